Context: an optimization exercise on an open-source flow, tuned for small area. The choices shown serve that exercise and are no tape-out recipe.
Only simulation tests tie the RTL to the original design; equivalence was not proved.
The runs stand in the order in which they began. Some may have run side by side, so a run need not build on the results above it, and the first need not be the original design.
The series may have gaps, and a smaller design here may also do less where the tests do not look.
The clock cells of runs 2 to 10 come from the design's own scripts or RTL, not from TritonCTS.
The flow treats the clock pin as an ideal source. Dropping or thinning the clock tree relies on that and would not hold on a real chip.
Power is estimated from default activity; no workload was simulated.

[flow/run.sh]
#!/bin/bash
# synth_recipe.tcl (not shown) runs the flow's synth.tcl, then flattens the netlist and writes it again
# the make line also repeats each setting of config.mk as NAME=value (left out here)
make -C /OpenROAD-flow-scripts/flow DESIGN_CONFIG=/design/flow/config.mk WORK_HOME=/design/flow/orfs CLKGATE_MAP_FILE= SYNTH_SCRIPT=/design/flow/synth_recipe.tcl finish
[flow/config.mk]
export PLATFORM = sky130hd
export DESIGN_NAME = blink_led_BlinkLED
export DESIGN_NICKNAME = blink_led_BlinkLED
export VERILOG_FILES = /design/flow/design.v
export SDC_FILE = /design/flow/constraint.sdc
export NUM_CORES = 4
export LEC_CHECK = 0
export CAP_MARGIN = 20
export CORE_MARGIN = 2
export CORE_UTILIZATION = 40
export SLEW_MARGIN = 20
[flow/constraint.sdc]
create_clock -name core_clock -period 5.0 [get_ports {clk}]
set_input_delay 1.0000 -clock core_clock [delete_from_list [all_inputs] [get_ports {clk}]]
set_output_delay 1.0000 -clock core_clock [all_outputs]
set_load 0.01 [all_outputs]
[flow/design.v]
module blink_led_BlinkLED
(
  input  clk,
  input  reset,
  input  led_in,
  input  led_we,
  output  led_out,
  output  run_busy,
  input  run_req
);
  wire  clk_sig;
  wire  reset_sig;
  wire  led_in_sig;
  wire  led_we_sig;
  wire  led_out_sig;
  reg  run_busy_sig;
  wire  run_req_sig;
  reg  class_led_0000;
  wire  class_led_0000_mux;
  wire  tmp_0001;
  reg signed [32-1 : 0] run_i_0001;
  reg  binary_expr_00002;
  reg signed [32-1 : 0] unary_expr_00003;
  reg signed [32-1 : 0] run_i_0004;
  reg  binary_expr_00005;
  reg signed [32-1 : 0] unary_expr_00006;
  wire  run_req_flag;
  wire  run_req_local = 1'b0;
  wire  tmp_0002;
  localparam run_method_IDLE = 32'd0;
  localparam run_method_S_0000 = 32'd1;
  localparam run_method_S_0001 = 32'd2;
  localparam run_method_S_0002 = 32'd3;
  localparam run_method_S_0003 = 32'd4;
  localparam run_method_S_0004 = 32'd5;
  localparam run_method_S_0006 = 32'd6;
  localparam run_method_S_0007 = 32'd7;
  localparam run_method_S_0008 = 32'd8;
  localparam run_method_S_0009 = 32'd9;
  localparam run_method_S_0010 = 32'd10;
  localparam run_method_S_0011 = 32'd11;
  localparam run_method_S_0012 = 32'd12;
  localparam run_method_S_0013 = 32'd13;
  localparam run_method_S_0015 = 32'd14;
  localparam run_method_S_0016 = 32'd15;
  localparam run_method_S_0017 = 32'd16;
  localparam run_method_S_0018 = 32'd17;
  localparam run_method_S_0019 = 32'd18;
  localparam run_method_S_0020 = 32'd19;
  localparam run_method_S_0021 = 32'd20;
  localparam run_method_S_0022 = 32'd21;
  localparam run_method_S_0023 = 32'd22;
  reg [31:0] run_method;
  reg signed [32-1 : 0] run_method_delay;
  reg  run_req_flag_d;
  wire  run_req_flag_edge;
  wire  tmp_0003;
  wire  tmp_0004;
  wire  tmp_0005;
  wire  tmp_0006;
  wire  tmp_0007;
  wire  tmp_0008;
  wire  tmp_0009;
  wire  tmp_0010;
  wire  tmp_0011;
  wire  tmp_0012;
  wire  tmp_0013;
  wire  tmp_0014;
  wire  tmp_0015;
  wire  tmp_0016;
  wire  tmp_0017;
  wire signed [32-1 : 0] tmp_0018;
  wire  tmp_0019;
  wire signed [32-1 : 0] tmp_0020;
  assign clk_sig = clk;
  assign reset_sig = reset;
  assign led_in_sig = led_in;
  assign led_we_sig = led_we;
  assign led_out = led_out_sig;
  assign led_out_sig = class_led_0000;
  assign run_busy = run_busy_sig;
  always @(posedge clk) begin
    if(reset == 1'b1) begin
      run_busy_sig <= 1'b1;
    end else begin
      if (run_method == run_method_S_0000) begin
        run_busy_sig <= 1'b0;
      end else if (run_method == run_method_S_0001) begin
        run_busy_sig <= tmp_0006;
      end
    end
  end
  assign run_req_sig = run_req;
  assign tmp_0001 = led_we_sig == 1'b1 ? led_in_sig : class_led_0000;
  assign tmp_0002 = run_req_local | run_req_sig;
  assign tmp_0003 = ~run_req_flag_d;
  assign tmp_0004 = run_req_flag & tmp_0003;
  assign tmp_0005 = run_req_flag | run_req_flag_d;
  assign tmp_0006 = run_req_flag | run_req_flag_d;
  assign tmp_0007 = 1'b1 == 1'b1 ? 1'b1 : 1'b0;
  assign tmp_0008 = 1'b1 == 1'b0 ? 1'b1 : 1'b0;
  assign tmp_0009 = binary_expr_00002 == 1'b1 ? 1'b1 : 1'b0;
  assign tmp_0010 = binary_expr_00002 == 1'b0 ? 1'b1 : 1'b0;
  assign tmp_0011 = binary_expr_00005 == 1'b1 ? 1'b1 : 1'b0;
  assign tmp_0012 = binary_expr_00005 == 1'b0 ? 1'b1 : 1'b0;
  assign tmp_0013 = run_method != run_method_S_0000 ? 1'b1 : 1'b0;
  assign tmp_0014 = run_method != run_method_S_0001 ? 1'b1 : 1'b0;
  assign tmp_0015 = tmp_0014 & run_req_flag_edge;
  assign tmp_0016 = tmp_0013 & tmp_0015;
  assign tmp_0017 = run_i_0001 < 32'h004c4b40 ? 1'b1 : 1'b0;
  assign tmp_0018 = run_i_0001 + 32'h00000001;
  assign tmp_0019 = run_i_0004 < 32'h004c4b40 ? 1'b1 : 1'b0;
  assign tmp_0020 = run_i_0004 + 32'h00000001;
  always @(posedge clk) begin
    if(reset == 1'b1) begin
      run_method <= run_method_IDLE;
      run_method_delay <= 32'h0;
      run_req_flag_d <= 1'b0;
    end else begin
      case (run_method)
        run_method_IDLE : begin
          run_method <= run_method_S_0000;
        end
        run_method_S_0000 : begin
          run_method <= run_method_S_0001;
        end
        run_method_S_0001 : begin
          if (tmp_0005 == 1'b1) begin
            run_method <= run_method_S_0002;
          end
        end
        run_method_S_0002 : begin
          if (tmp_0007 == 1'b1) begin
            run_method <= run_method_S_0004;
          end else if (tmp_0008 == 1'b1) begin
            run_method <= run_method_S_0003;
          end
        end
        run_method_S_0003 : begin
          run_method <= run_method_S_0023;
        end
        run_method_S_0004 : begin
          run_method <= run_method_S_0006;
        end
        run_method_S_0006 : begin
          run_method <= run_method_S_0007;
        end
        run_method_S_0007 : begin
          if (tmp_0009 == 1'b1) begin
            run_method <= run_method_S_0012;
          end else if (tmp_0010 == 1'b1) begin
            run_method <= run_method_S_0008;
          end
        end
        run_method_S_0008 : begin
          run_method <= run_method_S_0013;
        end
        run_method_S_0009 : begin
          run_method <= run_method_S_0010;
        end
        run_method_S_0010 : begin
          run_method <= run_method_S_0011;
        end
        run_method_S_0011 : begin
          run_method <= run_method_S_0006;
        end
        run_method_S_0012 : begin
          run_method <= run_method_S_0009;
        end
        run_method_S_0013 : begin
          run_method <= run_method_S_0015;
        end
        run_method_S_0015 : begin
          run_method <= run_method_S_0016;
        end
        run_method_S_0016 : begin
          if (tmp_0011 == 1'b1) begin
            run_method <= run_method_S_0021;
          end else if (tmp_0012 == 1'b1) begin
            run_method <= run_method_S_0017;
          end
        end
        run_method_S_0017 : begin
          run_method <= run_method_S_0022;
        end
        run_method_S_0018 : begin
          run_method <= run_method_S_0019;
        end
        run_method_S_0019 : begin
          run_method <= run_method_S_0020;
        end
        run_method_S_0020 : begin
          run_method <= run_method_S_0015;
        end
        run_method_S_0021 : begin
          run_method <= run_method_S_0018;
        end
        run_method_S_0022 : begin
          run_method <= run_method_S_0002;
        end
        run_method_S_0023 : begin
          run_method <= run_method_S_0000;
        end
      endcase
      run_req_flag_d <= run_req_flag;
      if(tmp_0013 & tmp_0015 == 1'b1) begin
        run_method <= run_method_S_0001;
      end
    end
  end
  always @(posedge clk) begin
    if(reset == 1'b1) begin
      class_led_0000 <= 1'b0;
    end else begin
      if (run_method == run_method_S_0004) begin
        class_led_0000 <= 1'b1;
      end else if (run_method == run_method_S_0013) begin
        class_led_0000 <= 1'b0;
      end else begin
        class_led_0000 <= class_led_0000_mux;
      end
    end
  end
  assign class_led_0000_mux = tmp_0001;
  always @(posedge clk) begin
    if(reset == 1'b1) begin
      run_i_0001 <= 32'h00000000;
    end else begin
      if (run_method == run_method_S_0004) begin
        run_i_0001 <= 32'h00000000;
      end else if (run_method == run_method_S_0010) begin
        run_i_0001 <= unary_expr_00003;
      end
    end
  end
  always @(posedge clk) begin
    if(reset == 1'b1) begin
      binary_expr_00002 <= 1'b0;
    end else begin
      if (run_method == run_method_S_0006) begin
        binary_expr_00002 <= tmp_0017;
      end
    end
  end
  always @(posedge clk) begin
    if(reset == 1'b1) begin
      unary_expr_00003 <= 0;
    end else begin
      if (run_method == run_method_S_0009) begin
        unary_expr_00003 <= tmp_0018;
      end
    end
  end
  always @(posedge clk) begin
    if(reset == 1'b1) begin
      run_i_0004 <= 32'h00000000;
    end else begin
      if (run_method == run_method_S_0013) begin
        run_i_0004 <= 32'h00000000;
      end else if (run_method == run_method_S_0019) begin
        run_i_0004 <= unary_expr_00006;
      end
    end
  end
  always @(posedge clk) begin
    if(reset == 1'b1) begin
      binary_expr_00005 <= 1'b0;
    end else begin
      if (run_method == run_method_S_0015) begin
        binary_expr_00005 <= tmp_0019;
      end
    end
  end
  always @(posedge clk) begin
    if(reset == 1'b1) begin
      unary_expr_00006 <= 0;
    end else begin
      if (run_method == run_method_S_0018) begin
        unary_expr_00006 <= tmp_0020;
      end
    end
  end
  assign run_req_flag = tmp_0002;
  assign run_req_flag_edge = tmp_0004;
endmodule
==> reports/metrics.cfg, run 1 <==
[run_status]
run_status = finished clean

[yosys]
synthesis.nets = 799
yosysSeqAreaShare_pct = 43.19
syn_inst = 792
synth.avg_cell_area_um2 = 8.076
ys_types = 44
ys_ff_latch = 138
synth_area_um2 = 6396
yosysWarnings = 1

[timing]
min_period_ns = 2.594
finClkSkew_ns = 0.007485
setup_ws_ns = 2.406
hold_violations = 0
finalCritPeriodShare_pct = 51.87
fmax_mhz = 385.6
slew_headroom_pct = 49.88
fin_setup_tns_ns = 0
finalSetupViolations = 0
drv_slew = 0
rsz0062_at_grt = false
tightest_slew_ns = 0.7517

[routing]
drtIter0Drc = 283
via_count = 5300
avgRoutedWirePerCell_um = 14.17
dr.pass1.iters = 4
drc_errors = 0
wirelength_um = 14090
ant_nets = 0
via_per_inst = 5.332

[clock_tree]
numCtsBuffers = 17
postCtsResizedCells = 0
root_buffer = clkbuf_16
cts_buffer_depth = 2
cts_sinks = 138
clock_latency_ns = 0.42
htree_levels = 4
cts.reportedPaths.clkPinSlew_ns = 0.05
cts_setup_buffers = 0
hold_buffers = 0
cts_tree = done

[floorplanning]
coreArea_um2 = 15770
die_w_um = 130.5
die-area_um2 = 17020
die_h_um = 130.5
ioPinCount = 7
start_util_pct = 40.56
rows = 46

[global_routing]
grt_pass1_vias = 5178
grt_max_degree = 61
grt_pass1_wl_um = 24200
grt-ovfl-total = 0
antenna_found_initial = 0
gr-usage-all-layers_pct = 17.57

[cells_and_area]
design_area_um2 = 7124
area_growth_pct = 11.38
layout_commonest_cell = nand2_1
fin_nets = 775
nFillCells = 1547
mostFrequentLayoutCells = 157 x nand2_1, 138 x dfxtp_1, 84 x nor2_1
diodes = 0
drive_gt1_share_pct = 7.969
fin_cells = 994

[placement]
place_inst = 965
place_area_um2 = 6549
place_congestion = 0.7913
dp_slack_ns = 2.295
dp_hpwl_um = 8708
port-buffer-count = 6

[power_and_ir_drop]
leakage_uw = 0.002207
power_density_nw_per_um2 = 365.8
vdd_drop_max_mv = 0.2544

[critical_path]
r2r_slack_ns = 2.41
crit_chain = nor2b_1 -> and3_2 -> buf_4 -> mux2i_1 -> nor2_1
max_stage_delay_ns = 0.72
path_delay_family = simple AND/OR/NAND/NOR gates
cp.depth = 5
crit_required_ns = 5.29
cp-start-kind = flop
critical_path_class = flop to flop
r2r-start = run_method[0]$_SDFFE_PP0P_
crit_fanout = 34
rr_endpoint = unary_expr_00003[1]$_SDFFE_PP0P_
rr_worst_depth = 5
cp-endpoint = unary_expr_00003[1]$_SDFFE_PP0P_
arrival_ns = 2.88
end_kind = flop
cp_slowest_cell = dfxtp_1
crit_buf_inv = 1
cp-startpoint = run_method[0]$_SDFFE_PP0P_

[min_path]
hold_class = flop to flop

[flow_run]
cap_violations = 0

layer usage:
metal	track usage (%)	part of all wire [%]	up-vias
met5	0	0	-
met1	21.48	47	2534
met3	4.601	3.3	14
met2	30.61	48	60
li1	-	-	2692
met4	5.131	1.1	0
synth_stat cells, drive strengths merged:
library cell / number / share of area, %
clkbuf: 34 / 2.0
inv: 9 / 0.53
nand2: 158 / 9.3
nand4: 23 / 2.7
nor3b: 1 / 0.12
buf: 22 / 1.7
o21ai: 7 / 0.55
nor2b: 8 / 0.78
a41o: 1 / 0.16
a21oi: 76 / 5.9
a211oi: 62 / 8.4
o211ai: 4 / 0.47
o2111ai: 1 / 0.14
a2111oi: 1 / 0.14
o31ai: 3 / 0.35
nand2b: 2 / 0.20
a21boi: 1 / 0.12
and2: 2 / 0.20
mux2i: 3 / 0.47
nand3b: 1 / 0.12
and4: 4 / 0.55
o211a: 1 / 0.16
and3: 10 / 0.98
ha: 2 / 0.39
a31oi: 3 / 0.29
dfxtp: 138 / 43
o21bai: 3 / 0.35
a21o: 1 / 0.12
nor3: 16 / 1.7
xnor2: 19 / 2.6
xor2: 43 / 5.9
nand4b: 1 / 0.14
nand3: 37 / 2.9
a221o: 1 / 0.16
nor4: 10 / 1.4
nor2: 84 / 4.9
cell families after synthesis:
logic type | after synthesis | synth area share (%)
adder cells (fa/ha/maj) | 2 | 0.3912
buffers and inverters | 65 | 4.186
AO/OA/AOI/OAI | 165 | 17.31
XOR/XNOR | 62 | 8.490
multiplexers | 3 | 0.4695
AND/OR/NAND/NOR | 357 | 25.96
flip-flops | 138 | 43.19
area by class of cell:
cell class                      count  area [um^2]  share of cell area [%]
Multi-Input combinational cell    589         3378                   47.42
Clock inverter                      9        125.1                   1.756
Clock buffer                       20        446.7                   6.270
Tap cell                          216        270.3                   3.793
Sequential cell                   138         2763                   38.78
Timing Repair Buffer               13        107.6                   1.510
Inverter                            9        33.78                  0.4742
state kept, by name (all words and copies together) (netlist names):
signal / count
binary_expr_00002: 1
run_busy_sig: 1
unary_expr_00003: 32
run_method: 5
run_i_0001: 32
run_req_flag_d: 1
class_led_0000: 1
binary_expr_00005: 1
unary_expr_00006: 32
run_i_0004: 32
worst reg2reg max path, cell delays in order, from the launching register on:
cell,delay (ns)
dfxtp_1,0.72
nor2b_1,0.33
and3_2,0.66
buf_4,0.47
mux2i_1,0.24
nor2_1,0.05
how the worst min path moves through the flow:
stage	endpoint	start	cells after the start	slack, ns
2_1_floorplan	unary_expr_00006[29]$_SDFFE_PP0P_	unary_expr_00006[29]$_SDFFE_PP0P_	2	0.42
5_1_grt	run_i_0001[9]$_SDFFE_PP0P_	unary_expr_00003[9]$_SDFFE_PP0P_	2	0.46
3_5_place_dp	run_i_0001[0]$_SDFFE_PP0P_	unary_expr_00003[0]$_SDFFE_PP0P_	2	0.44
4_1_cts	run_i_0001[31]$_SDFFE_PP0P_	unary_expr_00003[31]$_SDFFE_PP0P_	2	0.45
6_report	run_i_0004[19]$_SDFFE_PP0P_	unary_expr_00006[19]$_SDFFE_PP0P_	2	0.45
3_3_place_gp	run_i_0004[10]$_SDFFE_PP0P_	unary_expr_00006[10]$_SDFFE_PP0P_	2	0.44
per-stage QoR:
step	util (%)	total power [uW]	hold slack, ns
4_1_cts	45.15	2628	0.4510
3_5_place_dp	41.53	1398	0.4413
6_report	45.18	2606	0.4496
3_3_place_gp	41.51	1389	0.4353
2_1_floorplan	-	1346	0.4249
5_1_grt	45.18	2711	0.4626
power by group:
group          switching (uW)  leakage (uW)  internal (uW)
combinational             122      0.000817           75.0
clock                     445      0.000277            784
sequential               51.1       0.00111           1130
==> run 2, diff against run 1 <==
==> flow/design.v (replaced) <==
module blink_led_BlinkLED
(
  input  clk,
  input  reset,
  input  led_in,
  input  led_we,
  output  led_out,
  output  run_busy,
  input  run_req
);
  localparam [2:0] ST_IDLE  = 3'b000;
  localparam [2:0] ST_EXIT  = 3'b001;
  localparam [2:0] ST_WAIT0 = 3'b010;
  localparam [2:0] ST_WAIT1 = 3'b011;
  localparam [2:0] ST_RUN0  = 3'b100;
  localparam [2:0] ST_RUN1  = 3'b110;
  localparam [24:0] POL  = 25'h0aaaaaa;
  localparam [24:0] LA   = 25'h0aaaaaa;
  localparam [24:0] LB   = 25'h02aaaaa;
  localparam [24:0] TERM = 25'h059fdf7;
  localparam [24:0] ID   = 25'h02cfefb;
  localparam [24:0] TMASK = 25'h1f7fff7;
  reg  [2:0]  st;
  reg         req_d;
  reg         led;
  reg  [24:0] cnt;      
  wire        run     = st[2];
  wire        ph      = st[1];
  wire [24:0] x       = cnt ^ POL;
  wire        term    = ((x ^ TERM) & TMASK) == 25'd0;
  wire        req_any = run_req | req_d;
  wire        restart = run_req & ~req_d & (run | (st[1:0] == 2'b00));
  wire        go      = run & ~restart & ~reset;
  assign led_out  = led;
  assign run_busy = ~(~st[2] & st[1] & ~st[0]);
  always @(posedge clk) begin
    if (reset) begin
      st    <= ST_IDLE;
      req_d <= 1'b0;
      led   <= 1'b0;
    end else begin
      req_d <= run_req;
      if (restart)
        st <= ST_WAIT1;
      else if (run)
        st <= {2'b10 | {1'b0, ph ^ term}, 1'b0};
      else case (st[1:0])
        2'b00:   st <= ST_EXIT;
        2'b01:   st <= ST_WAIT0;
        default: st <= req_any ? ST_RUN0 : ST_WAIT0;
      endcase
      if (term)
        led <= ~ph;
      else if (led_we)
        led <= led_in;
    end
  end
  always @(posedge clk) begin
    if (!go)
      cnt <= ID ^ POL;
    else if (term)
      cnt <= (ph ? LB : LA) ^ POL;
    else
      cnt <= {x[23:0], x[24] ^ x[21]} ^ POL;
  end
endmodule
==> flow/flow/run.sh (new file) <==
#!/bin/bash
# Layout flow: the standard synthesis and ORFS flow, with
#  - port buffers of the smallest buffer cell (buf_1),
#  - a clock tree of one clock buffer at the flip-flops' centre (cts_hook.tcl)
#    instead of TritonCTS's H-tree (which builds five buffers for 30 sinks).
# Each step's full output goes to its own log here; ORFS's own per-stage
# logs are under orfs/logs/.
set -euo pipefail
W=$(pwd)
bash standard.sh synth > "$W/synth.log" 2>&1
bash standard.sh \
  "BUFFER_PORTS_ARGS=-buffer_cell sky130_fd_sc_hd__buf_1" \
  "PRE_CTS_TCL=$W/flow/cts_hook.tcl" \
  finish > "$W/layout.log" 2>&1
==> flow/flow/cts_hook.tcl (new file) <==
# Sourced by ORFS's cts.tcl before it calls clock_tree_synthesis. Replaces
# that call: the clock port drives one clkbuf_16 placed at the centre of the
# flip-flops, which drives every flip-flop clock pin (all sinks see the same
# single buffer, so no register is skewed against another).
rename clock_tree_synthesis orfs_clock_tree_synthesis
proc clock_tree_synthesis {args} {
  set block [ord::get_db_block]
  set net [$block findNet clk]
  set n 0
  set sx 0
  set sy 0
  foreach it [$net getITerms] {
    set inst [$it getInst]
    set bb [$inst getBBox]
    set sx [expr {$sx + ([$bb xMin] + [$bb xMax]) / 2}]
    set sy [expr {$sy + ([$bb yMin] + [$bb yMax]) / 2}]
    incr n
  }
  set dbu [$block getDbUnitsPerMicron]
  set x [expr {double($sx) / $n / $dbu}]
  set y [expr {double($sy) / $n / $dbu}]
  puts "clock buffer for $n sinks at ($x, $y)"
  insert_buffer -buffer_cell sky130_fd_sc_hd__clkbuf_16 -net clk \
    -location [list $x $y] -buffer_name clkbuf_root -net_name clk_root
  set_propagated_clock [all_clocks]
}
==> flow/standard.sh (new file) <==
#!/bin/bash
# synth_recipe.tcl (not shown) runs the flow's synth.tcl, then flattens the netlist and writes it again
# the make line also repeats each setting of config.mk as NAME=value (left out here)
make -C /OpenROAD-flow-scripts/flow DESIGN_CONFIG=/design/flow/config.mk WORK_HOME=/design/flow/orfs CLKGATE_MAP_FILE= SYNTH_SCRIPT=/design/flow/synth_recipe.tcl "${@:-finish}"
removed: flow/run.sh
==> run 2 against run 1 <==
  * Still clean on timing, DRC and antenna
  * Via count fell by 88%
  * Clock power fell by 92%
  * Sequential power fell by 78%
  * Maximum frequency rose by 34%
  * Area after synthesis fell by 85%
  * Register-to-register slack improved by 0.80 ns
  * Die area fell by 83%
  * Synthesized cell count fell by 88%
  * Cell count fell by 87%
  * Critical path depth fell by 2
  * Core utilization rose by 0.55 points
  * Critical path type is now flop to primary output
==> reports/metrics.cfg, run 2 <==
[floorplanning]
start_util_pct = 42.79  ; +2.2 points
die-area_um2 = 2821  ; -83%
coreArea_um2 = 2255  ; -86%
die_h_um = 53.11  ; -59%
die_w_um = 53.11  ; -59%
ioPinCount = 7  ; unchanged
rows = 17  ; -63%

[critical_path]
arrival_ns = 0.93  ; -1.95 ns
rr_endpoint = st[1]$_SDFF_PP0_
cp-startpoint = st[2]$_SDFF_PP0_
r2r-start = cnt[15]$_SDFF_PP0_
r2r_slack_ns = 3.21  ; +0.80 ns
crit_required_ns = 4.00  ; -1.29 ns
crit_fanout = 9  ; -74%
rr_worst_depth = 4  ; -1
cp-start-kind = flop
critical_path_class = flop to primary output
cp-endpoint = run_busy
end_kind = primary output

[power_and_ir_drop]
clockPowerShare_pct = 24.4  ; -23 points
vdd_drop_max_mv = 0.1964  ; -23%
power_density_nw_per_um2 = 368.8  ; +0.83%
leakage_uw = 0.0003915  ; -82%
seq_power_share_pct = 68.1  ; +23 points
p_sw_share_pct = 21.16  ; -2.6 points
pwr-share-comb_pct = 7.4  ; -0.2 points
intPower_uw = 299.8  ; -85%
switching_power_uw = 80.47  ; -87%

[placement]
place_congestion = 0.7406  ; -6.4%
dp_slack_ns = 2.949  ; +0.6540 ns
dp_hpwl_um = 1211  ; -86%
port-buffer-count = 6  ; unchanged
place_inst = 127  ; -87%

[yosys]
synth_compound_area_share_pct = 8.690  ; -8.6 points
syn_inst = 97  ; -88%
synth_area_um2 = 964.7  ; -85%
synth-async-reset-ratio_pct = 0  ; unchanged
synth.top_cell.area_share_pct = 62.26  ; +19 points
yosysWarnings = 1  ; unchanged
synth.avg_cell_area_um2 = 9.945  ; +23%
synthesis.nets = 102  ; -87%
synth_top_family_by_area = simple AND/OR/NAND/NOR gates
ys_types = 28  ; -36%
synth_mux_area_share_pct = 1.038  ; +0.57 points
synth_commonest_cells = 30 x dfxtp_1, 19 x nor2_1, 9 x nand2_1
yosys.area_share.simple_pct = 24.64  ; -1.3 points
synth_xor_area_share_pct = 0.9079  ; -7.6 points
synthFlopType = dfxtp_1
ys_ff_latch = 30  ; -78%
synth_fa_ha_area_share_pct = 0  ; -0.39 points
synth_edf_count = 0  ; unchanged
ys_top_cells_by_area = dfxtp_1 62%, nor2_1 7.4%, nand2_1 3.5%, o21ai_0 2.6%, and4b_1 2.1%
yosysMostFrequentCell = dfxtp_1
yosys.area.top_type = dfxtp_1
yosysSeqAreaShare_pct = 62.26  ; +19 points

[routing]
ant_nets = 0  ; unchanged
via_per_inst = 4.969  ; -6.8%
drc_errors = 0  ; unchanged
wirelength_um = 1550  ; -89%
via_count = 636  ; -88%
dr.pass1.iters = 3  ; -1
avgRoutedWirePerCell_um = 12.11  ; -15%
drtIter0Drc = 8  ; -97%

[cells_and_area]
drive_gt1_share_pct = 2.000  ; -6.0 points
fin_cells = 128  ; -87%
layout_commonest_cell = dfxtp_1
largest_register_ffs = 25
diodes = 0  ; unchanged
mostFrequentLayoutCells = 30 x dfxtp_1, 19 x nor2_1, 9 x nand2_1
largestRegisters = cnt (25), st (3)
post-route-util_pct = 45.73  ; +0.55 points
fin_nets = 107  ; -86%
area_growth_pct = 6.874
regMostFlops = cnt

[global_routing]
grt_pass1_vias = 601  ; -88%
gr-usage-all-layers_pct = 12.13  ; -5.4 points
grt-ovfl-total = 0  ; unchanged
grt_max_degree = 31  ; -49%
antenna_found_initial = 0  ; unchanged
grt_pass1_wl_um = 2615  ; -89%

[timing]
finClkSkew_ns = 0.003343  ; -0.004141 ns
setup_ws_ns = 3.071  ; +0.6644 ns
drv_slew = 0  ; unchanged
slew_headroom_pct = 73.46  ; +24 points
whs_ns = 0.3910  ; -0.05864 ns
min_period_ns = 1.929  ; -0.6644 ns
finalCritPeriodShare_pct = 38.58  ; -13 points
rsz0062_at_grt = false
finalSetupViolations = 0  ; unchanged
fin_setup_tns_ns = 0  ; unchanged
tightest_slew_ns = 0.3981  ; -0.3536 ns
hold_violations = 0  ; unchanged
fmax_mhz = 518.3  ; +34%

[flow_run]
cap_violations = 0  ; unchanged

[min_path]
hold_class = flop to flop

[clock_tree]
postCtsResizedCells = 0  ; unchanged
cts.reportedPaths.clkPinSlew_ns = 0.10  ; +0.05 ns
hold_buffers = 0  ; unchanged
clock_latency_ns = 0.16  ; -0.26 ns
cts_setup_buffers = 0  ; unchanged

[run_status]
run_status = finished clean

-- run 2: changes by cell type in the layout (fill, tap and decap cells not counted), sizes merged, moves of 21 or more --
cell | previous run | this run
a211oi | 62 | 2
a21oi | 76 | 1
xor2 | 43 | 1
nand2 | 158 | 9
nor2 | 84 | 19
nand3 | 37 | 1
dfxtp | 138 | 30
nand4 | 23 | 2
-- run 2: layer usage --
layer,vias up,track usage (%),share of wire (%)
met5,-,0,0
met2,5,21.88,47
met3,0,0.8475,2.7
li1,336,-,-
met1,295,16.70,50
met4,0,0.4274,0
-- run 2: worst min path at each step --
| stage | start | to | depth (start not counted) |
|---|---|---|---|
| after detailed placement | cnt[17]$_SDFF_PP1_ | cnt[18]$_SDFF_PP1_ | 1 |
| after global placement | cnt[17]$_SDFF_PP1_ | cnt[18]$_SDFF_PP1_ | 1 |
| after floorplan | cnt[9]$_SDFF_PP0_ | cnt[10]$_SDFF_PP1_ | 1 |
| after global routing | cnt[16]$_SDFF_PP0_ | cnt[17]$_SDFF_PP1_ | 1 |
| after CTS | cnt[17]$_SDFF_PP1_ | cnt[18]$_SDFF_PP1_ | 1 |
| final | cnt[17]$_SDFF_PP1_ | cnt[18]$_SDFF_PP1_ | 1 |
-- run 2: logic make-up (layout without fill, tap and decap cells) --
| family | Yosys count | in the layout |
|---|---|---|
| DFF | 30 | 30 |
| AOI/OAI and AO/OA | 13 | 13 |
| muxes | 1 | 1 |
| buffers and inverters | 6 | 9 |
| xor gates and xnor gates | 1 | 1 |
| and+or+nand+nor | 46 | 46 |
-- run 2: layout make-up, without the clock buffers --
class / count / area, um^2
repair buffers: 6 / 22.52
well taps: 28 / 35.03
flip-flops and latches: 30 / 600.6
multi-input cells: 61 / 340.3
inverters: 2 / 7.507
fillers: 232 / 1224
-- run 2: power groups by stage --
stage | Clock [uW] | Sequential, uW | Combinational (uW)
CTS | 95.0 | 259 | 28.9
finish | 92.9 | 259 | 28.3
detailed placement | 0 | 264 | 28.8
global route | 105 | 261 | 32.9
floorplan | 0 | 258 | 27.8
global placement | 0 | 265 | 28.8
-- run 2: worst max-delay path, stage by stage, from the launching register on --
cell and delay, ns:
dfxtp_1 0.47, nor2_1 0.08, nand2_1 0.07, buf_1 0.14
-- run 2: stage by stage --
stage,total power (uW),area [um^2]
6_report,380.2,1031
5_1_grt,398.6,1031
4_1_cts,383.2,1031
3_5_place_dp,293.3,1006
3_3_place_gp,293.4,1006
2_1_floorplan,285.8,964.7
==> run 3, diff against run 2 <==
--- a/flow/flow/cts_hook.tcl
+++ b/flow/flow/cts_hook.tcl
@@ -1,5 +1,5 @@
 # Sourced by ORFS's cts.tcl before it calls clock_tree_synthesis. Replaces
-# that call: the clock port drives one clkbuf_16 placed at the centre of the
+# that call: the clock port drives one buf_12 placed at the centre of the
 # flip-flops, which drives every flip-flop clock pin (all sinks see the same
 # single buffer, so no register is skewed against another).
 rename clock_tree_synthesis orfs_clock_tree_synthesis
@@ -20,7 +20,7 @@
   set x [expr {double($sx) / $n / $dbu}]
   set y [expr {double($sy) / $n / $dbu}]
   puts "clock buffer for $n sinks at ($x, $y)"
-  insert_buffer -buffer_cell sky130_fd_sc_hd__clkbuf_16 -net clk \
+  insert_buffer -buffer_cell sky130_fd_sc_hd__buf_12 -net clk \
     -location [list $x $y] -buffer_name clkbuf_root -net_name clk_root
   set_propagated_clock [all_clocks]
 }
==> run 3 against run 2 <==
  * Register-to-register slack is essentially flat
  * Still clean on timing, DRC and antenna
  * Core utilization shrank 0.22 points
  * Sequential power is essentially flat
  * Wire length grew 0.45%
  * Synthesized cell count is the same
  * Highest routed layer unchanged
==> reports/metrics.cfg, run 3 <==
[timing]
finalCritPeriodShare_pct = 38.17  ; -0.42 points
slew_headroom_pct = 73.52  ; about the same
finalSetupViolations = 0  ; unchanged
min_period_ns = 1.908  ; -0.02094 ns
finClkSkew_ns = 0.003184  ; -0.0001594 ns
drv_slew = 0  ; unchanged
fin_setup_tns_ns = 0  ; unchanged
whs_ns = 0.3923  ; +0.001282 ns
tightest_slew_ns = 0.3972  ; -0.0009172 ns
fmax_mhz = 524.0  ; +1.1%
hold_violations = 0  ; unchanged
rsz0062_at_grt = false

[floorplanning]
rows = 17  ; unchanged
die-area_um2 = 2821  ; unchanged
ioPinCount = 7  ; unchanged
start_util_pct = 42.79  ; unchanged
die_w_um = 53.11  ; unchanged
coreArea_um2 = 2255  ; unchanged
die_h_um = 53.11  ; unchanged

[global_routing]
grt-ovfl-total = 0  ; unchanged
antenna_found_initial = 0  ; unchanged
grt_max_degree = 31  ; unchanged
grt_pass1_vias = 601  ; unchanged
gr-usage-all-layers_pct = 12.13  ; unchanged
grt_pass1_wl_um = 2615  ; unchanged

[cells_and_area]
drive_gt1_share_pct = 2.000  ; unchanged
fin_nets = 107  ; unchanged
mostFrequentLayoutCells = 30 x dfxtp_1, 19 x nor2_1, 9 x nand2_1
largest_register_ffs = 25  ; unchanged
largestRegisters = cnt (25), st (3)
layout_commonest_cell = dfxtp_1
post-route-util_pct = 45.51  ; -0.22 points
area_growth_pct = 6.355
diodes = 0  ; unchanged
regMostFlops = cnt

[yosys]
yosysWarnings = 1  ; unchanged
synth.top_cell.area_share_pct = 62.26  ; unchanged
yosysSeqAreaShare_pct = 62.26  ; unchanged
synth-async-reset-ratio_pct = 0  ; unchanged
yosys.area.top_type = dfxtp_1
ys_top_cells_by_area = dfxtp_1 62%, nor2_1 7.4%, nand2_1 3.5%, o21ai_0 2.6%, and4b_1 2.1%
synth_edf_count = 0  ; unchanged
ys_types = 28  ; unchanged
synth.avg_cell_area_um2 = 9.945  ; unchanged
synth_area_um2 = 964.7  ; unchanged
ys_ff_latch = 30  ; unchanged
synthFlopType = dfxtp_1
synthesis.nets = 102  ; unchanged
synth_commonest_cells = 30 x dfxtp_1, 19 x nor2_1, 9 x nand2_1
syn_inst = 97  ; unchanged
yosysMostFrequentCell = dfxtp_1

[critical_path]
crit_required_ns = 4.00  ; about the same
end_kind = primary output
arrival_ns = 0.91  ; -0.02 ns
cp-start-kind = flop
critical_path_class = flop to primary output
crit_fanout = 9  ; unchanged

[power_and_ir_drop]
clockPowerShare_pct = 23.8  ; -0.6 points
intPower_uw = 295.3  ; -1.5%
pwr-share-comb_pct = 7.5  ; about the same
switching_power_uw = 81.85  ; +1.7%
leakage_uw = 0.0003886  ; -0.75%
power_density_nw_per_um2 = 367.6  ; -0.32%
seq_power_share_pct = 68.7  ; +0.6 points
p_sw_share_pct = 21.70  ; +0.54 points
vdd_drop_max_mv = 0.2281  ; +16%

[flow_run]
cap_violations = 0  ; unchanged

[routing]
via_count = 637  ; +0.16%
drc_errors = 0  ; unchanged
drtIter0Drc = 7  ; -1
dr.pass1.iters = 3  ; unchanged
ant_nets = 0  ; unchanged
avgRoutedWirePerCell_um = 12.16  ; +0.45%
wirelength_um = 1557  ; +0.45%
via_per_inst = 4.977  ; +0.16%

[placement]
place_congestion = 0.7406  ; unchanged
port-buffer-count = 6  ; unchanged
dp_hpwl_um = 1211  ; unchanged

[run_status]
run_status = finished clean

[clock_tree]
hold_buffers = 0  ; unchanged
cts_setup_buffers = 0  ; unchanged
postCtsResizedCells = 0  ; unchanged
clock_latency_ns = 0.14  ; -0.02 ns
cts.reportedPaths.clkPinSlew_ns = 0.11  ; about the same

[min_path]
hold_class = flop to flop

[run 3: cells by family (layout without fill, tap and decap cells)]
group                     Yosys count  count (layout)  share of synthesized area, %
and+or+nand+nor                    46              46                         24.64
buffers and inverters               6               9                         2.464
DFF                                30              30                         62.26
xor gates and xnor gates            1               1                        0.9081
AOI/OAI and AO/OA                  13              13                         8.689
muxes                               1               1                         1.038
[run 3: power groups by stage]
stage | logic (uW) | clock network (uW) | registers, uW
global route | 32.9 | 99.7 | 261
finish | 28.3 | 89.9 | 259
detailed placement | 28.8 | 0 | 264
floorplan | 27.8 | 0 | 258
CTS | 28.9 | 90.5 | 259
global placement | 28.8 | 0 | 265
[run 3: metal layers]
layer	up-vias	GRT usage (%)	share of wire, %
met1	295	16.70	50
li1	337	-	-
met4	0	0.4274	0
met2	5	21.88	47
met5	-	0	0
met3	0	0.8475	2.7
[run 3: critical path, stage by stage, from the launching register on]
cell and delay, ns:
dfxtp_1 0.48, nor2_1 0.08, nand2_1 0.07, buf_1 0.14
[run 3: final cells by class, without the clock buffers]
cell class | count | area [um^2]
Sequential cell | 30 | 600.6
Multi-Input combinational cell | 61 | 340.3
Tap cell | 28 | 35.03
Timing Repair Buffer | 6 | 22.52
Inverter | 2 | 7.507
Fill cell | 233 | 1229
[run 3: stage by stage]
stage,instance area (um^2),total power (uW),setup WS (ns),cells
floorplan,964.7,285.8,3.170,97
global placement,1006,293.4,2.989,127
detailed placement,1006,293.3,2.949,127
CTS,1026,378.7,3.081,128
global route,1026,393.7,2.941,128
finish,1026,377.2,3.092,128
[run 3: path summary, 6_finish.rpt]
kind                                    startpoint            endpoint  slack (ns)  cells past startpoint
worst max-delay path              st[2]$_SDFF_PP0_            run_busy        3.09                      3
worst min-delay path            cnt[17]$_SDFF_PP1_  cnt[18]$_SDFF_PP1_        0.39                      1
worst max register to register  cnt[15]$_SDFF_PP0_    st[1]$_SDFF_PP0_        3.21                      4
worst min register to register  cnt[17]$_SDFF_PP1_  cnt[18]$_SDFF_PP1_        0.39                      1
==> run 4, diff against run 3 <==
==> flow/flow/run.sh (replaced) <==
#!/bin/bash
# Layout flow: the standard synthesis script and ORFS flow, with
#  - synthesis run with an area-oriented ABC mapping script (abc_area.script,
#    used in place of ORFS's abc_speed.script; everything else in synthesis,
#    including synth_recipe.tcl, is unchanged, so the registers and their names
#    are those of the standard synthesis),
#  - port buffers of the smallest buffer cell (buf_1),
#  - a clock tree of one buffer at the flip-flops' centre (cts_hook.tcl)
#    instead of TritonCTS's H-tree (which builds five buffers for 30 sinks).
# Each step's full output goes to its own log here; ORFS's own per-stage
# logs are under orfs/logs/.
set -euo pipefail
W=$(pwd)
rm -rf "$W/scripts_area"
cp -r "$FLOW_HOME/scripts" "$W/scripts_area"
cp "$W/flow/abc_area.script" "$W/scripts_area/abc_speed.script"
bash standard.sh "SCRIPTS_DIR=$W/scripts_area" synth > "$W/synth.log" 2>&1
bash standard.sh \
  "BUFFER_PORTS_ARGS=-buffer_cell sky130_fd_sc_hd__buf_1" \
  "PRE_CTS_TCL=$W/flow/cts_hook.tcl" \
  finish > "$W/layout.log" 2>&1
==> flow/flow/abc_area.script (new file) <==
strash
&get -n
&fraig -x
&put
scorr
dc2
dretime
strash
&get -n
&dch -f
&nf -R 1000
&put
dnsize
==> run 4 against run 3 <==
  * Still clean on timing, DRC and antenna
  * Final area down 5.7%
  * Clock skew down 0.00052 ns
  * Flip-flop and latch count is the same
  * Via count down 13%
  * Wire length is 16% lower
  * First-iteration DRC count grew 71%
  * Synthesized cell count shrank 12%
  * Sequential power hardly changed
  * Maximum frequency is 14% lower
  * Die area decreased by 7.9%
  * Register-to-register slack worse by 0.14 ns
  * Area after synthesis down 8.6%
  * Critical path type is now input port to flop
  * Largest cell class unchanged
==> reports/metrics.cfg, run 4 <==
[timing]
finClkSkew_ns = 0.002662  ; -0.0005221 ns
setup_ws_ns = 2.771  ; -0.3205 ns
finalSetupViolations = 0  ; unchanged
fmax_mhz = 448.7  ; -14%
rsz0062_at_grt = false
whs_ns = 0.3867  ; -0.005537 ns
finalCritPeriodShare_pct = 44.58  ; +6.4 points
hold_violations = 0  ; unchanged
tightest_slew_ns = 0.5679  ; +0.1707 ns
drv_slew = 0  ; unchanged
slew_headroom_pct = 62.14  ; -11 points
min_period_ns = 2.229  ; +0.3205 ns
fin_setup_tns_ns = 0  ; unchanged

[yosys]
yosysWarnings = 1  ; unchanged
synthesis.nets = 90  ; -12%
synth_commonest_cells = 30 x dfxtp_1, 20 x nor2_1, 6 x nand2_1
yosys.area.top_type = dfxtp_1
synth.top_cell.area_share_pct = 68.09  ; +5.8 points
synth.avg_cell_area_um2 = 10.38  ; +4.3%
synth_edf_count = 0  ; unchanged
synth_area_um2 = 882.1  ; -8.6%
ys_types = 17  ; -39%
yosysMostFrequentCell = dfxtp_1
synthFlopType = dfxtp_1
yosysSeqAreaShare_pct = 68.09  ; +5.8 points
synth-async-reset-ratio_pct = 0  ; unchanged
syn_inst = 85  ; -12%
ys_top_cells_by_area = dfxtp_1 68%, nor2_1 8.5%, a211oi_1 3.4%, o21ai_0 2.8%, nand2_1 2.6%
ys_ff_latch = 30  ; unchanged

[critical_path]
crit_chain = buf_1 -> nand2b_1 -> nand2_1 -> nor2_1 -> nand2b_1 -> nor2_1
cp-start-kind = input port
arrival_ns = 2.30  ; +1.39 ns
cp_slowest_cell = nand2b_1
r2r-start = cnt[7]$_SDFF_PP0_
rr_worst_depth = 6  ; +2
crit_fanout = 16  ; +7
max_stage_delay_ns = 0.43  ; -0.05 ns
r2r_slack_ns = 3.07  ; -0.14 ns
cp.depth = 6  ; +3
rr_endpoint = cnt[22]$_SDFF_PP0_
path_delay_family = simple AND/OR/NAND/NOR gates
crit_required_ns = 5.07  ; +1.07 ns
end_kind = flop
critical_path_class = input port to flop
crit_buf_inv = 1  ; unchanged

[global_routing]
grt-ovfl-total = 0  ; unchanged
grt_pass1_vias = 500  ; -17%
grt_pass1_wl_um = 2311  ; -12%
grt_max_degree = 31  ; unchanged
antenna_found_initial = 0  ; unchanged
gr-usage-all-layers_pct = 11.15  ; -0.99 points

[power_and_ir_drop]
leakage_uw = 0.0003483  ; -10%
p_total_uw = 368.6  ; -2.3%
power_density_nw_per_um2 = 381.1  ; +3.7%
vdd_drop_max_mv = 0.1954  ; -14%

[cells_and_area]
diodes = 0  ; unchanged
mostFrequentLayoutCells = 30 x dfxtp_1, 20 x nor2_1, 6 x nand2_1, 6 x buf_1, 5 x o21ai_0
drive_gt1_share_pct = 2.151  ; +0.15 points
layout_commonest_cell = dfxtp_1
largest_register_ffs = 25  ; unchanged
regMostFlops = cnt
largestRegisters = cnt (25), st (3)
area_growth_pct = 9.645
register_area_um2 = 600.6  ; unchanged
multiInputGateArea_um2 = 277.8  ; -18%
nFillCells = 211  ; -9.4%
fin_nets = 100  ; -6.5%

[clock_tree]
hold_buffers = 0  ; unchanged
cts_setup_buffers = 0  ; unchanged
clock_latency_ns = 0.14  ; about the same
cts.reportedPaths.clkPinSlew_ns = 0.10  ; about the same
postCtsResizedCells = 0  ; unchanged

[placement]
dp_slack_ns = 2.629  ; -0.3198 ns
dp_hpwl_um = 967.5  ; -20%
place_congestion = 0.8002  ; +8.0%
port-buffer-count = 6  ; unchanged

[routing]
ant_nets = 0  ; unchanged
via_count = 557  ; -13%
avgRoutedWirePerCell_um = 10.83  ; -11%
dr.pass1.iters = 4  ; +1
wirelength_um = 1310  ; -16%
drtIter0Drc = 12  ; +5
drc_errors = 0  ; unchanged
via_per_inst = 4.603  ; -7.5%

[min_path]
hold_class = flop to flop
hold_depth = 1  ; unchanged
hold_path_startpoint = cnt[19]$_SDFF_PP0_
hold_path_end = cnt[20]$_SDFF_PP0_

[flow_run]
cap_violations = 0  ; unchanged

[floorplanning]
start_util_pct = 41.06  ; -1.7 points
rows = 17  ; unchanged
die_h_um = 50.96  ; -4.0%
coreArea_um2 = 2148  ; -4.7%
die-area_um2 = 2597  ; -7.9%
ioPinCount = 7  ; unchanged
die_w_um = 50.96  ; -4.0%

[run_status]
run_status = finished clean

run 4: per-stage QoR:
step	cells	utilization [%]	area, um^2
floorplan	85	-	882.1
CTS	121	45.02	967.2
finish	121	45.02	967.2
global placement	120	44.09	947.2
detailed placement	120	44.09	947.2
global route	121	45.02	967.2
run 4: worst max path at each step:
stage / slack [ns] / start / to
2_1_floorplan: 3.02 / run_req / cnt[11]$_SDFF_PP0_
3_3_place_gp: 2.67 / run_req / cnt[5]$_SDFF_PP0_
3_5_place_dp: 2.63 / run_req / cnt[7]$_SDFF_PP0_
4_1_cts: 2.77 / run_req / cnt[13]$_SDFF_PP0_
5_1_grt: 2.50 / run_req / cnt[15]$_SDFF_PP0_
6_report: 2.77 / run_req / cnt[22]$_SDFF_PP0_
run 4: cell families after synthesis:
kind of cell,count (synthesis),share of synthesized area [%]
AND/OR/NAND/NOR,42,23.12
flip-flops,30,68.09
AO/OA/AOI/OAI,11,7.376
XOR/XNOR,1,0.9931
buffers and inverters,1,0.4251
run 4: cell type report, without the clock buffers:
cell class                 count  area share, %
tap                           28          3.622
multi-input combinational     54          28.72
inverter                       1         0.3881
timing repair buffer           7          3.105
sequential                    30          62.10
run 4: layer usage:
metal | routed length, um | share of wire (%) | vias up | global-route usage, %
met1 | 747 | 57 | 250 | 18.59
met3 | 22 | 1.7 | 2 | 0.8772
li1 | - | - | 304 | -
met5 | 0 | 0 | - | 0
met4 | 9 | 0.69 | 0 | 0.9009
met2 | 530 | 40 | 1 | 16.02
run 4: report_power, final:
| part | switching [uW] | total [uW] | internal, uW |
|---|---|---|---|
| sequential | 7.23 | 256 | 248 |
| combinational | 15.2 | 26.4 | 11.2 |
| clock | 54.0 | 86.7 | 32.7 |
| total | 76.4 | 369 | 292 |
==> run 5, diff against run 4 <==
--- a/flow/config.mk
+++ b/flow/config.mk
@@ -6,6 +6,6 @@
 export NUM_CORES = 4
 export LEC_CHECK = 0
 export CAP_MARGIN = 20
-export CORE_MARGIN = 2
-export CORE_UTILIZATION = 40
+export CORE_AREA = 2.3 2.72 59.8 59.84
+export DIE_AREA = 0 0 62.1 62.1
 export SLEW_MARGIN = 20
==> run 5 against run 4 <==
  * Still clean
  * Cell count up 14%
  * First-iteration DRC count grew 17%
  * Via count grew 5.0%
  * Hold slack better by 0.0071 ns
  * Synthesized cell count unchanged
  * Flip-flop and latch count did not move
  * Wire length up 7.7%
  * Worst setup slack lost 0.11 ns
  * Final area grew 2.2%
  * Die area rose by 48%
  * Highest routed layer is now met3
==> reports/metrics.cfg, run 5 <==
[timing]
finClkSkew_ns = 0.004150  ; +0.001488 ns
hold_violations = 0  ; unchanged
fin_setup_tns_ns = 0  ; unchanged
tightest_slew_ns = 0.6350  ; +0.06714 ns
finalCritPeriodShare_pct = 46.75  ; +2.2 points
slew_headroom_pct = 57.31  ; -4.8 points
finalSetupViolations = 0  ; unchanged
drv_slew = 0  ; unchanged
fmax_mhz = 427.9  ; -4.6%
rsz0062_at_grt = false
whs_ns = 0.3938  ; +0.007094 ns
min_period_ns = 2.337  ; +0.1085 ns

[critical_path]
critical_path_class = input port to flop
arrival_ns = 2.41  ; +0.11 ns
end_kind = flop
crit_fanout = 16  ; unchanged
crit_required_ns = 5.07  ; about the same
cp-start-kind = input port
rr_worst_depth = 5  ; -1

[flow_run]
cap_violations = 0  ; unchanged

[yosys]
synth.avg_cell_area_um2 = 10.38  ; unchanged
yosysSeqAreaShare_pct = 68.09  ; unchanged
synthFlopType = dfxtp_1
ys_top_cells_by_area = dfxtp_1 68%, nor2_1 8.5%, a211oi_1 3.4%, o21ai_0 2.8%, nand2_1 2.6%
synth_edf_count = 0  ; unchanged
yosys.area.top_type = dfxtp_1
ys_types = 17  ; unchanged
synth_commonest_cells = 30 x dfxtp_1, 20 x nor2_1, 6 x nand2_1
synth-async-reset-ratio_pct = 0  ; unchanged
yosysMostFrequentCell = dfxtp_1
ys_ff_latch = 30  ; unchanged
yosysWarnings = 1  ; unchanged
syn_inst = 85  ; unchanged
synthesis.nets = 90  ; unchanged
synth_area_um2 = 882.1  ; unchanged
synth.top_cell.area_share_pct = 68.09  ; unchanged

[cells_and_area]
fin_nets = 99  ; -1.0%
regMostFlops = cnt
largestRegisters = cnt (25), st (3)
mostFrequentLayoutCells = 30 x dfxtp_1, 20 x nor2_1, 6 x nand2_1, 6 x buf_1, 5 x o21ai_0
layout_commonest_cell = dfxtp_1
fin_cells = 138  ; +14%
diodes = 0  ; unchanged
drive_gt1_share_pct = 2.174  ; +0.023 points
largest_register_ffs = 25  ; unchanged
area_growth_pct = 12.06
nFillCells = 355  ; +68%

[floorplanning]
die_w_um = 62.10  ; +22%
die-area_um2 = 3856  ; +48%
ioPinCount = 7  ; unchanged
start_util_pct = 26.86  ; -14 points
rows = 21  ; +4
coreArea_um2 = 3284  ; +53%
die_h_um = 62.10  ; +22%

[global_routing]
grt_pass1_wl_um = 2484  ; +7.5%
grt-ovfl-total = 0  ; unchanged
grt_pass1_vias = 524  ; +4.8%
antenna_found_initial = 0  ; unchanged
grt_max_degree = 31  ; unchanged
gr-usage-all-layers_pct = 7.336  ; -3.8 points

[routing]
drc_errors = 0  ; unchanged
via_per_inst = 4.239  ; -7.9%
ant_nets = 0  ; unchanged
wirelength_um = 1411  ; +7.7%
dr.pass1.iters = 5  ; +1
via_count = 585  ; +5.0%
avgRoutedWirePerCell_um = 10.22  ; -5.6%
drtIter0Drc = 14  ; +2

[min_path]
hold_depth = 1  ; unchanged
hold_class = flop to flop

[clock_tree]
hold_buffers = 0  ; unchanged
cts.reportedPaths.clkPinSlew_ns = 0.11  ; about the same
postCtsResizedCells = 0  ; unchanged
cts_setup_buffers = 0  ; unchanged
clock_latency_ns = 0.14  ; about the same

[placement]
dp_hpwl_um = 1042  ; +7.7%
place_inst = 137  ; +14%
place_congestion = 0.7597  ; -5.1%
port-buffer-count = 6  ; unchanged

[power_and_ir_drop]
power_density_nw_per_um2 = 376.1  ; -1.3%
leakage_uw = 0.0003429  ; -1.6%
vdd_drop_max_mv = 0.1141  ; -42%

[run_status]
run_status = finished clean

[run 5: cell counts after synthesis]
Identical to the previous run, type by type.
[run 5: per-stage QoR]
step / worst slack, ns / utilization, % / power, uW / area (um^2)
after global routing: 2.472 / 30.10 / 386.1 / 988.4
final: 2.663 / 30.10 / 371.8 / 988.4
after floorplan: 3.022 / - / 279.2 / 882.1
after CTS: 2.568 / 29.90 / 373.3 / 982.2
after detailed placement: 2.515 / 29.30 / 287.9 / 962.2
after global placement: 2.514 / 29.30 / 287.4 / 962.2
[run 5: worst paths after layout]
path	startpoint	end	slack, ns
setup reg to reg	cnt[7]$_SDFF_PP0_	cnt[7]$_SDFF_PP0_	2.85
hold reg to reg	cnt[19]$_SDFF_PP0_	cnt[20]$_SDFF_PP0_	0.39
hold / removal	cnt[19]$_SDFF_PP0_	cnt[20]$_SDFF_PP0_	0.39
setup / recovery	run_req	cnt[7]$_SDFF_PP0_	2.66
[run 5: layout make-up, without the clock buffers]
class	instances	area (um^2)	share of cell area, %
flip-flops and latches	30	600.6	60.76
inverters	1	3.754	0.3797
well taps	46	57.56	5.823
multi-input cells	54	284.0	28.73
repair buffers	6	22.52	2.278
[run 5: kinds of logic after synthesis]
| family | count (synthesis) | synth area share [%] |
|---|---|---|
| and+or+nand+nor | 42 | 23.12 |
| DFF | 30 | 68.09 |
| AOI/OAI and AO/OA | 11 | 7.376 |
| xor gates and xnor gates | 1 | 0.9931 |
| buffers and inverters | 1 | 0.4251 |
[run 5: where the power goes]
group          internal, uW  leakage (uW)  switching (uW)
combinational          11.2     0.0000900            15.7
sequential              248      0.000243            7.46
clock                  32.7    0.00000940            56.4
[run 5: worst max-delay path: stages]
cell      delay, ns
buf_1          0.09
nand2b_1       0.11
nand2_1        0.06
nor2_1         0.46
nand2b_1       0.46
nor2_1         0.22
[run 5: layer usage]
metal	vias to the layer above	GRT usage [%]	wire [um]
met1	277	11.49	709
met5	-	0	0
met3	0	0.7246	46
li1	301	-	-
met4	0	0.2778	0
met2	7	11.55	655
==> run 6, diff against run 5 <==
--- a/flow/design.v
+++ b/flow/design.v
@@ -14,12 +14,12 @@
   localparam [2:0] ST_WAIT1 = 3'b011;
   localparam [2:0] ST_RUN0  = 3'b100;
   localparam [2:0] ST_RUN1  = 3'b110;
-  localparam [24:0] POL  = 25'h0aaaaaa;
-  localparam [24:0] LA   = 25'h0aaaaaa;
-  localparam [24:0] LB   = 25'h02aaaaa;
-  localparam [24:0] TERM = 25'h059fdf7;
-  localparam [24:0] ID   = 25'h02cfefb;
-  localparam [24:0] TMASK = 25'h1f7fff7;
+  localparam [24:0] POL  = 25'h1555555;
+  localparam [24:0] LA   = 25'h1555555;
+  localparam [24:0] LB   = 25'h0555555;
+  localparam [24:0] TERM = 25'h0b3fbee;
+  localparam [24:0] ID   = 25'h059fdf7;
+  localparam [24:0] TMASK = 25'h1efffef;
   reg  [2:0]  st;
   reg         req_d;
   reg         led;
--- a/flow/config.mk
+++ b/flow/config.mk
@@ -5,7 +5,8 @@
 export SDC_FILE = /design/flow/constraint.sdc
 export NUM_CORES = 4
 export LEC_CHECK = 0
-export CAP_MARGIN = 20
+export CAP_MARGIN = 0
 export CORE_AREA = 2.3 2.72 59.8 59.84
 export DIE_AREA = 0 0 62.1 62.1
-export SLEW_MARGIN = 20
+export GPL_TIMING_DRIVEN = 0
+export SLEW_MARGIN = 0
==> run 6 against run 5 <==
  * Maximum frequency is 4.2% lower
  * Critical path depth is 1 lower
  * Flip-flop and latch count stayed put
  * Cell count is 0.72% higher
  * Final area is 1.4% lower
  * Wire length is 0.28% higher
  * Die area stayed put
  * Register-to-register slack worse by 0.29 ns
  * Global-route usage is 0.34 points higher
  * Area after synthesis is 0.85% lower
  * Critical endpoint is now cnt[8]$_SDFF_PP0_
==> reports/metrics.cfg, run 6 <==
[yosys]
ys_ff_latch = 30  ; unchanged
synthesis.nets = 91  ; +1.1%
yosysWarnings = 1  ; unchanged
ys_types = 16  ; -1
ys_top_cells_by_area = dfxtp_1 69%, nor2_1 9.4%, o21ai_0 3.4%, nand4_1 2.9%, nand2_1 2.6%
synth_commonest_cells = 30 x dfxtp_1, 22 x nor2_1, 6 x nand2_1, 6 x o21ai_0, 4 x nand4_1
synth_area_um2 = 874.6  ; -0.85%
yosys.area.top_type = dfxtp_1
yosysSeqAreaShare_pct = 68.67  ; +0.58 points
synth.top_cell.area_share_pct = 68.67  ; +0.58 points
synth_edf_count = 0  ; unchanged
yosysMostFrequentCell = dfxtp_1
synth-async-reset-ratio_pct = 0  ; unchanged
synthFlopType = dfxtp_1
synth.avg_cell_area_um2 = 10.17  ; -2.0%
syn_inst = 86  ; +1.2%

[routing]
via_count = 590  ; +0.85%
via_per_inst = 4.245  ; +0.13%
wirelength_um = 1415  ; +0.28%
drc_errors = 0  ; unchanged
ant_nets = 0  ; unchanged
avgRoutedWirePerCell_um = 10.18  ; -0.44%
drtIter0Drc = 34  ; +20
dr.pass1.iters = 4  ; -1

[global_routing]
grt_max_degree = 31  ; unchanged
grt_pass1_wl_um = 2573  ; +3.6%
antenna_found_initial = 0  ; unchanged
grt_pass1_vias = 588  ; +12%
grt-ovfl-total = 0  ; unchanged
gr-usage-all-layers_pct = 7.675  ; +0.34 points

[cells_and_area]
layout_commonest_cell = dfxtp_1
area_growth_pct = 11.44
largest_register_ffs = 25  ; unchanged
fin_nets = 100  ; +1.0%
regMostFlops = cnt
post-route-util_pct = 29.68  ; -0.42 points
mostFrequentLayoutCells = 30 x dfxtp_1, 22 x nor2_1, 6 x o21ai_0, 6 x nand2_1, 6 x buf_1
drive_gt1_share_pct = 1.075  ; -1.1 points
nFillCells = 344  ; -3.1%
largestRegisters = cnt (25), st (3)
diodes = 0  ; unchanged

[critical_path]
crit_fanout = 16  ; unchanged
critical_path_class = flop to flop
cp-start-kind = flop
arrival_ns = 2.46  ; +0.05 ns
end_kind = flop
crit_required_ns = 5.02  ; -0.05 ns

[timing]
tightest_slew_ns = 1.113  ; +0.4783 ns
finalSetupViolations = 0  ; unchanged
fin_setup_tns_ns = 0  ; unchanged
slew_headroom_pct = 25.09  ; -32 points
finalCritPeriodShare_pct = 48.77  ; +2.0 points
hold_violations = 0  ; unchanged
finClkSkew_ns = 0.007258  ; +0.003109 ns
drv_slew = 0  ; unchanged
rsz0062_at_grt = false
min_period_ns = 2.439  ; +0.1013 ns
fmax_mhz = 410.1  ; -4.2%

[floorplanning]
die-area_um2 = 3856  ; unchanged
coreArea_um2 = 3284  ; unchanged
ioPinCount = 7  ; unchanged
die_w_um = 62.10  ; unchanged
die_h_um = 62.10  ; unchanged
rows = 21  ; unchanged
start_util_pct = 26.63  ; -0.23 points

[clock_tree]
hold_buffers = 0  ; unchanged
cts_setup_buffers = 0  ; unchanged
postCtsResizedCells = 0  ; unchanged
cts.reportedPaths.clkPinSlew_ns = 0.11  ; about the same
clock_latency_ns = 0.14  ; about the same

[power_and_ir_drop]
leakage_uw = 0.0003455  ; +0.77%
power_density_nw_per_um2 = 383.3  ; +1.9%
vdd_drop_max_mv = 0.1610  ; +41%

[placement]
place_congestion = 0.7931  ; +4.4%
port-buffer-count = 6  ; unchanged
dp_hpwl_um = 1060  ; +1.7%

[min_path]
hold_class = flop to flop

[run_status]
run_status = finished clean

[flow_run]
cap_violations = 0  ; unchanged

## run 6: final timing paths
check / from / endpoint / slack, ns / cells past startpoint
worst min register to register: cnt[0]$_SDFF_PP0_ / cnt[1]$_SDFF_PP1_ / 0.39 / 1
worst min-delay path: cnt[0]$_SDFF_PP0_ / cnt[1]$_SDFF_PP1_ / 0.39 / 1
worst max register to register: cnt[16]$_SDFF_PP0_ / cnt[8]$_SDFF_PP0_ / 2.56 / 5
worst max-delay path: cnt[16]$_SDFF_PP0_ / cnt[8]$_SDFF_PP0_ / 2.56 / 5
## run 6: logic make-up after synthesis
logic type      synth area share (%)
buf+inv                       0.8587
xor+xnor                       1.002
simple gates                   23.03
flops                          68.67
compound gates                 6.437
## run 6: worst max-delay path, cell delays in order (launching register included)
cell	delay (ns)
dfxtp_1	0.33
nor4_1	0.29
nand4_1	0.13
nor4_1	0.91
nand2b_1	0.55
nor2_1	0.10
## run 6: report_power, final
part	internal (uW)	switching (uW)
Clock	32.7	54.4
Sequential	250	7.84
Combinational	11.6	17.3
Total	294	79.5
## run 6: cell type report, without the clock buffers
type	instances	area [um^2]	area share, %
Sequential cell	30	600.6	61.62
Tap cell	46	57.56	5.905
Timing Repair Buffer	6	22.52	2.311
Inverter	2	7.507	0.7702
Multi-Input combinational cell	54	266.5	27.34
## run 6: metal layers
layer	track usage (%)	routed length, um	vias to the layer above
met5	0	0	-
met4	1.667	40	0
met3	0.7246	35	2
met2	12.91	639	5
met1	10.77	700	280
li1	-	-	303
## run 6: metrics by stage
stage / hold WS [ns] / std cells / area, um^2 / power, uW / setup WS [ns]
after floorplan: 0.3538 / 86 / 874.6 / 282.8 / 3.025
after global placement: 0.3620 / 138 / 954.7 / 290.6 / 2.531
after detailed placement: 0.3690 / 138 / 954.7 / 292.3 / 2.502
after CTS: 0.3959 / 139 / 974.7 / 377.8 / 2.494
after global routing: 0.4139 / 139 / 974.7 / 392.2 / 2.304
final: 0.3892 / 139 / 974.7 / 373.6 / 2.561
==> run 7, diff against run 6 <==
--- a/flow/config.mk
+++ b/flow/config.mk
@@ -8,5 +8,4 @@
 export CAP_MARGIN = 0
 export CORE_AREA = 2.3 2.72 59.8 59.84
 export DIE_AREA = 0 0 62.1 62.1
-export GPL_TIMING_DRIVEN = 0
 export SLEW_MARGIN = 0
==> run 7 against run 6 <==
  * Clock power rose by 3.3%
  * Synthesized cell count did not move
  * Combinational power barely moved
  * Worst setup slack improved by 0.20 ns
  * Cell count did not move
  * Die area did not move
  * Total power rose by 0.77%
  * Still clean on timing, DRC and antenna
  * Global-route usage rose by 0.080 points
  * Core utilization did not move
  * Final area did not move
  * Register-to-register slack improved by 0.22 ns
  * Via count fell by 1.5%
==> reports/metrics.cfg, run 7 <==
[flow_run]
cap_violations = 0  ; unchanged

[timing]
drv_slew = 0  ; unchanged
whs_ns = 0.3972  ; +0.007955 ns
finalSetupViolations = 0  ; unchanged
hold_violations = 0  ; unchanged
min_period_ns = 2.239  ; -0.1998 ns
finClkSkew_ns = 0.002839  ; -0.004419 ns
slew_headroom_pct = 41.74  ; +17 points
finalCritPeriodShare_pct = 44.77  ; -4.0 points
tightest_slew_ns = 0.8659  ; -0.2475 ns
rsz0062_at_grt = false
setup_ws_ns = 2.761  ; +0.1998 ns
fin_setup_tns_ns = 0  ; unchanged
fmax_mhz = 446.7  ; +8.9%

[global_routing]
grt_pass1_wl_um = 2587  ; +0.54%
grt-ovfl-total = 0  ; unchanged
grt_pass1_vias = 572  ; -2.7%
grt_max_degree = 31  ; unchanged
antenna_found_initial = 0  ; unchanged
gr-usage-all-layers_pct = 7.755  ; +0.080 points

[yosys]
synth.top_cell.area_share_pct = 68.67  ; unchanged
synth.avg_cell_area_um2 = 10.17  ; unchanged
yosysSeqAreaShare_pct = 68.67  ; unchanged
syn_inst = 86  ; unchanged
synth_area_um2 = 874.6  ; unchanged
synthesis.nets = 91  ; unchanged
synthFlopType = dfxtp_1
yosysWarnings = 1  ; unchanged
synth_commonest_cells = 30 x dfxtp_1, 22 x nor2_1, 6 x nand2_1, 6 x o21ai_0, 4 x nand4_1
ys_ff_latch = 30  ; unchanged
yosys.area.top_type = dfxtp_1
synth_edf_count = 0  ; unchanged
ys_types = 16  ; unchanged
yosysMostFrequentCell = dfxtp_1
ys_top_cells_by_area = dfxtp_1 69%, nor2_1 9.4%, o21ai_0 3.4%, nand4_1 2.9%, nand2_1 2.6%
synth-async-reset-ratio_pct = 0  ; unchanged

[placement]
place_congestion = 0.8108  ; +2.2%
dp_hpwl_um = 1109  ; +4.7%
port-buffer-count = 6  ; unchanged
place_inst = 138  ; unchanged
dp_slack_ns = 2.564  ; +0.06221 ns

[floorplanning]
ioPinCount = 7  ; unchanged
rows = 21  ; unchanged
die_w_um = 62.10  ; unchanged
coreArea_um2 = 3284  ; unchanged
die-area_um2 = 3856  ; unchanged
start_util_pct = 26.63  ; unchanged
die_h_um = 62.10  ; unchanged

[routing]
wirelength_um = 1453  ; +2.7%
via_per_inst = 4.180  ; -1.5%
avgRoutedWirePerCell_um = 10.45  ; +2.7%
drtIter0Drc = 7  ; -79%
via_count = 581  ; -1.5%
drc_errors = 0  ; unchanged
dr.pass1.iters = 4  ; unchanged
ant_nets = 0  ; unchanged

[power_and_ir_drop]
switching_power_uw = 82.35  ; +3.5%
leakage_uw = 0.0003455  ; unchanged
clockPowerShare_pct = 23.9  ; +0.6 points
intPower_uw = 294.1  ; about the same
pwr-share-comb_pct = 7.6  ; about the same
power_density_nw_per_um2 = 386.3  ; +0.77%
seq_power_share_pct = 68.5  ; -0.5 points
vdd_drop_max_mv = 0.1260  ; -22%
p_sw_share_pct = 21.87  ; +0.59 points

[critical_path]
r2r-start = cnt[16]$_SDFF_PP0_
rr_worst_depth = 5  ; unchanged
cp.depth = 6  ; +1
critical_path_class = input port to flop
max_stage_delay_ns = 0.44  ; -0.47 ns
end_kind = flop
cp-endpoint = cnt[17]$_SDFF_PP0_
crit_chain = buf_1 -> nand2b_1 -> nand2_1 -> nor2_1 -> nand2b_1 -> nor2_1
path_delay_family = simple AND/OR/NAND/NOR gates
cp-start-kind = input port
cp-startpoint = run_req
crit_buf_inv = 1  ; +1
crit_required_ns = 5.07  ; +0.05 ns
crit_fanout = 16  ; unchanged
r2r_slack_ns = 2.78  ; +0.22 ns
cp_slowest_cell = nand2b_1
arrival_ns = 2.31  ; -0.15 ns
rr_endpoint = cnt[0]$_SDFF_PP0_

[clock_tree]
postCtsResizedCells = 0  ; unchanged
cts.reportedPaths.clkPinSlew_ns = 0.11  ; about the same
cts_setup_buffers = 0  ; unchanged
clock_latency_ns = 0.14  ; about the same
hold_buffers = 0  ; unchanged

[cells_and_area]
regMostFlops = cnt
layout_commonest_cell = dfxtp_1
largest_register_ffs = 25  ; unchanged
fin_nets = 100  ; unchanged
mostFrequentLayoutCells = 30 x dfxtp_1, 22 x nor2_1, 6 x o21ai_0, 6 x nand2_1, 6 x buf_1
fin_cells = 139  ; unchanged
area_growth_pct = 11.44  ; unchanged
diodes = 0  ; unchanged
drive_gt1_share_pct = 1.075  ; unchanged
largestRegisters = cnt (25), st (3)

[min_path]
hold_class = flop to flop

[run_status]
run_status = finished clean

run 7: cell counts in the layout (fill, tap and decap cells not counted):
Identical to the previous run, type by type.
run 7: how the worst min path moves through the flow:
stage,start,end,slack (ns),cells past startpoint
2_1_floorplan,cnt[17]$_SDFF_PP0_,cnt[18]$_SDFF_PP1_,0.35,1
3_3_place_gp,cnt[17]$_SDFF_PP0_,cnt[18]$_SDFF_PP1_,0.36,1
3_5_place_dp,cnt[17]$_SDFF_PP0_,cnt[18]$_SDFF_PP1_,0.37,1
4_1_cts,cnt[17]$_SDFF_PP0_,cnt[18]$_SDFF_PP1_,0.39,1
5_1_grt,cnt[17]$_SDFF_PP0_,cnt[18]$_SDFF_PP1_,0.41,1
6_report,cnt[20]$_SDFF_PP0_,cnt[21]$_SDFF_PP0_,0.40,1
run 7: area by class of cell, without the clock buffers:
type / instances / area, um^2
fillers: 365 / 2310
repair buffers: 6 / 22.52
flip-flops and latches: 30 / 600.6
inverters: 2 / 7.507
multi-input cells: 54 / 266.5
well taps: 46 / 57.56
run 7: kinds of logic (layout without fill, tap and decap cells):
family | after synthesis | after routing | share of synthesized area (%)
flip-flops | 30 | 30 | 68.67
AO/OA/AOI/OAI | 10 | 10 | 6.437
AND/OR/NAND/NOR | 43 | 43 | 23.03
buffers and inverters | 2 | 9 | 0.8587
XOR/XNOR | 1 | 1 | 1.002
run 7: metrics by stage:
step           power (uW)  utilization (%)  cell area [um^2]
2_1_floorplan       282.8                -             874.6
3_3_place_gp        291.7            29.07             954.7
3_5_place_dp        292.6            29.07             954.7
4_1_cts             378.5            29.68             974.7
5_1_grt             395.3            29.68             974.7
6_report            376.5            29.68             974.7
run 7: power by group through the flow:
stage | sequential, uW | combinational [uW] | clock (uW)
2_1_floorplan | 261 | 21.5 | 0
6_report | 258 | 28.7 | 90.0
5_1_grt | 260 | 34.6 | 101
3_5_place_dp | 263 | 29.2 | 0
4_1_cts | 258 | 29.3 | 91.3
3_3_place_gp | 264 | 28.2 | 0
run 7: worst register-to-register path: stages, from the launching register on:
cell and delay [ns]:
dfxtp_1 0.33, nor4_1 0.26, nand4_1 0.13, nor4_1 0.73
nand2b_1 0.55, nor2_1 0.10
run 7: metal layers:
| metal | GRT usage [%] | share of wire, % |
|---|---|---|
| met4 | 1.111 | 1.8 |
| met2 | 13.04 | 43 |
| met5 | 0 | 0 |
| met3 | 0.7246 | 3.3 |
| met1 | 11.12 | 52 |
==> run 8, diff against run 7 <==
--- a/flow/design.v
+++ b/flow/design.v
@@ -14,12 +14,14 @@
   localparam [2:0] ST_WAIT1 = 3'b011;
   localparam [2:0] ST_RUN0  = 3'b100;
   localparam [2:0] ST_RUN1  = 3'b110;
-  localparam [24:0] POL  = 25'h1555555;
-  localparam [24:0] LA   = 25'h1555555;
-  localparam [24:0] LB   = 25'h0555555;
-  localparam [24:0] TERM = 25'h0b3fbee;
-  localparam [24:0] ID   = 25'h059fdf7;
-  localparam [24:0] TMASK = 25'h1efffef;
+  localparam [24:0] POL  = 25'h09a66b6;
+  localparam [24:0] LA   = 25'h0a00157;
+  localparam [24:0] LB   = 25'h0a80055;
+  localparam [24:0] TERM = 25'h0c3006e;
+  localparam [24:0] ID   = 25'h1618037;
+  localparam [24:0] TMASK = 25'h1ffbfff;
+  localparam [24:0] NEED = 25'h12e018a;
+  localparam [24:0] FREE = 25'h0555524;
   reg  [2:0]  st;
   reg         req_d;
   reg         led;
@@ -55,12 +57,9 @@
         led <= led_in;
     end
   end
-  always @(posedge clk) begin
-    if (!go)
-      cnt <= ID ^ POL;
-    else if (term)
-      cnt <= (ph ? LB : LA) ^ POL;
-    else
-      cnt <= {x[23:0], x[24] ^ x[21]} ^ POL;
-  end
+  wire [24:0] step = {x[23:0], x[24] ^ x[2]};
+  wire [24:0] load = ph ? LB : LA;
+  wire [24:0] nrun = term ? ((load & NEED) | (step & ~NEED)) : step;
+  always @(posedge clk)
+    cnt <= (go ? nrun : ((ID & ~FREE) | (nrun & FREE))) ^ POL;
 endmodule
==> run 8 against run 7 <==
  * Final area decreased by 1.7%
  * Clock skew increased by 0.0015 ns
  * Synthesized cell count decreased by 4.7%
  * Flip-flop and latch count unchanged
  * Total power decreased by 0.36%
  * Sequential share of layout area increased by 1.0 points
  * Via count decreased by 2.2%
  * Sequential power about the same
  * Cell count decreased by 2.9%
  * Worst setup slack got worse by 0.20 ns
  * Largest power group unchanged
  * First-iteration DRC count increased by 29%
  * Still clean on timing, DRC and antenna
  * Core utilization decreased by 0.50 points
  * Highest routed layer is now met3
==> reports/metrics.cfg, run 8 <==
[yosys]
yosysWarnings = 1  ; unchanged
ys_ff_latch = 30  ; unchanged
ys_top_cells_by_area = dfxtp_1 70%, nor2_1 5.7%, nand2_1 4.4%, o21ai_0 3.5%, a211oi_1 3.5%
yosysSeqAreaShare_pct = 69.97  ; +1.3 points
ys_types = 17  ; +1
synth_area_um2 = 858.3  ; -1.9%
synth_commonest_cells = 30 x dfxtp_1, 13 x nor2_1, 10 x nand2_1
synth.top_cell.area_share_pct = 69.97  ; +1.3 points
synth.avg_cell_area_um2 = 10.47  ; +2.9%
synthesis.nets = 87  ; -4.4%
synth_edf_count = 0  ; unchanged
syn_inst = 82  ; -4.7%
synth-async-reset-ratio_pct = 0  ; unchanged
yosysMostFrequentCell = dfxtp_1
synthFlopType = dfxtp_1
yosys.area.top_type = dfxtp_1

[cells_and_area]
fin_cells = 135  ; -2.9%
largest_register_ffs = 25  ; unchanged
largestRegisters = cnt (25), st (3)
drive_gt1_share_pct = 1.124  ; +0.048 points
multiInputGateArea_um2 = 246.5  ; -7.5%
register_area_um2 = 600.6  ; unchanged
nFillCells = 358  ; -1.9%
area_growth_pct = 11.66
diodes = 0  ; unchanged
layout_commonest_cell = dfxtp_1
fin_nets = 96  ; -4.0%
mostFrequentLayoutCells = 30 x dfxtp_1, 13 x nor2_1, 10 x nand2_1
regMostFlops = cnt

[floorplanning]
rows = 21  ; unchanged
ioPinCount = 7  ; unchanged
die_h_um = 62.10  ; unchanged
coreArea_um2 = 3284  ; unchanged
die_w_um = 62.10  ; unchanged
die-area_um2 = 3856  ; unchanged
start_util_pct = 26.13  ; -0.50 points

[routing]
wirelength_um = 1383  ; -4.8%
ant_nets = 0  ; unchanged
drc_errors = 0  ; unchanged
via_count = 568  ; -2.2%
via_per_inst = 4.207  ; +0.66%
dr.pass1.iters = 4  ; unchanged
drtIter0Drc = 9  ; +2
avgRoutedWirePerCell_um = 10.24  ; -2.0%

[global_routing]
grt_max_degree = 31  ; unchanged
grt_pass1_vias = 575  ; +0.52%
antenna_found_initial = 0  ; unchanged
grt-ovfl-total = 0  ; unchanged
grt_pass1_wl_um = 2380  ; -8.0%
gr-usage-all-layers_pct = 7.047  ; -0.71 points

[timing]
tightest_slew_ns = 0.8956  ; +0.02970 ns
hold_violations = 0  ; unchanged
slew_headroom_pct = 39.75  ; -2.0 points
finalSetupViolations = 0  ; unchanged
fmax_mhz = 410.0  ; -8.2%
finalCritPeriodShare_pct = 48.78  ; +4.0 points
min_period_ns = 2.439  ; +0.2004 ns
drv_slew = 0  ; unchanged
fin_setup_tns_ns = 0  ; unchanged
rsz0062_at_grt = false
finClkSkew_ns = 0.004312  ; +0.001473 ns

[flow_run]
cap_violations = 0  ; unchanged

[clock_tree]
postCtsResizedCells = 0  ; unchanged
clock_latency_ns = 0.14  ; about the same
cts_setup_buffers = 0  ; unchanged
cts.reportedPaths.clkPinSlew_ns = 0.11  ; about the same
hold_buffers = 0  ; unchanged

[power_and_ir_drop]
vdd_drop_max_mv = 0.1508  ; +20%
p_total_uw = 375.1  ; -0.36%
power_density_nw_per_um2 = 391.4  ; +1.3%
leakage_uw = 0.0003427  ; -0.83%

[critical_path]
crit_fanout = 7  ; -9
cp-start-kind = flop
end_kind = flop
critical_path_class = flop to flop
arrival_ns = 2.47  ; +0.16 ns
crit_required_ns = 5.03  ; -0.04 ns

[min_path]
hold_class = flop to flop

[placement]
place_inst = 134  ; -2.9%
port-buffer-count = 6  ; unchanged
dp_hpwl_um = 1083  ; -2.3%
place_congestion = 0.7180  ; -11%

[run_status]
run_status = finished clean

-- run 8: final timing paths --
check / slack, ns / end / startpoint / cells after the start
setup / recovery: 2.56 / st[1]$_SDFF_PP0_ / cnt[1]$_DFF_P_ / 7
hold / removal: 0.35 / cnt[2]$_DFF_P_ / cnt[1]$_DFF_P_ / 0
setup reg to reg: 2.56 / st[1]$_SDFF_PP0_ / cnt[1]$_DFF_P_ / 7
hold reg to reg: 0.35 / cnt[2]$_DFF_P_ / cnt[1]$_DFF_P_ / 0
-- run 8: kinds of logic (layout without fill, tap and decap cells) --
logic type             Yosys count  count (layout)  synth area share [%]
and+or+nand+nor                 35              35                 18.81
muxes                            1               1                 1.166
buffers and inverters            3              10                 1.312
DFF                             30              30                 69.97
AOI/OAI and AO/OA               13              13                 8.746
-- run 8: where the power goes --
group	total [uW]	internal, uW	switching (uW)	leakage, uW
Clock	89.4	32.7	56.7	0.00000940
Sequential	258	250	7.78	0.000244
Combinational	27.9	10.9	17.0	0.0000894
-- run 8: per-stage QoR --
step           hold WS (ns)  cell area (um^2)  util, %  worst slack, ns
3_3_place_gp         0.3268             938.4    28.57            2.707
3_5_place_dp         0.3354             938.4    28.57            2.566
6_report             0.3514             958.4    29.18            2.561
4_1_cts              0.3525             958.4    29.18            2.551
5_1_grt              0.3597             958.4    29.18            2.271
2_1_floorplan        0.3233             858.3        -            2.888
-- run 8: final cells by class, without the clock buffers --
cell class                 count  area share, %
multi-input combinational     49          25.72
timing repair buffer           6          2.350
tap                           46          6.005
inverter                       3          1.175
sequential                    30          62.66
-- run 8: routing by layer --
layer / GRT usage [%] / routed length [um]
met5: 0 / 0
met3: 0.7246 / 39
met4: 0.2778 / 0
met2: 12.64 / 664
met1: 9.692 / 678
-- run 8: worst max-delay path, stage by stage (launching register included) --
cell and delay (ns):
dfxtp_1 0.32, or4_1 0.51, nor4_1 0.78, clkinv_1 0.27, nor2_1 0.24, nor2_1 0.06, o21ai_0 0.07, a21oi_1 0.08
==> run 9, diff against run 8 <==
==> flow/design.v (replaced) <==
module blink_led_BlinkLED
(
  input  clk,
  input  reset,
  input  led_in,
  input  led_we,
  output  led_out,
  output  run_busy,
  input  run_req
);
  localparam integer PB = 23;
  localparam [1:0] C_IDLE = 2'b01, C_EXIT = 2'b00, C_WAIT0 = 2'b11, C_WAIT1 = 2'b10;
  localparam [24:0] POL  = 25'h09a66b6;
  localparam [24:0] LA   = 25'h0a00157;
  localparam [24:0] LB   = 25'h0a80055;
  localparam [24:0] TERM = 25'h0c3006e;
  localparam [24:0] ID   = 25'h1618037;
  localparam [24:0] TMASK = 25'h1ffbfff;
  localparam [24:0] NEED = 25'h12e018a;
  localparam [24:0] FREE = 25'h0555524;
  reg         run;
  reg         ph;
  reg         req_d;
  reg         led;
  reg  [24:0] cnt;      
  wire [24:0] x       = cnt ^ POL;
  wire        pin     = x[PB] == ID[PB];
  wire [1:0]  code    = {ph, pin};
  wire        s_idle  = ~run & (code == C_IDLE);
  wire        s_exit  = ~run & (code == C_EXIT);
  wire        s_wait  = ~run & ((code == C_WAIT0) | (code == C_WAIT1));
  wire        term    = ((x ^ TERM) & TMASK) == 25'd0;
  wire        req_any = run_req | req_d;
  wire        restart = run_req & ~req_d & (run | s_idle);
  wire        go      = run & ~restart & ~reset;
  wire        start   = s_wait & req_any;
  wire [1:0]  ncode   = reset   ? C_IDLE :
                        restart ? C_WAIT1 :
                        start   ? 2'b01 :
                        s_idle  ? C_EXIT : C_WAIT0;
  assign led_out  = led;
  assign run_busy = ~(~run & (code == C_WAIT0));
  always @(posedge clk) begin
    if (reset) begin
      run   <= 1'b0;
      req_d <= 1'b0;
      led   <= 1'b0;
    end else begin
      req_d <= run_req;
      run   <= go | start;
      if (term)
        led <= ~ph;
      else if (led_we)
        led <= led_in;
    end
    ph <= go ? ph ^ term : ncode[1];
  end
  wire [24:0] idle = (ID & ~FREE) ^ (ncode[0] ? 25'd0 : (25'd1 << PB));
  wire [24:0] step = {x[23:0], x[24] ^ x[2]};
  wire [24:0] load = ph ? LB : LA;
  wire [24:0] nrun = term ? ((load & NEED) | (step & ~NEED)) : step;
  always @(posedge clk)
    cnt <= (go ? nrun : (idle | (nrun & FREE))) ^ POL;
endmodule
==> run 9 against run 8 <==
  * Flip-flop and latch count fell by 1
  * Total power shrank 7.4%
  * Die area did not move
  * Sequential share of layout area fell by 0.38 points
  * Sequential power down 5%
  * Clock skew fell by 0.00079 ns
  * Combinational power fell by 31%
  * Global-route usage shrank 0.62 points
  * Hold slack better by 0.0073 ns
  * Largest cell class unchanged
==> reports/metrics.cfg, run 9 <==
[run_status]
run_status = finished clean

[timing]
min_period_ns = 2.451  ; +0.01207 ns
fmax_mhz = 408.0  ; -0.49%
finClkSkew_ns = 0.003526  ; -0.0007860 ns
finalCritPeriodShare_pct = 49.02  ; +0.24 points
finalSetupViolations = 0  ; unchanged
slew_headroom_pct = 35.03  ; -4.7 points
fin_setup_tns_ns = 0  ; unchanged
setup_ws_ns = 2.549  ; -0.01207 ns
hold_violations = 0  ; unchanged
tightest_slew_ns = 0.9656  ; +0.07003 ns
rsz0062_at_grt = false
drv_slew = 0  ; unchanged

[yosys]
yosysMostFrequentCell = dfxtp_1
synth.top_cell.area_share_pct = 69.77  ; -0.20 points
yosysSeqAreaShare_pct = 69.77  ; -0.20 points
synth.avg_cell_area_um2 = 10.27  ; -1.9%
ys_types = 16  ; -1
synth-async-reset-ratio_pct = 0  ; unchanged
synthFlopType = dfxtp_1
synth_edf_count = 0  ; unchanged
synth_area_um2 = 832.0  ; -3.1%
synthesis.nets = 86  ; -1.1%
ys_ff_latch = 29  ; -3.3%
yosysWarnings = 1  ; unchanged
yosys.area.top_type = dfxtp_1
syn_inst = 81  ; -1.2%
synth_commonest_cells = 29 x dfxtp_1, 14 x nor2_1, 11 x nand2_1
ys_top_cells_by_area = dfxtp_1 70%, nor2_1 6.3%, nand2_1 5.0%, o21ai_0 3.6%, a21oi_1 1.8%

[cells_and_area]
largest_register_ffs = 25  ; unchanged
diodes = 0  ; unchanged
fin_cells = 134  ; -0.74%
fin_nets = 95  ; -1.0%
mostFrequentLayoutCells = 29 x dfxtp_1, 14 x nor2_1, 11 x nand2_1
nFillCells = 337  ; -5.9%
layout_commonest_cell = dfxtp_1
regMostFlops = cnt
area_growth_pct = 12.03
drive_gt1_share_pct = 1.136  ; +0.013 points
design_area_um2 = 932.1  ; -2.7%

[placement]
dp_hpwl_um = 995.1  ; -8.1%
place_inst = 133  ; -0.75%
place_congestion = 0.7291  ; +1.5%
port-buffer-count = 6  ; unchanged
dp_slack_ns = 2.622  ; +0.05631 ns
place_area_um2 = 912.1  ; -2.8%

[routing]
wirelength_um = 1254  ; -9.3%
ant_nets = 0  ; unchanged
via_count = 549  ; -3.3%
avgRoutedWirePerCell_um = 9.358  ; -8.7%
drtIter0Drc = 3  ; -6
dr.pass1.iters = 3  ; -1
drc_errors = 0  ; unchanged
via_per_inst = 4.097  ; -2.6%

[critical_path]
crit_required_ns = 5.02  ; about the same
critical_path_class = flop to flop
crit_chain = or4_1 -> nor4_1 -> clkinv_1 -> nor2_1 -> o31ai_1
max_stage_delay_ns = 0.83  ; +0.05 ns
crit_fanout = 7  ; unchanged
end_kind = flop
r2r_slack_ns = 2.55  ; about the same
cp-start-kind = flop
cp_slowest_cell = nor4_1
arrival_ns = 2.47  ; about the same

[global_routing]
use_met2_pct = 9.918  ; -2.7 points
grt-ovfl-total = 0  ; unchanged
grt_max_degree = 30  ; -3.2%
grt_pass1_vias = 470  ; -18%
use_met1_pct = 10.01  ; +0.32 points
gr-usage-all-layers_pct = 6.426  ; -0.62 points
antenna_found_initial = 0  ; unchanged
grtUsageMet3_pct = 0.9058  ; +0.18 points
grt-busiest-layer = met1
grt_pass1_wl_um = 2152  ; -9.6%

[clock_tree]
hold_buffers = 0  ; unchanged
cts.reportedPaths.clkPinSlew_ns = 0.10  ; about the same
clock_latency_ns = 0.13  ; about the same
cts_setup_buffers = 0  ; unchanged
postCtsResizedCells = 0  ; unchanged

[power_and_ir_drop]
leakage_uw = 0.0003392  ; -1.0%
vdd_drop_max_mv = 0.1565  ; +3.8%
p_total_uw = 347.4  ; -7.4%
power_density_nw_per_um2 = 372.7  ; -4.8%

[floorplanning]
rows = 21  ; unchanged
coreArea_um2 = 3284  ; unchanged
start_util_pct = 25.33  ; -0.80 points
die-area_um2 = 3856  ; unchanged
ioPinCount = 7  ; unchanged
die_h_um = 62.10  ; unchanged
die_w_um = 62.10  ; unchanged

[flow_run]
cap_violations = 0  ; unchanged

[min_path]
hold_class = flop to flop

-- run 9: changes by cell type after synthesis, sizes merged --
cell | before | now
dfxtp | 30 | 29
or3 | 1 | 0
o31ai | 0 | 1
nand2b | 1 | 0
nand2 | 10 | 11
xor2 | 0 | 1
nor2b | 1 | 0
a211oi | 4 | 2
nor2 | 13 | 14
clkinv | 3 | 4
-- run 9: through the flow --
stage,util [%],hold WS (ns)
6_report,28.38,0.3587
3_5_place_dp,27.77,0.3416
4_1_cts,28.38,0.3605
2_1_floorplan,-,0.3260
5_1_grt,28.38,0.3679
3_3_place_gp,27.77,0.3359
-- run 9: metal layers --
| metal | vias to the layer above | wire length [um] | share of wire [%] |
|---|---|---|---|
| met4 | 0 | 0 | 0 |
| met2 | 4 | 544 | 43 |
| met5 | - | 0 | 0 |
| met1 | 255 | 667 | 53 |
| met3 | 0 | 42 | 3.3 |
| li1 | 290 | - | - |
-- run 9: area by class of cell, without the clock buffers --
cell class	count	area, um^2	share of cell area (%)
inverters	4	15.01	1.611
multi-input cells	48	236.5	25.37
repair buffers	6	22.52	2.416
well taps	46	57.56	6.174
flip-flops and latches	29	580.6	62.28
-- run 9: worst paths after layout --
| kind | from | end | depth (start not counted) |
|---|---|---|---|
| min reg2reg | cnt[9]$_DFF_P_ | cnt[10]$_DFF_P_ | 0 |
| max | cnt[23]$_DFF_P_ | ph$_DFF_P_ | 5 |
| max reg2reg | cnt[23]$_DFF_P_ | ph$_DFF_P_ | 5 |
| min | cnt[9]$_DFF_P_ | cnt[10]$_DFF_P_ | 0 |
-- run 9: cell families (layout without fill, tap and decap cells) --
logic type	Yosys count	after routing	synth area share, %
simple gates	34	34	18.05
mux	1	1	1.203
compound gates	12	12	8.120
buf+inv	4	11	1.804
xor+xnor	1	1	1.053
flops	29	29	69.77
-- run 9: power by group --
part	switching (uW)	leakage, uW	total (uW)	internal, uW
sequential	5.08	0.000236	244	239
combinational	12.1	0.0000939	19.3	7.27
clock	51.7	0.00000940	84.3	32.6
-- run 9: worst max-delay path, delay by kind of cell, from the launching register on --
kind	cells	cell delay (ns)
AND/OR/NAND/NOR	3	1.58
flip-flops	1	0.35
buffers and inverters	1	0.28
AO/OA/AOI/OAI	1	0.12
==> run 10, diff against run 9 <==
--- a/flow/design.v
+++ b/flow/design.v
@@ -8,16 +8,16 @@
   output  run_busy,
   input  run_req
 );
-  localparam integer PB = 23;
+  localparam integer PB = 12;
   localparam [1:0] C_IDLE = 2'b01, C_EXIT = 2'b00, C_WAIT0 = 2'b11, C_WAIT1 = 2'b10;
-  localparam [24:0] POL  = 25'h09a66b6;
-  localparam [24:0] LA   = 25'h0a00157;
-  localparam [24:0] LB   = 25'h0a80055;
-  localparam [24:0] TERM = 25'h0c3006e;
-  localparam [24:0] ID   = 25'h1618037;
-  localparam [24:0] TMASK = 25'h1ffbfff;
-  localparam [24:0] NEED = 25'h12e018a;
-  localparam [24:0] FREE = 25'h0555524;
+  localparam [24:0] POL  = 25'h1a69334;
+  localparam [24:0] LA   = 25'h100bfea;
+  localparam [24:0] LB   = 25'h1402ffa;
+  localparam [24:0] TERM = 25'h0c0c7f9;
+  localparam [24:0] ID   = 25'h06063fc;
+  localparam [24:0] TMASK = 25'h1ffffbf;
+  localparam [24:0] NEED = 25'h0c1b018;
+  localparam [24:0] FREE = 25'h1554aaa;
   reg         run;
   reg         ph;
   reg         req_d;
@@ -56,7 +56,7 @@
     ph <= go ? ph ^ term : ncode[1];
   end
   wire [24:0] idle = (ID & ~FREE) ^ (ncode[0] ? 25'd0 : (25'd1 << PB));
-  wire [24:0] step = {x[23:0], x[24] ^ x[2]};
+  wire [24:0] step = {x[23:0], x[24] ^ x[21]};
   wire [24:0] load = ph ? LB : LA;
   wire [24:0] nrun = term ? ((load & NEED) | (step & ~NEED)) : step;
   always @(posedge clk)
==> run 10 against run 9 <==
  * Via count decreased by 1.8%
  * Total power increased by 0.28%
  * Cell count decreased by 1.5%
  * Area after synthesis decreased by 0.60%
  * Hold slack got worse by 0.019 ns
  * Wire length decreased by 4.2%
  * Sequential power about the same
  * Sequential share of layout area increased by 0.34 points
  * Critical path type is now input port to flop
==> reports/metrics.cfg, run 10 <==
[cells_and_area]
drive_gt1_share_pct = 1.163  ; +0.026 points
layout_commonest_cell = dfxtp_1
diodes = 0  ; unchanged
multiInputGateArea_um2 = 239.0  ; +1.1%
fin_nets = 93  ; -2.1%
area_growth_pct = 12.10  ; about the same
regMostFlops = cnt
mostFrequentLayoutCells = 29 x dfxtp_1, 11 x nor2_1, 10 x nand2_1
post-route-util_pct = 28.23  ; -0.15 points
nFillCells = 346  ; +2.7%
fin_cells = 132  ; -1.5%
register_area_um2 = 580.6  ; unchanged
largest_register_ffs = 25  ; unchanged

[yosys]
yosys.area.top_type = dfxtp_1
yosysMostFrequentCell = dfxtp_1
yosysSeqAreaShare_pct = 70.20  ; +0.42 points
synth_commonest_cells = 29 x dfxtp_1, 11 x nor2_1, 10 x nand2_1
synth-async-reset-ratio_pct = 0  ; unchanged
ys_ff_latch = 29  ; unchanged
syn_inst = 79  ; -2.5%
ys_top_cells_by_area = dfxtp_1 70%, nor2_1 5.0%, nand2_1 4.5%, o21ai_0 3.0%, a21oi_1 2.4%
yosysWarnings = 1  ; unchanged
synth.top_cell.area_share_pct = 70.20  ; +0.42 points
synth_area_um2 = 827.0  ; -0.60%
synthFlopType = dfxtp_1
ys_types = 18  ; +2
synthesis.nets = 84  ; -2.3%
synth.avg_cell_area_um2 = 10.47  ; +1.9%
synth_edf_count = 0  ; unchanged

[placement]
port-buffer-count = 6  ; unchanged
place_inst = 131  ; -1.5%
place_congestion = 0.8058  ; +11%
dp_slack_ns = 2.921  ; +0.2989 ns
dp_hpwl_um = 931.1  ; -6.4%

[global_routing]
grt_pass1_wl_um = 2145  ; -0.33%
gr-usage-all-layers_pct = 6.366  ; -0.060 points
grt_pass1_vias = 517  ; +10%
antenna_found_initial = 0  ; unchanged
grt_max_degree = 30  ; unchanged
grt-ovfl-total = 0  ; unchanged

[min_path]
hold_path_startpoint = cnt[6]$_SDFF_PP1_
hold_path_end = cnt[7]$_DFF_P_
hold_class = flop to flop
hold_depth = 0  ; unchanged

[timing]
tightest_slew_ns = 0.5433  ; -0.4223 ns
rsz0062_at_grt = false
finalSetupViolations = 0  ; unchanged
fin_setup_tns_ns = 0  ; unchanged
slew_headroom_pct = 63.50  ; +28 points
hold_violations = 0  ; unchanged
setup_ws_ns = 3.060  ; +0.5113 ns
min_period_ns = 1.940  ; -0.5113 ns
fmax_mhz = 515.5  ; +26%
finalCritPeriodShare_pct = 38.80  ; -10 points
finClkSkew_ns = 0.004750  ; +0.001224 ns
drv_slew = 0  ; unchanged

[routing]
dr.pass1.iters = 4  ; +1
drtIter0Drc = 14  ; +11
ant_nets = 0  ; unchanged
via_count = 539  ; -1.8%
via_per_inst = 4.083  ; -0.33%
avgRoutedWirePerCell_um = 9.098  ; -2.8%
drc_errors = 0  ; unchanged
wirelength_um = 1201  ; -4.2%

[power_and_ir_drop]
p_sw_share_pct = 19.33  ; -0.47 points
clockPowerShare_pct = 24.0  ; -0.3 points
seq_power_share_pct = 70.3  ; about the same
p_total_uw = 348.4  ; +0.28%
intPower_uw = 281.0  ; +0.87%
switching_power_uw = 67.35  ; -2.1%
power_density_nw_per_um2 = 375.8  ; +0.82%
leakage_uw = 0.0003349  ; -1.3%
vdd_drop_max_mv = 0.2138  ; +37%
pwr-share-comb_pct = 5.6  ; about the same

[clock_tree]
cts_setup_buffers = 0  ; unchanged
cts.reportedPaths.clkPinSlew_ns = 0.10  ; about the same
clock_latency_ns = 0.13  ; about the same
postCtsResizedCells = 0  ; unchanged
hold_buffers = 0  ; unchanged

[floorplanning]
die_h_um = 62.10  ; unchanged
ioPinCount = 7  ; unchanged
die-area_um2 = 3856  ; unchanged
die_w_um = 62.10  ; unchanged
rows = 21  ; unchanged
coreArea_um2 = 3284  ; unchanged
start_util_pct = 25.18  ; -0.15 points

[critical_path]
critical_path_class = input port to flop
rr_worst_depth = 6  ; +1
cp-start-kind = input port
r2r_slack_ns = 3.17  ; +0.62 ns
end_kind = flop
arrival_ns = 2.01  ; -0.46 ns
r2r-start = cnt[20]$_DFF_P_
rr_endpoint = ph$_DFF_P_
crit_fanout = 8  ; +1
crit_required_ns = 5.07  ; +0.05 ns

[run_status]
run_status = finished clean

[flow_run]
cap_violations = 0  ; unchanged

-- run 10: critical path, stage by stage --
cell and delay (ns):
buf_1 0.08, clkinv_1 0.06, o21ai_0 0.13, nor2_1 0.40, nand2_1 0.15, o22ai_1 0.18
-- run 10: worst max path at each step --
stage / start / to / slack, ns
final: run_req / ph$_DFF_P_ / 3.06
after global routing: run_req / cnt[0]$_SDFF_PP0_ / 2.95
after CTS: run_req / ph$_DFF_P_ / 3.08
after detailed placement: run_req / cnt[12]$_DFF_P_ / 2.92
after global placement: run_req / ph$_DFF_P_ / 2.98
after floorplan: run_req / cnt[12]$_DFF_P_ / 3.18
-- run 10: routing by layer --
metal,wire (um),up-vias,global-route usage (%)
met5,0,-,0
met4,0,0,0
met3,44,0,0.5435
met2,580,8,12.23
met1,576,249,8.257
li1,-,282,-
-- run 10: cell families after synthesis --
kind of cell | synth area share (%)
AOI/OAI and AO/OA | 8.170
and+or+nand+nor | 19.52
DFF | 70.20
buffers and inverters | 0.9081
muxes | 1.210
-- run 10: final cells by class, without the clock buffers --
class / count / area share, %
multi-input cells: 48 / 25.78
inverters: 2 / 0.8097
flip-flops and latches: 29 / 62.62
well taps: 46 / 6.208
repair buffers: 6 / 2.429
-- run 10: metrics by stage --
step | cell area (um^2) | hold slack, ns
2_1_floorplan | 827.0 | 0.3096
3_3_place_gp | 907.1 | 0.3154
3_5_place_dp | 907.1 | 0.3182
4_1_cts | 927.1 | 0.3456
5_1_grt | 927.1 | 0.3605
6_report | 927.1 | 0.3393
-- run 10: power by group through the flow --
| stage | sequential, uW | clock, uW | combinational [uW] |
|---|---|---|---|
| 5_1_grt | 246 | 96.6 | 22.5 |
| 3_3_place_gp | 250 | 0 | 19.5 |
| 3_5_place_dp | 250 | 0 | 19.8 |
| 2_1_floorplan | 249 | 0 | 14.1 |
| 4_1_cts | 245 | 87.8 | 19.9 |
| 6_report | 245 | 83.7 | 19.6 |

separate check: timing with driven ports:
In the flow no input, the clock included, has a driving cell. The finished layouts below were timed again as built, in two steps. Step 1 assumes that a clkbuf_16 drives the clock port and a buf_2 every other input. Step 2, shift: input delay + t, output delay - t, t = (earliest + latest rising clock arrival at the registers) / 2. This alone moves slack from input paths to output paths. a / b / c = ideal ports / drivers / drivers and shift; a / b = the first two.
run	shift t [ns]	setup WS [ns]	worst setup path at the end	worst register clock-pin slew, ns	worst slew at a driven data input, ns
run 1	0.457	2.406 / 2.406 / 2.328	input to register	0.06 / 0.06	0.04
run 2	0.186	3.071 / 3.046 / 2.971	input to register	0.10 / 0.10	0.03
run 3	0.166	3.092 / 3.064 / 2.972	input to register	0.11 / 0.11	0.03
run 4	0.165	2.771 / 2.781 / 2.617	input to register	0.10 / 0.10	0.03
run 5	0.167	2.663 / 2.671 / 2.505	input to register	0.11 / 0.11	0.03
run 6	0.168	2.561 / 2.561 / 2.531	input to register	0.11 / 0.11	0.03
run 7	0.170	2.761 / 2.770 / 2.601	input to register	0.11 / 0.11	0.03
run 8	0.167	2.561 / 2.561 / 2.561	register to register	0.11 / 0.11	0.03
run 9	0.161	2.549 / 2.549 / 2.549	register to register	0.10 / 0.10	0.03
run 10	0.160	3.060 / 3.066 / 2.909	input to register	0.10 / 0.10	0.03
After both steps setup and hold are still met in every run listed. The setup slack of run 7, which loses most, moves by +0.009 ns with the drivers and by -0.160 ns with both steps.
